Context: an optimization exercise on an open-source flow, tuned for small area and a short achievable clock period. The choices shown serve that exercise and are no tape-out recipe.
Where RTL was checked, it was by simulation tests only, not by an equivalence proof against the original.
The runs stand in the order in which they began. Some may have run side by side, so a run need not build on the results above it, and the first need not be the original design.
The series may have gaps, and a smaller design here may also do less where the tests do not look.
The RTL of run 1 was laid out without a check of its function.
Power figures rest on the tool's default switching activity, not on a simulated workload.

===== flow/config.mk =====
export PLATFORM = sky130hd
export DESIGN_NAME = main
export DESIGN_NICKNAME = main
export VERILOG_FILES = /design/flow/design.v
export SDC_FILE = /design/flow/constraint.sdc
export NUM_CORES = 4
export LEC_CHECK = 0
export CAP_MARGIN = 20
export CORE_MARGIN = 2
export CORE_UTILIZATION = 40
export PLACE_DENSITY = 0.6
export SLEW_MARGIN = 20

===== flow/constraint.sdc =====
create_clock -name core_clock -period 5.5 [get_ports {clk}]
set_input_delay 1.1000 -clock core_clock [delete_from_list [all_inputs] [get_ports {clk}]]
set_output_delay 1.1000 -clock core_clock [all_outputs]
set_load 0.01 [all_outputs]

===== flow/run.sh =====
#!/bin/bash
# synth_recipe.tcl (not shown) runs the flow's synth.tcl, then flattens the netlist and writes it again
# the make line also repeats each setting of config.mk as NAME=value (left out here)
make -C /OpenROAD-flow-scripts/flow DESIGN_CONFIG=/design/flow/config.mk WORK_HOME=/design/flow/orfs CLKGATE_MAP_FILE= SYNTH_SCRIPT=/design/flow/synth_recipe.tcl finish

===== flow/design.v =====
module PC(  
    output reg [31:0] PC_out,		 
    input [31:0] branch_add,		 
	 input PCSrc, jump, 
	 input [25:0] jump_add, 
    input clk,
    input rst
    );
	always @(posedge clk or posedge rst)
		begin
			if (rst)
				begin
					PC_out <= 0;
				end
			else
				begin
					if (PCSrc)
						begin
							PC_out <= branch_add;
						end
					else if (jump)
						begin
							PC_out <= {PC_out[31:28], jump_add, 2'b00};
						end
					else
						begin
							PC_out <= PC_out + 1;
						end
				end			
		end
endmodule
module Instr_mem(
    output reg [31:0] instr_out,
    input [31:0] imem_data,		 
    input clk,
    input rst
    );
	always @(*)
		begin
			if (rst)
				begin
					instr_out = 32'b0;
				end
			else
				begin
					instr_out = imem_data;
				end
		end
endmodule
module IF_ID_reg(
	output reg [31:0] instr_out_reg,
	output reg [31:0] PC_out_reg,
	input [31:0] PC_out,
	input [31:0] instr_out, 
	input clk, rst
    );
	always@(posedge clk or posedge rst)
		begin 
			if (rst)
				begin
					instr_out_reg <= 0;
					PC_out_reg <= 0;
				end
			else 
				begin
					instr_out_reg <= instr_out;
					PC_out_reg <= PC_out;
				end
		end
endmodule
module IF(
	 output [31:0] instr_out_reg,
	 output [31:0] PC_out_reg,
    input [31:0] branch_add,		 
	 input [25:0] jump_add, 
	 input PCSrc, Jump, 
	 output [31:0] imem_addr,		 
	 input [31:0] imem_data,		 
	 input clk,
    input rst
    );
	 wire [31:0] PC_out;		 
    wire [31:0] instr_out;
	 assign imem_addr = PC_out;
	 PC PC_IF (
    .PC_out(PC_out),		
    .branch_add(branch_add),		
	 .PCSrc(PCSrc),	
	 .jump(Jump),
	 .jump_add(jump_add),
    .clk(clk),
    .rst(rst)
    );
	 Instr_mem instr_IF (
    .instr_out(instr_out),
    .imem_data(imem_data),
    .clk(clk),
    .rst(rst)
    );
	 IF_ID_reg reg1 (
	 .instr_out_reg(instr_out_reg),
	 .PC_out_reg(PC_out_reg),
	 .PC_out(PC_out),
	 .instr_out(instr_out), 
	 .clk(clk),
	 .rst(rst)
    );
endmodule
module decoder(
	output reg [25:0] add_jType, 
	output reg [15:0] imm_val_iType,
	output reg [5:0] opcode_instr,	
	output reg [5:0] funct_instr,	
	output reg [4:0] rs_add,	
	output reg [4:0] rt_add,	
	output reg [4:0] rd_add,	
	output reg [4:0] shamt,
	input [31:0] instr_out_reg,	 
	input clk, rst
    );
	always @(*)
		begin
			if(rst)
				begin
					add_jType = 0;
					imm_val_iType <= 0;
					opcode_instr <= 0;
					funct_instr <= 0;
					rs_add <= 0;
					rt_add <= 0;
					rd_add <= 0;
					shamt <= 0;
				end
			else
				begin 
					add_jType = instr_out_reg[25:0];
					imm_val_iType <= instr_out_reg[15:0];
					opcode_instr <= instr_out_reg[31:26];
					funct_instr <= instr_out_reg[5:0];
					rs_add <= instr_out_reg[25:21];
					rt_add <= instr_out_reg[20:16];
					rd_add <= instr_out_reg[15:11];
					shamt <= instr_out_reg[10:6];
				end
		end
endmodule
module controlSignals(
	output reg RegDst,
	output reg ExtOp,
	output reg ALUsrc,
	output reg Branch,
	output reg Jump, 
	output reg MemWrite,
	output reg MemRead,
	output reg MemToReg,
	output reg RegWriteFromCS,
	output reg [1:0]ALUop,
	input[5:0] opcode_instr,
	input clk, rst
    );
	always @(*)
		begin
			if(rst)
				begin 
					ALUop <= 2'b00;
					RegDst <= 0;
					ExtOp <= 0;	
					ALUsrc <= 0;
					Branch <= 0;
					Jump <= 0;
					MemWrite <= 0;
					MemRead <= 0;
					MemToReg <= 0;
					RegWriteFromCS <= 0; 
				end
			else
				begin
					case(opcode_instr)
						6'b100011:		 
							begin
								ALUop <= 2'b00;
								RegDst <= 0;
								ExtOp <= 1;	
								ALUsrc <= 1;
								Branch <= 0;
								Jump <= 0;
								MemWrite <= 0;
								MemRead <= 1;
								MemToReg <= 1;
								RegWriteFromCS <= 1; 
							end
						6'b101011:		 
							begin
								ALUop <= 2'b00;
								RegDst <= 0;
								ExtOp <= 1;
								ALUsrc <= 1;
								Branch <= 0;
								Jump <= 0;
								MemWrite <= 1;
								MemRead <= 0;
								MemToReg <= 0;
								RegWriteFromCS <= 0; 
							end
						6'b000100:		 
							begin
								ALUop <= 2'b01;
								RegDst <= 0;
								ExtOp <= 1;
								ALUsrc <= 0;
								Branch <= 1;
								Jump <= 0;
								MemWrite <= 0;	
								MemRead <= 0;
								MemToReg <= 0;
								RegWriteFromCS <= 0;
							end
						6'b000000:		 
							begin
								ALUop <= 2'b10;
								RegDst <= 1;
								ExtOp <= 0;	
								ALUsrc <= 0;
								Branch <= 0;
								Jump <= 0;
								MemWrite <= 0;
								MemRead <= 0;
								MemToReg <= 1;
								RegWriteFromCS <= 1; 
							end
						6'b000010:
							begin
								ALUop = 2'b00;
								RegDst = 0;
								ExtOp = 0;	
								ALUsrc = 0;
								Branch = 0;
								Jump = 1;
								MemWrite = 0;
								MemRead = 0;
								MemToReg = 0;
								RegWriteFromCS = 0; 
							end
						default:
							begin
								ALUop <= 2'b01;
								RegDst <= 0;
								ExtOp <= 1;	
								ALUsrc <= 0;
								Branch <= 1;
								Jump <= 0;
								MemWrite <= 0;	
								MemRead <= 0;
								MemToReg <= 0;
								RegWriteFromCS <= 0;
							end
					endcase
				end
		end
endmodule
module regFile(
	output [31:0] Rs_Data, Rt_Data, 		 
	output reg [31:0] Rd_data,
	input regWriteFromWB, regDst, extOp, clk, rst,
	input [4:0] rs_add, rt_add,
	input [31:0] writeData,			 
	input [4:0] Destination			 
    );
	function [31:0] regInit;
		input [4:0] idx;
		begin
			case (idx)
				5'd16: regInit = 32'h00000011;
				5'd17: regInit = 32'h00000012;
				5'd18: regInit = 32'h00000013;
				5'd19: regInit = 32'h00000014;
				5'd20: regInit = 32'h00000015;
				5'd21: regInit = 32'h00000016;
				5'd22: regInit = 32'h00000017;
				5'd23: regInit = 32'h00000018;
				5'd24: regInit = 32'h00000019;
				5'd25: regInit = 32'h0000001A;
				5'd26: regInit = 32'h0000001B;
				5'd27: regInit = 32'h0000001C;
				5'd28: regInit = 32'h0000001D;
				5'd29: regInit = 32'h0000001E;
				5'd30: regInit = 32'h0000001F;
				5'd31: regInit = 32'h00000010;
				default: regInit = {27'b0, idx};
			endcase
		end
	endfunction
	wire [31:0] rf [0:31];
	genvar g;
	generate
		for (g = 0; g < 32; g = g + 1) begin : regs
			reg [31:0] q;
			always @(posedge clk or posedge rst)
			begin
				if (rst)
					q <= regInit(g);
				else if (regWriteFromWB && Destination == g)
					q <= writeData;
			end
			assign rf[g] = q;
		end
	endgenerate
	assign Rs_Data = rf[rs_add];
	assign Rt_Data = rf[rt_add];
	always @(posedge clk or posedge rst)
	begin
		if (rst)
			Rd_data <= 32'b0;
	end
endmodule
module ext_immediate(
	 output reg [31:0] ext_imm,
	 input [15:0] imm_val_iType,
	 input extOp,
	 input clk, rst
    );
	always @(*) 		
		begin
			if (rst)
				begin
					ext_imm <= 0;
				end
			else 
				begin 
					if (extOp) 
						begin		 
							ext_imm <= { {16{imm_val_iType[15]}}, imm_val_iType};
						end
					else 
						begin		 
							ext_imm <= {16'b0, imm_val_iType};
						end
				end
		end
endmodule
module ID_EXE_reg(
	output reg RegDst_reg,
	output reg ALUsrc_reg,
	output reg Branch_reg,
	output reg Jump_reg, 
	output reg MemWrite_reg,
	output reg MemRead_reg,
	output reg MemToReg_reg,
	output reg RegWriteFromCS_reg,
	output reg [1:0] ALUop_reg,	
	output reg [4:0] rt_add_reg,	
	output reg [4:0] rd_add_reg,
	output reg [31:0] Rs_Data_reg, Rt_Data_reg,
	output reg [31:0] ext_imm_reg,
	output reg [31:0] PC_out_reg_out, 
	output reg [25:0] add_jType_out, 
	input RegDst,
	input ALUsrc,
	input Branch,
	input Jump, 
	input MemWrite,
	input MemRead,
	input MemToReg,
	input RegWriteFromCS,
	input [1:0] ALUop,	
	input [4:0] rt_add,	
	input [4:0] rd_add,
	input [31:0] Rs_Data, Rt_Data,
	input [31:0] ext_imm,
	input [31:0] PC_out_reg_in, 
	input [25:0] add_jType_in, 
	input clk, rst
    );
	 always@(posedge clk or posedge rst)
		begin 
			if (rst)
				begin
					RegDst_reg <= 0; 
					ALUsrc_reg <= 0;
					Branch_reg <= 0;
					Jump_reg <= 0;
					MemWrite_reg <= 0;
					MemRead_reg <= 0;
					MemToReg_reg <= 0;
					RegWriteFromCS_reg <= 0;
					ALUop_reg <= 0;
					rt_add_reg <= 0;
					rd_add_reg <= 0;
					Rs_Data_reg <= 0;
					Rt_Data_reg <= 0;
					ext_imm_reg <= 0;
					PC_out_reg_out <= 0;	
					add_jType_out <= 0;
				end
			else 
				begin
					RegDst_reg <= RegDst; 
					ALUsrc_reg <= ALUsrc;
					Branch_reg <= Branch;
					Jump_reg <= Jump;
					MemWrite_reg <= MemWrite;
					MemRead_reg <= MemRead;
					MemToReg_reg <= MemToReg;
					RegWriteFromCS_reg <= RegWriteFromCS;
					ALUop_reg <= ALUop;
					rt_add_reg <= rt_add;
					rd_add_reg <= rd_add;
					Rs_Data_reg <= Rs_Data;
					Rt_Data_reg <= Rt_Data;
					ext_imm_reg <= ext_imm;
					PC_out_reg_out <= PC_out_reg_in;	
					add_jType_out <= add_jType_in;
				end
		end
endmodule
module ID(
    output [31:0] PC_out_reg_out,
    output [31:0] Rs_Data_reg,
    output [31:0] Rt_Data_reg,
    output [31:0] ext_imm_reg,
    output [4:0] rt_add_reg,
    output [4:0] rd_add_reg,			 
    output [1:0] ALUop_reg,
	 output [25:0] add_jType_out, 
	 output Jump_reg, 
    output RegDst_reg,
    output ALUsrc_reg,
    output Branch_reg,
    output MemWrite_reg,
    output MemRead_reg,
    output MemToReg_reg,
    output RegWriteFromCS_reg,
	 input regWriteFromWB, 				 
	 input [31:0] writeData,			 
	 input [4:0] Destination, 			 
    input [31:0] instr_out_reg,  
    input [31:0] PC_out_reg_in,  
    input clk, 
    input rst
    );
    wire [5:0] opcode_instr;
    wire [5:0] funct_instr;
    wire [4:0] rs_add;
    wire [4:0] rt_add;
    wire [4:0] rd_add;
    wire [4:0] shamt;
    wire [15:0] imm_val_iType;
    wire [31:0] Rs_Data;
    wire [31:0] Rt_Data;
    wire [31:0] Rd_Data;
    wire [31:0] ext_imm;
	 wire [25:0] add_jType;
    wire RegDst;
    wire ExtOp;
    wire ALUsrc;
    wire Branch;
    wire MemWrite;
    wire MemRead;
    wire MemToReg;
    wire RegWriteFromCS, jump;
    wire [1:0] ALUop;
    decoder decode (
        .add_jType(add_jType),
		  .imm_val_iType(imm_val_iType),
        .opcode_instr(opcode_instr),
        .funct_instr(funct_instr),
        .rs_add(rs_add),
        .rt_add(rt_add),
        .rd_add(rd_add),
        .shamt(shamt),
        .instr_out_reg(instr_out_reg),
        .clk(clk),
        .rst(rst)
    );
    controlSignals control (
        .RegDst(RegDst),
        .ExtOp(ExtOp),
        .ALUsrc(ALUsrc),
        .Branch(Branch),
		  .Jump(jump),
        .MemWrite(MemWrite),
        .MemRead(MemRead),
        .MemToReg(MemToReg),
        .RegWriteFromCS(RegWriteFromCS),
        .ALUop(ALUop),
        .opcode_instr(opcode_instr),
        .clk(clk),
        .rst(rst)
    );
    regFile registers (
        .Rs_Data(Rs_Data),
        .Rt_Data(Rt_Data),
        .Rd_data(Rd_data), 
        .regWriteFromWB(regWriteFromWB), 
        .regDst(RegDst),
        .extOp(ExtOp),
        .clk(clk),
        .rst(rst),
        .rs_add(rs_add),
		  .rt_add(rt_add), 
        .writeData(writeData), 
        .Destination(Destination)
    );
    ext_immediate extender (
        .ext_imm(ext_imm),
        .imm_val_iType(imm_val_iType),
		  .extOp(ExtOp),
        .clk(clk),
        .rst(rst)
    );
    ID_EXE_reg reg2 (
        .RegDst_reg(RegDst_reg),
        .ALUsrc_reg(ALUsrc_reg),
        .Branch_reg(Branch_reg),
		  .Jump_reg(Jump_reg),
        .MemWrite_reg(MemWrite_reg),
        .MemRead_reg(MemRead_reg),
        .MemToReg_reg(MemToReg_reg),
        .RegWriteFromCS_reg(RegWriteFromCS_reg),
        .ALUop_reg(ALUop_reg),
        .rt_add_reg(rt_add_reg),
        .rd_add_reg(rd_add_reg),
        .Rs_Data_reg(Rs_Data_reg),
        .Rt_Data_reg(Rt_Data_reg),
        .ext_imm_reg(ext_imm_reg),
        .PC_out_reg_out(PC_out_reg_out),
		  .add_jType_out(add_jType_out),
        .RegDst(RegDst),
        .ALUsrc(ALUsrc),
        .Branch(Branch),
		  .Jump(jump),
        .MemWrite(MemWrite),
        .MemRead(MemRead),
        .MemToReg(MemToReg),
        .RegWriteFromCS(RegWriteFromCS),
        .ALUop(ALUop),
        .rt_add(rt_add),
        .rd_add(rd_add),
        .Rs_Data(Rs_Data),
        .Rt_Data(Rt_Data),
        .ext_imm(ext_imm),
        .PC_out_reg_in(PC_out_reg_in),
		  .add_jType_in(add_jType),
        .clk(clk),
        .rst(rst)
    );
endmodule
module PC_branch(
	 output reg [31:0] branchAddOut,		 
    input [31:0] addFromPC,		 
    input [31:0] branch_add,		 
    input clk,
    input rst
    );
	reg [31:0]	temp_branch;
	always @(posedge clk or posedge rst)
		begin
			if (rst)
				begin
					branchAddOut <= 0;
					temp_branch <= 0;
				end
			else
				begin
					temp_branch <= branch_add << 2;
					branchAddOut <= temp_branch + addFromPC;
				end			
		end
endmodule
module ALUcontrol(
	output reg [3:0] ALUoperation,
	input [1:0] ALUop_controlSignals,
	input [5:0] funct,
	input clk, rst
    );
	always @(*)
		begin
			if (rst) 
				begin
					ALUoperation <= 0;
				end
			else 
				begin
					case (ALUop_controlSignals)
						2'b00:
							begin
								ALUoperation <= 4'b0010;
							end
						2'b01: ALUoperation <= 4'b0110;
						2'b10:
							begin
								case (funct)
									6'b100000: ALUoperation <= 4'b0010;
									6'b100010: ALUoperation <= 4'b0110;
									6'b100100: ALUoperation <= 4'b0000;
									6'b100101: ALUoperation <= 4'b0001;
									6'b101010: ALUoperation <= 4'b0111;
									default: ALUoperation <= 4'b0010;
								endcase
							end
						default: ALUoperation <= 4'b0010;
					endcase
				end
		end
endmodule
module ALU(
	output reg [31:0] ALUresult,
	output reg zero,
	input [31:0] Rs_Data, Rt_Data,
	input [31:0] ext_imm,
	input [3:0] ALUoperation, 
	input ALUsrc, clk, rst
    );
	always @(*)
		begin
			if (rst)
				begin
					ALUresult <= 0;
					zero <= 0;
				end
			else 
				begin 
					case (ALUoperation)
						4'b0010:
							begin 
								if (ALUsrc)
									begin
										ALUresult <= Rs_Data + ext_imm;
									end
								else
									begin
										ALUresult <= Rs_Data + Rt_Data;
									end
							end
						4'b0110:
							begin 
								if (ALUsrc)
									begin
										ALUresult <= Rs_Data - ext_imm;
									end
								else
									begin
										ALUresult <= Rs_Data - Rt_Data;
									end
							end
						4'b0000: ALUresult <= Rs_Data & Rt_Data;
						4'b0001: ALUresult <= Rs_Data | Rt_Data;
						4'b0111: ALUresult <= (Rs_Data < Rt_Data) ? 1 : 0;
						default: ALUresult <= 0;
					endcase
					if (ALUresult == 0)
						begin
							zero <= 1;
						end
					else
						begin
							zero <= 0;
						end
				end
		end
endmodule 
module EXE_MEM_reg(
	 output reg Branch_regOut,
    output reg MemWrite_regOut,
    output reg MemRead_regOut,
    output reg MemToReg_regOut,
    output reg RegWriteFromCS_regOut,
    output reg zeroOut,
    output reg [4:0] DestinationOut,
	 output reg [31:0] branchAddOut, ALUresultOut, Rt_Data_out,
	 input Branch_regIn,
    input MemWrite_regIn,
    input MemRead_regIn,
    input MemToReg_regIn,
    input RegWriteFromCS_regIn,
    input zeroIn,
    input [4:0] DestinationIn,
	 input [31:0] branchAddIn, ALUresultIn, Rt_Data_in,
	 input clk, rst
    );
	always@(posedge clk or posedge rst)
		begin 
			if (rst)
				begin
					 Branch_regOut <= 0;
					 MemWrite_regOut <= 0;
					 MemRead_regOut <= 0;
					 MemToReg_regOut <= 0;
					 RegWriteFromCS_regOut <= 0;
					 zeroOut <= 0;
					 DestinationOut <= 0;
					 branchAddOut <= 0;
					 ALUresultOut <= 0;
					 Rt_Data_out <= 0;		
				end
			else 
				begin
					 Branch_regOut <= Branch_regIn;
					 MemWrite_regOut <= MemWrite_regIn;
					 MemRead_regOut <= MemRead_regIn;
					 MemToReg_regOut <= MemToReg_regIn;
					 RegWriteFromCS_regOut <= RegWriteFromCS_regIn;
					 zeroOut <= zeroIn;
					 DestinationOut <= DestinationIn;
					 branchAddOut <= branchAddIn;
					 ALUresultOut <= ALUresultIn;
					 Rt_Data_out <= Rt_Data_in;	
				end
		end
endmodule
module EXE(
	 output Branch_regOut,
    output MemWrite_regOut,
    output MemRead_regOut,
    output MemToReg_regOut,
    output RegWriteFromCS_regOut,
    output zero,
    output [4:0] Destination,
	 output [31:0] branchAddOut, ALUresult, Rt_Data_out,
	 input [31:0] PC_out_reg_out,
    input [31:0] Rs_Data_reg,
    input [31:0] Rt_Data_reg,
    input [31:0] ext_imm_reg,
    input [4:0] rt_add_reg,
    input [4:0] rd_add_reg,			 
    input [1:0] ALUop_reg,
    input RegDst_reg,
    input ALUsrc_reg,
    input Branch_reg,
    input MemWrite_reg,
    input MemRead_reg,
    input MemToReg_reg,
    input RegWriteFromCS_reg, clk, rst
    );
	wire [3:0] ALUoperation;
	wire [31:0] branch_address;
	wire [31:0] ALUresult_temp;
	wire zeroIn;
	wire [4:0] DestinationIn;
	ALUcontrol alu_control (
		.ALUoperation(ALUoperation),
		.ALUop_controlSignals(ALUop_reg),
		.funct(ext_imm_reg[5:0]),
		.clk(clk),
		.rst(rst)
	);
	ALU alu (
		.ALUresult(ALUresult_temp),
		.zero(zeroIn),
		.Rs_Data(Rs_Data_reg),
		.Rt_Data(Rt_Data_reg),
		.ext_imm(ext_imm_reg),	
		.ALUoperation(ALUoperation),
		.ALUsrc(ALUsrc_reg),
		.clk(clk),
		.rst(rst)
	);
	PC_branch pc_branch (
		.branchAddOut(branch_address),
		.addFromPC(PC_out_reg_out),
		.branch_add(ext_imm_reg),
		.clk(clk),
		.rst(rst)
	);
	assign DestinationIn = (RegDst_reg) ? rd_add_reg : rt_add_reg;
	EXE_MEM_reg exe_mem_reg (
		.Branch_regOut(Branch_regOut),
		.MemWrite_regOut(MemWrite_regOut),
		.MemRead_regOut(MemRead_regOut),
		.MemToReg_regOut(MemToReg_regOut),
		.RegWriteFromCS_regOut(RegWriteFromCS_regOut),
		.zeroOut(zero),
		.DestinationOut(Destination),
		.branchAddOut(branchAddOut),
		.ALUresultOut(ALUresult),
		.Rt_Data_out(Rt_Data_out),
		.Branch_regIn(Branch_reg),
		.MemWrite_regIn(MemWrite_reg),
		.MemRead_regIn(MemRead_reg),
		.MemToReg_regIn(MemToReg_reg),
		.RegWriteFromCS_regIn(RegWriteFromCS_reg),
		.zeroIn(zeroIn),
		.DestinationIn(DestinationIn),
		.branchAddIn(branch_address),
		.ALUresultIn(ALUresult_temp),
		.Rt_Data_in(Rt_Data_reg),
		.clk(clk),
		.rst(rst)
	);
endmodule
module dataMemory(
	output reg [31:0] readData,							 
	input [31:0] ALUresult, writeData,		 
	input memWrite, memRead, clk, rst		 
    );
	function [31:0] memInit;
		input [4:0] idx;
		begin
			case (idx)
				5'd16: memInit = 32'h00000011;
				5'd17: memInit = 32'h00000012;
				5'd18: memInit = 32'h00000013;
				5'd19: memInit = 32'h00000014;
				5'd20: memInit = 32'h00000015;
				5'd21: memInit = 32'h00000001;
				5'd22: memInit = 32'h00000010;
				5'd23: memInit = 32'h00000018;
				5'd24: memInit = 32'h00000019;
				5'd25: memInit = 32'h0000001A;
				5'd26: memInit = 32'h0000001B;
				5'd27: memInit = 32'h0000001C;
				5'd28: memInit = 32'h0000001D;
				5'd29: memInit = 32'h0000001E;
				5'd30: memInit = 32'h0000001F;
				5'd31: memInit = 32'h00000010;
				default: memInit = {27'b0, idx};
			endcase
		end
	endfunction
	wire [31:0] dm [0:31];
	genvar g;
	generate
		for (g = 0; g < 32; g = g + 1) begin : words
			reg [31:0] q;
			always @(posedge clk or posedge rst)
			begin
				if (rst)
					q <= memInit(g);
				else if (memWrite && ALUresult[4:0] == g)
					q <= writeData;
			end
			assign dm[g] = q;
		end
	endgenerate
	always @(*)
		begin
			if (memRead)
				readData = dm[ALUresult[4:0]];
			else
				readData = 32'b0;
		end
endmodule
module MEM_WB_reg(
	 output reg [31:0] ALUresultOut, readDataOut,
	 output reg regWriteOut, MemToRegOut,
	 output reg [4:0] Destination_out,
	 input [31:0] ALUresultIn, readDataIn,
	 input regWriteIn, MemToRegIn,
	 input [4:0] Destination_in,
	 input clk, rst
    );
	 always @(posedge clk or posedge rst)
		begin
			if (rst)
				begin
					 ALUresultOut <= 0;
					 readDataOut <= 0;
					 regWriteOut <= 0;
					 MemToRegOut <= 0;
					 Destination_out <= 0;
				end
			else
				begin
					 ALUresultOut <= ALUresultIn;
					 readDataOut <= readDataIn;
					 regWriteOut <= regWriteIn;
					 MemToRegOut <= MemToRegIn;
					 Destination_out <= Destination_in;
				end
		end
endmodule
module MEM(
	 output [31:0] branch_out, ALUresultOut, readData,		 
	 output PCsrc, regWriteOut, MemToRegOut,
	 output [4:0] Destination_out,
	 input [31:0] branch_in, ALUresult, Rt_data,
	 input [4:0] Destination_in,
	 input memRead, memWrite, zero, branch, regWriteIn, MemToRegIn, clk, rst
    );
	 wire [31:0] readDataMemory;
    wire memWriteSignal, memReadSignal;
    dataMemory mem (
        .readData(readDataMemory),       
        .ALUresult(ALUresult),           
        .writeData(Rt_data),             
        .memWrite(memWrite),             
        .memRead(memRead),               
        .clk(clk), 
        .rst(rst)
    );
    assign PCsrc = branch && zero;
    assign branch_out = branch_in;
    MEM_WB_reg mem_wb (
        .ALUresultOut(ALUresultOut), 
        .readDataOut(readData), 
        .regWriteOut(regWriteOut), 
        .MemToRegOut(MemToRegOut), 
        .Destination_out(Destination_out),
        .ALUresultIn(ALUresult), 
        .readDataIn(readDataMemory), 
        .regWriteIn(regWriteIn), 
        .MemToRegIn(MemToRegIn), 
        .Destination_in(Destination_in), 
        .clk(clk), 
        .rst(rst)
    );
endmodule
module WB(
	 output reg [31:0] writeData,		 
	 output reg regWriteOut,
	 output reg [4:0] Destination_out,
	 input MemToReg, regWriteIn,	 
	 input [31:0] memData, 	 
	 input [31:0] ALUreseult,	 
	 input [4:0] Destination_in,	 
	 input clk, rst
    );
	 always@ (posedge clk or posedge rst)
		begin
			if (rst)
				begin
					writeData <= 0;
					regWriteOut <= 0;
					Destination_out <= 0;
				end
			else
				begin
					if(MemToReg)
						begin
							writeData <= ALUreseult;		 
						end
					else
						begin
							writeData <= memData;
						end
					regWriteOut <= regWriteIn;
					Destination_out <= Destination_in;
				end
		end
endmodule
module main(
	 output [31:0] instr_out_reg_IF,
    output [31:0] PC_out_reg_IF,
    output [31:0] PC_out_reg_ID,
    output [31:0] Rs_Data_reg_ID,
    output [31:0] Rt_Data_reg_ID,
    output [31:0] ext_imm_reg_ID,
    output [4:0] rt_add_reg_ID,
    output [4:0] rd_add_reg_ID,
    output [1:0] ALUop_reg_ID,
    output RegDst_reg_ID,
    output ALUsrc_reg_ID,
    output Branch_reg_ID,
    output MemWrite_reg_ID,
    output MemRead_reg_ID,
    output MemToReg_reg_ID,
    output RegWriteFromCS_reg_ID,
	 output [25:0] add_jType_ID, 
	 output Jump_reg_ID, 
    output Branch_reg_EXE,
    output MemWrite_reg_EXE,
    output MemRead_reg_EXE,
    output MemToReg_reg_EXE,
    output RegWriteFromCS_reg_EXE,
    output zero_EXE,
    output [4:0] Destination_EXE,
    output [31:0] branchAddOut_EXE,
    output [31:0] ALUresult_EXE,
    output [31:0] Rt_Data_out_EXE,
    output [31:0] branch_out_MEM,
    output [31:0] ALUresultOut_MEM,
    output [31:0] readData_MEM,
    output PCsrc_MEM,
    output regWriteOut_MEM,
    output MemToRegOut_MEM,
    output [4:0] Destination_out_MEM,
    output [31:0] writeData_WB,
    output regWriteOut_WB,
    output [4:0] Destination_out_WB,
    output [31:0] imem_addr,
    input [31:0] imem_data,
    input clk,
    input rst
);
    IF if_module (
        .instr_out_reg(instr_out_reg_IF),
        .PC_out_reg(PC_out_reg_IF),
        .branch_add(branch_out_MEM),
		  .jump_add(add_jType_ID),
        .PCSrc(PCsrc_MEM),
		  .Jump(Jump_reg_ID),
        .imem_addr(imem_addr),
        .imem_data(imem_data),
        .clk(clk),
        .rst(rst) 
    );
    ID id_module (
        .PC_out_reg_out(PC_out_reg_ID),
        .Rs_Data_reg(Rs_Data_reg_ID),
        .Rt_Data_reg(Rt_Data_reg_ID),
        .ext_imm_reg(ext_imm_reg_ID),
        .rt_add_reg(rt_add_reg_ID),
        .rd_add_reg(rd_add_reg_ID),
        .ALUop_reg(ALUop_reg_ID),
		  .add_jType_out(add_jType_ID),
		  .Jump_reg(Jump_reg_ID),
        .RegDst_reg(RegDst_reg_ID),
        .ALUsrc_reg(ALUsrc_reg_ID),
        .Branch_reg(Branch_reg_ID),
        .MemWrite_reg(MemWrite_reg_ID),
        .MemRead_reg(MemRead_reg_ID),
        .MemToReg_reg(MemToReg_reg_ID),
        .RegWriteFromCS_reg(RegWriteFromCS_reg_ID),
        .regWriteFromWB(regWriteOut_WB),
        .writeData(writeData_WB),
        .Destination(Destination_out_WB),
        .instr_out_reg(instr_out_reg_IF),
        .PC_out_reg_in(PC_out_reg_IF),
        .clk(clk),
        .rst(rst)
    );
    EXE exe_module (
        .Branch_regOut(Branch_reg_EXE),
        .MemWrite_regOut(MemWrite_reg_EXE),
        .MemRead_regOut(MemRead_reg_EXE),
        .MemToReg_regOut(MemToReg_reg_EXE),
        .RegWriteFromCS_regOut(RegWriteFromCS_reg_EXE),
        .zero(zero_EXE),
        .Destination(Destination_EXE),
        .branchAddOut(branchAddOut_EXE),
        .ALUresult(ALUresult_EXE),
        .Rt_Data_out(Rt_Data_out_EXE),
        .PC_out_reg_out(PC_out_reg_ID),
        .Rs_Data_reg(Rs_Data_reg_ID),
        .Rt_Data_reg(Rt_Data_reg_ID),
        .ext_imm_reg(ext_imm_reg_ID),
        .rt_add_reg(rt_add_reg_ID),
        .rd_add_reg(rd_add_reg_ID),
        .ALUop_reg(ALUop_reg_ID),
        .RegDst_reg(RegDst_reg_ID),
        .ALUsrc_reg(ALUsrc_reg_ID),
        .Branch_reg(Branch_reg_ID),
        .MemWrite_reg(MemWrite_reg_ID),
        .MemRead_reg(MemRead_reg_ID),
        .MemToReg_reg(MemToReg_reg_ID),
        .RegWriteFromCS_reg(RegWriteFromCS_reg_ID),
        .clk(clk),
        .rst(rst)
    );
    MEM mem_module (
        .branch_out(branch_out_MEM),
        .ALUresultOut(ALUresultOut_MEM),
        .readData(readData_MEM),
        .PCsrc(PCsrc_MEM),
        .regWriteOut(regWriteOut_MEM),
        .MemToRegOut(MemToRegOut_MEM),
        .Destination_out(Destination_out_MEM),
        .branch_in(branchAddOut_EXE),
        .ALUresult(ALUresult_EXE),
        .Rt_data(Rt_Data_out_EXE),
        .Destination_in(Destination_EXE),
        .memRead(MemRead_reg_EXE),
        .memWrite(MemWrite_reg_EXE),
        .zero(zero_EXE),
        .branch(Branch_reg_EXE),
        .regWriteIn(RegWriteFromCS_reg_EXE),
        .MemToRegIn(MemToReg_reg_EXE),
        .clk(clk),
        .rst(rst)
    );
    WB wb_module (
        .writeData(writeData_WB),
        .regWriteOut(regWriteOut_WB),
        .Destination_out(Destination_out_WB),
        .MemToReg(MemToRegOut_MEM),
        .regWriteIn(RegWriteFromCS_reg_EXE),
        .memData(readData_MEM),
        .ALUreseult(ALUresultOut_MEM),
        .Destination_in(Destination_EXE),
        .clk(clk),
        .rst(rst)
    );
endmodule

==> impl.org, run 1 <==
** Worst setup path
- Ordered cell list for the critical path :: buf_12 > buf_4 > o21ai_0 > ha_1 > a21oi_1 > o21ai_0 > nor3_1 > a2bb2oi_1 > a21oi_1 > a211o_1 > o21ai_0 > xnor2_1 > a21oi_1 > o211ai_1 > buf_4 > nor4_2
- Worst setup path startpoint :: id_module.reg2.ALUsrc_reg
- Along the worst path, the maximum fanout reaches 42.
- Critical setup path kind :: register to register
- For this run, the slowest stage of the critical path takes roughly 0.57 ns.
- In this run the worst setup path terminates at exe_module.exe_mem_reg.zeroOut.
- CP Capture Type :: register
- Kind of start point of the critical path :: register
- Required time at the endpoint of the critical path :: around 6.3 ns
- For this design, the slowest cell found on the critical path is sky130_fd_sc_hd__a2bb2oi_1.
- End of the worst register-to-register path :: exe_module.exe_mem_reg.zeroOut
- For the worst flop-to-flop path, the logic depth is 16.
- Worst endpoint data arrival time :: between 5 and 6 ns
- The worst register-to-register path begins at id_module.reg2.ALUsrc_reg.
- Setup slack of the worst register-to-register path :: roughly 0.47 ns

** Power
- Maximum ir drop on the vdd rail :: 0.000257 V
- Total power per unit cell area :: approximately 310 nW/um^2
- Summed over all cells, the static leakage comes to between 60 and 70 nW.

** Yosys
- Prevailing post-synth register cell :: sky130_fd_sc_hd__dfrtp_1
- Synthesis produced a netlist with a net count of slightly below 10000.
- Simple-gate portion of the synthesized area :: 0.0598
- For this run, the number of Yosys warnings is 17.
- In this run the cell area of the synthesized design comes to ~120000 um^2.
- Of all cell types, the one taking the most synthesized area is sky130_fd_sc_hd__dfrtp_1.
- After synthesis, the cell types taking the most area are sky130_fd_sc_hd__dfrtp_1 (51%), sky130_fd_sc_hd__mux2_2 (20%), sky130_fd_sc_hd__a22oi_1 (6.0%).
- Of the total synthesized cell area, the portion taken by XOR and XNOR cells is 0.00722.
- The cell count after synthesis came out at roughly 9500.
- Flip-flop and latch count after synthesis :: between 2000 and 3000
- The share of synthesized area in the top cell type comes to 0.506.
- The compound-gate portion of the synthesized area was 0.136.
- Of the post-synthesis cell area, the part taken by muxes is 0.201.
- Counting instances in the post-synthesis netlist gives the leading cell types as sky130_fd_sc_hd__dfrtp_1 (2378), sky130_fd_sc_hd__mux2_2 (2086), sky130_fd_sc_hd__a22oi_1 (945).
- Most used standard cell by instance count after synthesis :: sky130_fd_sc_hd__dfrtp_1
- Main combinational cell family by area after synthesis :: multiplexers
- Post-synthesis average cell area :: between 10 and 15 um^2
- Yosys mapped the design onto roughly 90 distinct sky130hd cell types.
- Arithmetic-cell share of the synthesized area counting full adders, half adders and majority gates :: 0.0210
- For this run, the register share of the synthesized area comes to 0.541.
- Async set-or-reset flop fraction in the synthesized netlist :: 1.00
- Count of flip-flops with a built-in enable after synthesis :: 0

** Cells and area
- Area growth from synthesis to layout :: 18.9%
- In the final design database the tool counted ~10000 nets.
- Share of post-route cells with drive strength above 1 :: 0.335
- Final design area excluding fillers :: ~140000 um^2
- Regs by FF count :: id_module.registers.regs.q: 1024 flops, mem_module.mem.words.q: 1024 flops
- Layout Cells excl Fill :: around 14000
- Once layout is complete, the utilization of the core stands at 0.477.

** Placed design
- During placement, the flow inserted port buffers numbering about 550.
- Detailed placement ended at an HPWL of 365000 um.
- Placed cells :: approximately 14000
- Summing all placed instances gives a cell area of roughly 130000 um^2.
- The congestion estimate from routability-driven global placement came to between 1 and 1.5.

** Clock tree
- CTS HTree Levels :: 5
- Number of setup buffers added after CTS :: 0
- At the later pin of the worst-skew pair, clock insertion delay measures between 0.9 and 1 ns.
- CTS placed an instance of sky130_fd_sc_hd__clkbuf_16 at the clock tree root.
- Hold bufs inserted after CTS :: 0
- # clock sinks :: about 2500
- The number of gates resized after CTS was 0.
- TritonCTS built the clock tree.
- Clock transition at path regs :: 0.06 ns
- Buffers inserted during clock tree synthesis total around 290.
- Counting along the longest clock path gives a buffer depth of 4.

** Timing
- Final Hold Violating Endpoints :: 0
- Worst hold slack across all endpoints :: about 0.34 ns
- Subtracting the final worst setup slack from the clock period gives a little over 5 ns.
- Final setup fails :: 0
- Setup repair after global routing left no endpoint under its margin.
- Highest clock rate :: just under 0.2 GHz
- Total negative setup slack :: 0 ns
- Measured slew at the worst slew-check pin :: about 1.3 ns
- Final worst path period share :: 0.915
- Headroom to the max-slew limit came out at 0.157.
- Final setup skew :: between 0.03 and 0.04 ns
- Max-slew violations :: 0

** Detailed routing
- The first detailed-routing pass took 13 iterations.
- After the first detailed-routing iteration, the DRC count stood at approximately 13000.
- Via count of the routed design :: roughly 94000
- After detailed routing, the number of remaining DRC violations is 0.
- Wire length per cell after detailed routing :: 40.0 um
- In this run the remaining antenna-violating nets after routing total 0.
- For this block, the routed nets add up to 563000 um of wire.
- Dividing the detail-routed via count by the number of cells gives around 6.7.

** Min path
- Hold crit path type :: register to register

** Global routing
- For this run, the total global-route usage over all layers was measured as 0.368.
- Entering global routing, the biggest net connects 190 pins.
- The initial antenna violation count is 33.
- The via count of the first global-routing pass came to between 90000 and 100k.
- The first global-routing pass estimated ~770000 um of wire.
- Overflow left after global routing :: 0

** Die
- From left edge to right edge, the die measures about 550 um.
- Floorplan die height :: around 550 um
- The die covers between 200000 and 300000 um^2.
- Num ports :: about 550
- Starting utilization of the core area :: 0.401
- Area of the core :: ~300000 um^2
- Placement row count :: ~200

** Status
- The flow ran to the end and the layout has no timing, DRC or antenna violations.

** Job
- Max cap viols :: 0
placed cells by master, fill, tap and decap left out, types with 30 or more instances in the layout:
master,n
sky130_fd_sc_hd__xor2_1,40
sky130_fd_sc_hd__xnor2_1,57
sky130_fd_sc_hd__nand3_1,159
sky130_fd_sc_hd__dfstp_2,155
sky130_fd_sc_hd__a21oi_1,262
sky130_fd_sc_hd__mux2_2,2086
sky130_fd_sc_hd__buf_12,55
sky130_fd_sc_hd__clkbuf_8,63
sky130_fd_sc_hd__a22o_1,204
sky130_fd_sc_hd__clkbuf_1,54
sky130_fd_sc_hd__a211oi_1,30
sky130_fd_sc_hd__clkdlybuf4s50_1,551
sky130_fd_sc_hd__inv_1,131
sky130_fd_sc_hd__nand2b_1,32
sky130_fd_sc_hd__buf_4,395
sky130_fd_sc_hd__nor2b_1,75
sky130_fd_sc_hd__a222oi_1,52
sky130_fd_sc_hd__nand4_1,229
sky130_fd_sc_hd__nor2_1,161
sky130_fd_sc_hd__or3_1,45
sky130_fd_sc_hd__a22oi_1,940
sky130_fd_sc_hd__o21ai_0,180
sky130_fd_sc_hd__nor3_1,71
sky130_fd_sc_hd__clkbuf_16,289
sky130_fd_sc_hd__a21o_1,43
sky130_fd_sc_hd__nor2_4,89
sky130_fd_sc_hd__nand2_2,43
sky130_fd_sc_hd__clkinv_2,47
sky130_fd_sc_hd__a221oi_1,202
sky130_fd_sc_hd__nor4_1,40
sky130_fd_sc_hd__ha_1,191
sky130_fd_sc_hd__o2111ai_1,32
sky130_fd_sc_hd__dfrtp_1,2364
sky130_fd_sc_hd__nand2_1,291
critical path: cells and delay by family (launching register included):
family | cells | cell delay, ns
xor+xnor | 1 | 0.14
flops | 1 | 0.56
simple gates | 2 | 0.39
buf+inv | 3 | 0.78
compound gates | 9 | 2.51
fa+ha+maj | 1 | 0.46
kinds of logic after synthesis:
kind of cell,after synthesis
buffers and inverters,988
AOI/OAI and AO/OA,2164
xor gates and xnor gates,97
adders and majority gates,195
muxes,2104
DFF,2533
and+or+nand+nor,1389
worst min path at each step:
| stage | startpoint | endpoint | slack, ns | depth (start not counted) |
|---|---|---|---|---|
| after global routing | exe_module.pc_branch.branchAddOut[7] | exe_module.exe_mem_reg.branchAddOut[7] | 0.35 | 0 |
| after global placement | exe_module.pc_branch.branchAddOut[27] | exe_module.exe_mem_reg.branchAddOut[27] | 0.33 | 0 |
| after detailed placement | exe_module.pc_branch.branchAddOut[3] | exe_module.exe_mem_reg.branchAddOut[3] | 0.33 | 0 |
| after CTS | exe_module.pc_branch.branchAddOut[10] | exe_module.exe_mem_reg.branchAddOut[10] | 0.34 | 0 |
| final | exe_module.pc_branch.branchAddOut[7] | exe_module.exe_mem_reg.branchAddOut[7] | 0.34 | 0 |
| after floorplan | exe_module.pc_branch.branchAddOut[0] | exe_module.exe_mem_reg.branchAddOut[0] | 0.33 | 0 |
final cells by class:
type / instances / area [um^2]
fillers: 26096 / 153000
clock inverters: 111 / 1510
multi-input cells: 5949 / 51200
diodes: 19 / 47.5
clock buffers: 406 / 8300
inverters: 136 / 539
flip-flops and latches: 2533 / 63600
well taps: 3919 / 4900
repair buffers: 1008 / 9760
routing by layer:
metal	GRT usage	share of wire	up-vias
met3	0.107	0.11	2309
met4	0.247	0.082	10
met5	0.000962	0.00018	-
met1	0.451	0.37	48832
met2	0.564	0.44	6498
li1	-	-	36573
report_power, final:
part	total, W	internal (W)	switching [W]
combinational	0.00376	0.00157	0.00219
sequential	0.0200	0.0192	0.000774
clock	0.0201	0.0117	0.00841
metrics by stage:
stage	power, W	setup WS, ns
6_report	0.0439	0.467
5_1_grt	0.0450	0.265
4_1_cts	0.0440	0.541
3_5_place_dp	0.0240	0.373
3_3_place_gp	0.0240	0.241
2_1_floorplan	0.0217	-3.00
==> inputs of run 2 (changes only) <==
==> flow/design.v (replaced) <==
module kogge_stone_carry32(
    output [31:0] c,         
    output        cout,
    input  [31:0] p,
    input  [31:0] g
);
    wire [32*6-1:0] G, P;
    assign G[31:0] = g;
    assign P[31:0] = p;
    genvar l, i;
    generate
        for (l = 0; l < 5; l = l + 1) begin : lvl
            for (i = 0; i < 32; i = i + 1) begin : bit_
                if (i >= (1 << l)) begin : comb
                    assign G[32*(l+1) + i] = G[32*l + i] | (P[32*l + i] & G[32*l + i - (1 << l)]);
                    assign P[32*(l+1) + i] = P[32*l + i] & P[32*l + i - (1 << l)];
                end else begin : pass
                    assign G[32*(l+1) + i] = G[32*l + i];
                    assign P[32*(l+1) + i] = P[32*l + i];
                end
            end
        end
    endgenerate
    assign c    = {G[32*5 +: 31], 1'b0};
    assign cout = G[32*5 + 31];
endmodule
module main(
    output [31:0] instr_out_reg_IF,
    output [31:0] PC_out_reg_IF,
    output [31:0] PC_out_reg_ID,
    output [31:0] Rs_Data_reg_ID,
    output [31:0] Rt_Data_reg_ID,
    output [31:0] ext_imm_reg_ID,
    output [4:0] rt_add_reg_ID,
    output [4:0] rd_add_reg_ID,
    output [1:0] ALUop_reg_ID,
    output RegDst_reg_ID,
    output ALUsrc_reg_ID,
    output Branch_reg_ID,
    output MemWrite_reg_ID,
    output MemRead_reg_ID,
    output MemToReg_reg_ID,
    output RegWriteFromCS_reg_ID,
    output [25:0] add_jType_ID,
    output Jump_reg_ID,
    output Branch_reg_EXE,
    output MemWrite_reg_EXE,
    output MemRead_reg_EXE,
    output MemToReg_reg_EXE,
    output RegWriteFromCS_reg_EXE,
    output zero_EXE,
    output [4:0] Destination_EXE,
    output [31:0] branchAddOut_EXE,
    output [31:0] ALUresult_EXE,
    output [31:0] Rt_Data_out_EXE,
    output [31:0] branch_out_MEM,
    output [31:0] ALUresultOut_MEM,
    output [31:0] readData_MEM,
    output PCsrc_MEM,
    output regWriteOut_MEM,
    output MemToRegOut_MEM,
    output [4:0] Destination_out_MEM,
    output [31:0] writeData_WB,
    output regWriteOut_WB,
    output [4:0] Destination_out_WB,
    output [31:0] imem_addr,
    input [31:0] imem_data,
    input clk,
    input rst
);
    function [31:0] regInit;
        input [4:0] idx;
        begin
            case (idx)
                5'd16: regInit = 32'h00000011;
                5'd17: regInit = 32'h00000012;
                5'd18: regInit = 32'h00000013;
                5'd19: regInit = 32'h00000014;
                5'd20: regInit = 32'h00000015;
                5'd21: regInit = 32'h00000016;
                5'd22: regInit = 32'h00000017;
                5'd23: regInit = 32'h00000018;
                5'd24: regInit = 32'h00000019;
                5'd25: regInit = 32'h0000001A;
                5'd26: regInit = 32'h0000001B;
                5'd27: regInit = 32'h0000001C;
                5'd28: regInit = 32'h0000001D;
                5'd29: regInit = 32'h0000001E;
                5'd30: regInit = 32'h0000001F;
                5'd31: regInit = 32'h00000010;
                default: regInit = {27'b0, idx};
            endcase
        end
    endfunction
    function [31:0] memInit;
        input [4:0] idx;
        begin
            case (idx)
                5'd16: memInit = 32'h00000011;
                5'd17: memInit = 32'h00000012;
                5'd18: memInit = 32'h00000013;
                5'd19: memInit = 32'h00000014;
                5'd20: memInit = 32'h00000015;
                5'd21: memInit = 32'h00000001;
                5'd22: memInit = 32'h00000010;
                5'd23: memInit = 32'h00000018;
                5'd24: memInit = 32'h00000019;
                5'd25: memInit = 32'h0000001A;
                5'd26: memInit = 32'h0000001B;
                5'd27: memInit = 32'h0000001C;
                5'd28: memInit = 32'h0000001D;
                5'd29: memInit = 32'h0000001E;
                5'd30: memInit = 32'h0000001F;
                5'd31: memInit = 32'h00000010;
                default: memInit = {27'b0, idx};
            endcase
        end
    endfunction
    reg  [31:0] rf_valid, dm_valid;
    wire [31:0] rf_q [0:31];
    wire [31:0] dm_q [0:31];
    wire [31:0] rf_we, dm_we;
    reg  [31:0] wdata_WB;          
    reg         regwrite_MEM;      
    reg  [4:0]  dest_MEM;          
    reg  [31:0] alu_EXE, rt_EXE;
    reg         memwrite_EXE;
    reg  [31:0] rf_wdata, dm_wdata;
    genvar w;
    generate
        for (w = 0; w < 32; w = w + 1) begin : rf
            reg [31:0] q;
            assign rf_we[w] = regwrite_MEM & (dest_MEM == w);
            always @(posedge clk)
                if (rf_we[w])
                    q <= rf_wdata;
            assign rf_q[w] = q;
        end
        for (w = 0; w < 32; w = w + 1) begin : dm
            reg [31:0] q;
            assign dm_we[w] = memwrite_EXE & (alu_EXE[4:0] == w);
            always @(posedge clk)
                if (dm_we[w])
                    q <= dm_wdata;
            assign dm_q[w] = q;
        end
    endgenerate
    wire [31:0] rf_valid_nx = rf_valid | rf_we;
    wire [31:0] dm_valid_nx = dm_valid | dm_we;
    always @(posedge clk or posedge rst) begin
        if (rst) begin
            rf_valid <= 32'b0;
            dm_valid <= 32'b0;
        end else begin
            rf_valid <= rf_valid_nx;
            dm_valid <= dm_valid_nx;
        end
    end
    reg [31:0] pc;
    reg [31:0] instr_IF, pc_IF;
    reg [31:0] rs_hit, rt_hit;
    reg        pcsrc_r;            
    reg        jump_ID;
    reg [9:0]  jt_hi_ID;
    reg [15:0] imm_ID;
    wire [4:0] rs_nx = imem_data[25:21];
    wire [4:0] rt_nx = imem_data[20:16];
    wire rs_wr = regwrite_MEM & (rs_nx == dest_MEM);
    wire rt_wr = regwrite_MEM & (rt_nx == dest_MEM);
    assign imem_addr = pc;
    assign instr_out_reg_IF = instr_IF;
    assign PC_out_reg_IF = pc_IF;
    integer k_if, k_ex;    
    always @(posedge clk or posedge rst) begin
        if (rst) begin
            pc <= 32'b0;
            instr_IF <= 32'b0;
            pc_IF <= 32'b0;
            rs_hit <= 32'b0;
            rt_hit <= 32'b0;
        end else begin
            if (pcsrc_r)
                pc <= branchAddOut_EXE;
            else if (jump_ID)
                pc <= {pc[31:28], jt_hi_ID, imm_ID, 2'b00};
            else
                pc <= pc + 32'd1;
            instr_IF <= imem_data;
            pc_IF <= pc;
            for (k_if = 0; k_if < 32; k_if = k_if + 1) begin
                rs_hit[k_if] <= (rs_nx == k_if) & (rf_valid[k_if] | rs_wr);
                rt_hit[k_if] <= (rt_nx == k_if) & (rf_valid[k_if] | rt_wr);
            end
        end
    end
    wire [5:0] opcode = instr_IF[31:26];
    wire [5:0] funct  = instr_IF[5:0];
    wire is_lw = (opcode == 6'b100011);
    wire is_sw = (opcode == 6'b101011);
    wire is_r  = (opcode == 6'b000000);
    wire is_j  = (opcode == 6'b000010);
    wire is_br = ~(is_lw | is_sw | is_r | is_j);    
    wire ext_op = ~(is_r | is_j);
    wire f_sub = (funct == 6'b100010);
    wire f_and = (funct == 6'b100100);
    wire f_or  = (funct == 6'b100101);
    wire f_slt = (funct == 6'b101010);
    wire op_and = is_r & f_and;
    wire op_or  = is_r & f_or;
    wire op_slt = is_r & f_slt;
    wire op_sub = is_br | (is_r & f_sub);
    wire op_add = ~(op_and | op_or | op_slt | op_sub);
    wire [31:0] rs_init = regInit(instr_IF[25:21]);
    wire [31:0] rt_init = regInit(instr_IF[20:16]);
    wire [32*33-1:0] rs_or, rt_or;
    assign rs_or[31:0] = (|rs_hit) ? 32'b0 : rs_init;
    assign rt_or[31:0] = (|rt_hit) ? 32'b0 : rt_init;
    generate
        for (w = 0; w < 32; w = w + 1) begin : rd
            assign rs_or[32*(w+1) +: 32] = rs_or[32*w +: 32] | ({32{rs_hit[w]}} & rf_q[w]);
            assign rt_or[32*(w+1) +: 32] = rt_or[32*w +: 32] | ({32{rt_hit[w]}} & rf_q[w]);
        end
    endgenerate
    wire [31:0] rs_val = rs_or[32*32 +: 32];
    wire [31:0] rt_val = rt_or[32*32 +: 32];
    wire op_inv = op_sub | op_slt;
    wire [31:0] a_val = rs_val ^ {32{op_inv}};
    wire [31:0] b_val = (is_lw | is_sw) ? {{16{ext_op & instr_IF[15]}}, instr_IF[15:0]} : rt_val;
    reg [31:0] pc_ID, rs_ID, rt_ID;
    reg [31:0] p_ID, g_ID;
    reg        imm_hi_ID;
    reg [4:0]  rt_add_ID;
    reg        regdst_ID, alusrc_ID, branch_ID, memwrite_ID, memread_ID, memtoreg_ID;
    reg        add_ID, sub_ID, and_ID, or_ID, slt_ID;    
    always @(posedge clk or posedge rst) begin
        if (rst) begin
            pc_ID <= 32'b0;
            rs_ID <= 32'b0;
            rt_ID <= 32'b0;
            p_ID <= 32'b0;
            g_ID <= 32'b0;
            imm_ID <= 16'b0;
            imm_hi_ID <= 1'b0;
            rt_add_ID <= 5'b0;
            jt_hi_ID <= 10'b0;
            regdst_ID <= 1'b0;
            alusrc_ID <= 1'b0;
            branch_ID <= 1'b0;
            jump_ID <= 1'b0;
            memwrite_ID <= 1'b0;
            memread_ID <= 1'b0;
            memtoreg_ID <= 1'b0;
            add_ID <= 1'b1;
            sub_ID <= 1'b0;
            and_ID <= 1'b0;
            or_ID <= 1'b0;
            slt_ID <= 1'b0;
        end else begin
            pc_ID <= pc_IF;
            rs_ID <= rs_val;
            rt_ID <= rt_val;
            p_ID <= a_val ^ b_val;
            g_ID <= a_val & b_val;
            imm_ID <= instr_IF[15:0];
            imm_hi_ID <= ext_op & instr_IF[15];
            rt_add_ID <= instr_IF[20:16];
            jt_hi_ID <= instr_IF[25:16];
            regdst_ID <= is_r;
            alusrc_ID <= is_lw | is_sw;
            branch_ID <= is_br;
            jump_ID <= is_j;
            memwrite_ID <= is_sw;
            memread_ID <= is_lw;
            memtoreg_ID <= is_lw | is_r;
            add_ID <= op_add;
            sub_ID <= op_sub;
            and_ID <= op_and;
            or_ID <= op_or;
            slt_ID <= op_slt;
        end
    end
    wire [31:0] imm_ext_ID = {{16{imm_hi_ID}}, imm_ID};
    assign PC_out_reg_ID = pc_ID;
    assign Rs_Data_reg_ID = rs_ID;
    assign Rt_Data_reg_ID = rt_ID;
    assign ext_imm_reg_ID = imm_ext_ID;
    assign rt_add_reg_ID = rt_add_ID;
    assign rd_add_reg_ID = imm_ID[15:11];
    assign ALUop_reg_ID = {regdst_ID, branch_ID};
    assign RegDst_reg_ID = regdst_ID;
    assign ALUsrc_reg_ID = alusrc_ID;
    assign Branch_reg_ID = branch_ID;
    assign MemWrite_reg_ID = memwrite_ID;
    assign MemRead_reg_ID = memread_ID;
    assign MemToReg_reg_ID = memtoreg_ID;
    assign RegWriteFromCS_reg_ID = memtoreg_ID;
    assign add_jType_ID = {jt_hi_ID, imm_ID};
    assign Jump_reg_ID = jump_ID;
    wire [31:0] p = p_ID;
    wire [31:0] g = g_ID;
    wire [31:0] c;           
    wire        cout;
    kogge_stone_carry32 carries (.c(c), .cout(cout), .p(p), .g(g));
    wire [31:0] sum = p ^ c;
    wire inv = sub_ID | slt_ID;
    wire [31:0] zk = {inv | g[30:0] | p[30:0], inv};
    wire z_arith = &(p ~^ zk);
    wire z_and = ~|g;
    wire z_or  = ~|(g | p);
    wire [31:0] alu_res = ({32{add_ID}} & sum)
                        | ({32{sub_ID}} & ~sum)
                        | ({32{and_ID}} & g)
                        | ({32{or_ID}} & (g | p))
                        | {31'b0, slt_ID & cout};
    wire alu_zero = ((add_ID | sub_ID) & z_arith) | (and_ID & z_and) | (or_ID & z_or) | (slt_ID & ~cout);
    reg [31:0] br_off;       
    reg [31:0] br_addr;      
    wire [31:0] br_p = br_off ^ pc_ID;
    wire [31:0] br_c;
    wire        br_cout;
    kogge_stone_carry32 br_carries (.c(br_c), .cout(br_cout), .p(br_p), .g(br_off & pc_ID));
    reg branch_EXE, memread_EXE, memtoreg_EXE, zero_r;
    reg [4:0] dest_EXE;
    reg [31:0] brout_EXE;
    reg [31:0] dm_hit;
    wire [4:0] da_nx = sum[4:0];
    wire da_wr = memwrite_EXE & (da_nx == alu_EXE[4:0]);    
    always @(posedge clk or posedge rst) begin
        if (rst) begin
            br_off <= 32'b0;
            br_addr <= 32'b0;
            branch_EXE <= 1'b0;
            memwrite_EXE <= 1'b0;
            memread_EXE <= 1'b0;
            memtoreg_EXE <= 1'b0;
            zero_r <= 1'b0;
            pcsrc_r <= 1'b0;
            dest_EXE <= 5'b0;
            brout_EXE <= 32'b0;
            alu_EXE <= 32'b0;
            rt_EXE <= 32'b0;
            dm_hit <= 32'b0;
        end else begin
            br_off <= {imm_ext_ID[29:0], 2'b00};
            br_addr <= br_p ^ br_c;
            branch_EXE <= branch_ID;
            memwrite_EXE <= memwrite_ID;
            memread_EXE <= memread_ID;
            memtoreg_EXE <= memtoreg_ID;
            zero_r <= alu_zero;
            pcsrc_r <= branch_ID & alu_zero;
            dest_EXE <= regdst_ID ? imm_ID[15:11] : rt_add_ID;
            brout_EXE <= br_addr;
            alu_EXE <= alu_res;
            rt_EXE <= rt_ID;
            for (k_ex = 0; k_ex < 32; k_ex = k_ex + 1)
                dm_hit[k_ex] <= memread_ID & (da_nx == k_ex) & (dm_valid[k_ex] | da_wr);
        end
    end
    always @(posedge clk)
        dm_wdata <= rt_ID;
    assign Branch_reg_EXE = branch_EXE;
    assign MemWrite_reg_EXE = memwrite_EXE;
    assign MemRead_reg_EXE = memread_EXE;
    assign MemToReg_reg_EXE = memtoreg_EXE;
    assign RegWriteFromCS_reg_EXE = memtoreg_EXE;
    assign zero_EXE = zero_r;
    assign Destination_EXE = dest_EXE;
    assign branchAddOut_EXE = brout_EXE;
    assign ALUresult_EXE = alu_EXE;
    assign Rt_Data_out_EXE = rt_EXE;
    wire [31:0] dm_init = memInit(alu_EXE[4:0]);
    wire [32*33-1:0] dm_or;
    assign dm_or[31:0] = (memread_EXE & ~|dm_hit) ? dm_init : 32'b0;
    generate
        for (w = 0; w < 32; w = w + 1) begin : mrd
            assign dm_or[32*(w+1) +: 32] = dm_or[32*w +: 32] | ({32{dm_hit[w]}} & dm_q[w]);
        end
    endgenerate
    wire [31:0] dm_val = dm_or[32*32 +: 32];
    reg [31:0] alu_MEM, rdata_MEM;
    reg memtoreg_MEM;
    always @(posedge clk or posedge rst) begin
        if (rst) begin
            alu_MEM <= 32'b0;
            rdata_MEM <= 32'b0;
            regwrite_MEM <= 1'b0;
            memtoreg_MEM <= 1'b0;
            dest_MEM <= 5'b0;
        end else begin
            alu_MEM <= alu_EXE;
            rdata_MEM <= dm_val;
            regwrite_MEM <= memtoreg_EXE;
            memtoreg_MEM <= memtoreg_EXE;
            dest_MEM <= dest_EXE;
        end
    end
    assign PCsrc_MEM = pcsrc_r;
    assign branch_out_MEM = brout_EXE;
    assign ALUresultOut_MEM = alu_MEM;
    assign readData_MEM = rdata_MEM;
    assign regWriteOut_MEM = regwrite_MEM;
    assign MemToRegOut_MEM = memtoreg_MEM;
    assign Destination_out_MEM = dest_MEM;
    always @(posedge clk or posedge rst) begin
        if (rst)
            wdata_WB <= 32'b0;
        else
            wdata_WB <= memtoreg_MEM ? alu_MEM : 32'b0;
    end
    always @(posedge clk)
        rf_wdata <= memtoreg_MEM ? alu_MEM : 32'b0;
    assign writeData_WB = wdata_WB;
    assign regWriteOut_WB = regwrite_MEM;
    assign Destination_out_WB = dest_MEM;
endmodule
==> flow/flow/run.sh (new file) <==
#!/bin/bash
# Standard ORFS layout (standard.sh) with two changes:
#  * the port buffers that buffer_ports inserts are sky130_fd_sc_hd__buf_2
#    instead of the cell it picks by default (a clkdlybuf4s50_1 delay cell);
#    every port still gets its buffer.
#  * clock tree synthesis clusters up to 20 sinks (80 um across) per leaf buffer and inserts
#    no dummy loads.
# The make output goes to orfs_make.log; each ORFS step keeps its own log
# under orfs/logs.
set -euo pipefail
export BUFFER_PORTS_ARGS="-buffer_cell sky130_fd_sc_hd__buf_2"
export CTS_ARGS="-sink_clustering_enable -repair_clock_nets -sink_clustering_size 20 -sink_clustering_max_diameter 80 -dont_use_dummy_load"
bash standard.sh "$@" > orfs_make.log 2>&1
==> flow/standard.sh (new file) <==
#!/bin/bash
# synth_recipe.tcl (not shown) runs the flow's synth.tcl, then flattens the netlist and writes it again
# the make line also repeats each setting of config.mk as NAME=value (left out here)
make -C /OpenROAD-flow-scripts/flow DESIGN_CONFIG=/design/flow/config.mk WORK_HOME=/design/flow/orfs CLKGATE_MAP_FILE= SYNTH_SCRIPT=/design/flow/synth_recipe.tcl "${@:-finish}"
--- a/flow/config.mk
+++ b/flow/config.mk
@@ -5,8 +5,10 @@
 export SDC_FILE = /design/flow/constraint.sdc
 export NUM_CORES = 4
 export LEC_CHECK = 0
+export ABC_CLOCK_PERIOD_IN_PS = 2000
 export CAP_MARGIN = 20
 export CORE_MARGIN = 2
-export CORE_UTILIZATION = 40
-export PLACE_DENSITY = 0.6
+export CORE_UTILIZATION = 50
+export PLACE_DENSITY = 0.65
+export SETUP_SLACK_MARGIN = 2.7
 export SLEW_MARGIN = 20
removed: flow/run.sh
==> run 2 against run 1 <==
- critical path depth fell by 10
- synthesized cell count decreased by 28%
- still clean on timing, DRC and antenna
- power decreased by 8.1%
- synthesized area shrank 8.9%
- worst hold slack got worse by 0.0054 ns
- clock-buffer cell count shrank 242
- clock power down about 40%
- combinational power decreased by 2%
==> impl.org, run 2 <==
** Clock tree
- Hold bufs inserted after CTS :: 0 (unchanged)
- The clock transition at the registers of the reported paths came to 0.09 ns (+0.03 ns).
- # clock sinks :: 2825 (+12%)
- The number of buffers on the longest clock path came to 3 (-1).
- TritonCTS built the clock tree.
- Clock root buffer :: sky130_fd_sc_hd__clkbuf_16
- Worst-skew pair later-pin latency :: 0.89 ns (-0.06 ns)
- Total CTS buffers :: 164 (-43%)
- CTS HTree Levels :: 4 (-1)

** Timing
- The max-slew violation total from the final report came to 0 (unchanged).
- The final critical path time including I/O delays and setup is 2.90 ns (-2.13 ns).
- The maximum operating frequency was 0.345 GHz (+73%).
- The worst clock skew came to 0.0897 ns (+0.0514 ns).
- Final worst path period share :: 0.528 (-0.387)
- The pin slew with the least headroom to its limit is 1.20 ns (-0.0665 ns).
- The relative slew slack was 0.202 (+0.0452).
- The hold violation total from the final report is 0 (unchanged).
- Setup repair after global routing could not meet its margin everywhere.
- The total negative slack for setup checks came to 0 ns (unchanged).
- Final setup fails :: 0 (unchanged)

** Yosys
- Compound-Gate Fraction of Synth Area :: 0.142 (+0.00589)
- Post-synthesis average cell area :: 15.7 um^2 (+26%)
- Async set-or-reset flop fraction in the synthesized netlist :: 0.252 (-0.748)
- Arithmetic-cell share of the synthesized area counting full adders, half adders and majority gates :: 0.00755 (-0.0135)
- Main combinational cell family by area after synthesis :: compound AO/OA/AOI/OAI gates
- The number of synthesized flops with an enable pin was 2048 (+2048).
- Simple-gate portion of the synthesized area :: 0.0611 (+0.00128)
- Post-synth design cell area :: 107000 um^2 (-8.9%)
- The post-synthesis mux area share was 0.00370 (-0.198).
- The net count after synthesis came to 6922 (-29%).
- Cell types with the largest area share after synthesis :: sky130_fd_sc_hd__edfxtp_1 (57%), sky130_fd_sc_hd__dfrtp_1 (17%), sky130_fd_sc_hd__a22oi_1 (8.2%)
- The most common cell in the synthesized netlist is sky130_fd_sc_hd__edfxtp_1.
- Flip-flop and latch count after synthesis :: 2825 (+12%)
- The commonest cells after synthesis are sky130_fd_sc_hd__edfxtp_1 (2048), sky130_fd_sc_hd__a22oi_1 (1169), sky130_fd_sc_hd__dfrtp_1 (712).
- Prevailing post-synth register cell :: sky130_fd_sc_hd__edfxtp_1
- The sequential-to-total area share from yosys stat was 0.753 (+0.212).
- Parity-gate share of the synthesized area counting xor and xnor cells :: 0.00965 (+0.00243)
- Yosys Warn Count :: 1 (-16)
- Gate count of the mapped netlist :: 6824 (-28%)
- Share of the synthesized area in the top cell type :: 0.574 (+0.0683)
- The distinct cell type count of the synthesized netlist came to 85 (-3.4%).
- Largest area contributor in the synthesized netlist :: sky130_fd_sc_hd__edfxtp_1

** Detailed routing
- Number of remaining DRC errors :: 0 (unchanged)
- The violation count after the first detailed-routing iteration is 15740 (+22%).
- The number of vias per cell came to 7.49 (+12%).
- Total Wirelength :: 465000 um (-17%)
- Wire length per cell after detailed routing :: 45.1 um (+13%)
- The number of detailed-routing iterations run before antenna repair was 13 (unchanged).
- Via count of the routed design :: 77303 (-18%)
- Number of routed nets with antenna violations :: 0 (unchanged)

** Placed design
- Placed cells :: 9875 (-27%)
- The quantity of I/O buffers inserted on ports was 552 (unchanged).
- The routability congestion estimate came to 0.992 (-1.5%).
- The placed wire-length estimate after detailed placement came to 267000 um (-27%).

** Cells and area
- The proportion of layout cells with a drive suffix above 1 came to 0.222 (-0.113).
- The count of placed standard cells in the final layout, fillers left out was 10319 (-27%).
- The final-layout fill cell count was 16426 (-37%).
- The library cells used most frequently in the layout, excluding fill and tap cells, are sky130_fd_sc_hd__edfxtp_1 (2048), sky130_fd_sc_hd__a22oi_1 (1168), sky130_fd_sc_hd__buf_2 (551).
- Total number of nets in the final design :: 7551 (-26%)
- Area growth from synthesis to layout :: 13.3%
- The storage element area was 81000 um^2 (+27%).
- Area of the multi-input gates :: 25400 um^2 (-50%)
- The largest registers in the layout are dm.q: 1024 flops, rf.q: 1024 flops.
- Leaving out fill and tap cells, the most frequent cell in the layout is sky130_fd_sc_hd__edfxtp_1.

** Die
- Area of the core :: 213000 um^2 (-28%)
- The total die area is 218000 um^2 (-27%).
- The number of rows created at floorplan came to 169 (-15%).
- The boundary pin count came to 553 (unchanged).
- The height of the chip came to 467 um (-15%).
- Starting utilization of the core area :: 0.504 (+0.103)
- The overall die width came to 467 um (-15%).

** Worst setup path
- The setup path with the least slack is of type register to register.
- Critical-path maximum fanout :: 17 (-60%)
- The data arrival at the endpoint of the critical path was 3.58 ns (-2.28 ns).
- Tracing the worst setup path back leads to its startpoint at dm_hit[31].
- The worst-case register-to-register setup slack came to 2.60 ns (+2.13 ns).
- Required time at the endpoint of the critical path :: 6.18 ns (-0.15 ns)
- Crit path capture :: rdata_MEM[4]
- Kind of start point of the critical path :: register
- FF-to-FF path depth :: 6 (-10)
- The worst setup path is captured at a register.
- In this run the critical register-to-register path is captured at rdata_MEM[4].
- R2R Path Start :: dm_hit[31]

** Global routing
- The total congestion overflow came to 0 (unchanged).
- The pin count of the biggest net entering global routing was 115 (-39%).
- The global-route total usage across every layer is 0.419 (+0.0503).
- First-pass GRT wire length :: 621000 um (-20%)
- The via count of the first global-routing pass came to 72487 (-23%).
- The initial antenna violation count came to 43 (+30%).

** Status
- Outcome :: complete, no violations

** Min path
- Worst Hold Depth :: 0 (unchanged)
- Hold crit path type :: register to register

** Power
- The power density relative to cell area was 332 nW/um^2 (+5.9%).
- The peak supply drop came to 0.000376 V (+46%).
- Static Leak :: 45.7 nW (-29%)

** Job
- The max-capacitance violation count came to 0 (unchanged).
## run 2: area by class of cell
class,count,area share
antenna,47,0.000969
clock buffer,164,0.0338
inverter,35,0.00114
multi-input combinational,3427,0.209
sequential,2825,0.667
tap,2821,0.0291
timing repair buffer,999,0.0585
timing repair inverter,1,0.0000412
## run 2: worst min-delay path by stage
stage,startpoint,endpoint
2_1_floorplan,br_addr[0],brout_EXE[0]
6_report,br_addr[27],brout_EXE[27]
4_1_cts,imem_data[4],instr_IF[4]
3_5_place_dp,br_addr[9],brout_EXE[9]
5_1_grt,imem_data[28],instr_IF[28]
3_3_place_gp,br_addr[3],brout_EXE[3]
## run 2: critical path, stage by stage (launching register included)
cell and delay, ns:
sky130_fd_sc_hd__dfrtp_2 0.64, sky130_fd_sc_hd__buf_4 0.35, sky130_fd_sc_hd__nor4_1 0.46, sky130_fd_sc_hd__nand4_1 0.14
sky130_fd_sc_hd__nor4_1 0.29, sky130_fd_sc_hd__nand4_1 0.32, sky130_fd_sc_hd__o21ai_0 0.52
## run 2: through the flow
step	setup slack [ns]	power (W)	cell area (um^2)	utilization	hold slack [ns]
2_1_floorplan	-5.36	0.0265	107000	-	0.331
3_3_place_gp	1.79	0.0283	113000	0.534	0.331
3_5_place_dp	2.00	0.0283	113000	0.534	0.336
4_1_cts	2.54	0.0401	120000	0.564	0.311
5_1_grt	2.53	0.0413	121000	0.571	0.328
6_report	2.60	0.0403	121000	0.571	0.337
## run 2: per-layer routing
| metal | routed length [um] | GRT usage | up-vias |
|---|---|---|---|
| met1 | 157000 | 0.526 | 38788 |
| met2 | 204000 | 0.624 | 7741 |
| met3 | 65000 | 0.138 | 2212 |
| met4 | 39300 | 0.270 | 20 |
| met5 | 358 | 0.00615 | - |
| li1 | - | - | 28542 |
## run 2: kinds of logic after synthesis
family / Yosys count
compound gates: 1980
flops: 2825
simple gates: 1225
mux: 38
fa+ha+maj: 64
xor+xnor: 118
buf+inv: 574
## run 2: report_power, final
part / internal (W) / switching, W
combinational: 0.00143 / 0.00225
sequential: 0.0235 / 0.00119
clock: 0.00529 / 0.00668
## run 2: what timing repair did
item / in CTS / in global routing
pin swaps: 67 / 48
setup buffers: 136 / 90
gates resized for setup: 244 / 129
endpoints found under the setup margin: 1860 / 254
cloned: 6 / 1
==> inputs of run 3 (changes only) <==
--- a/flow/design.v
+++ b/flow/design.v
@@ -119,7 +119,7 @@
     reg  [31:0] rf_valid, dm_valid;
     wire [31:0] rf_q [0:31];
     wire [31:0] dm_q [0:31];
-    wire [31:0] rf_we, dm_we;
+    reg  [31:0] rf_we, dm_we;
     reg  [31:0] wdata_WB;          
     reg         regwrite_MEM;      
     reg  [4:0]  dest_MEM;          
@@ -130,7 +130,6 @@
     generate
         for (w = 0; w < 32; w = w + 1) begin : rf
             reg [31:0] q;
-            assign rf_we[w] = regwrite_MEM & (dest_MEM == w);
             always @(posedge clk)
                 if (rf_we[w])
                     q <= rf_wdata;
@@ -138,7 +137,6 @@
         end
         for (w = 0; w < 32; w = w + 1) begin : dm
             reg [31:0] q;
-            assign dm_we[w] = memwrite_EXE & (alu_EXE[4:0] == w);
             always @(posedge clk)
                 if (dm_we[w])
                     q <= dm_wdata;
@@ -170,7 +168,7 @@
     assign imem_addr = pc;
     assign instr_out_reg_IF = instr_IF;
     assign PC_out_reg_IF = pc_IF;
-    integer k_if, k_ex;    
+    integer k_if, k_ex, k_mem;    
     always @(posedge clk or posedge rst) begin
         if (rst) begin
             pc <= 32'b0;
@@ -340,6 +338,7 @@
             alu_EXE <= 32'b0;
             rt_EXE <= 32'b0;
             dm_hit <= 32'b0;
+            dm_we <= 32'b0;
         end else begin
             br_off <= {imm_ext_ID[29:0], 2'b00};
             br_addr <= br_p ^ br_c;
@@ -353,8 +352,10 @@
             brout_EXE <= br_addr;
             alu_EXE <= alu_res;
             rt_EXE <= rt_ID;
-            for (k_ex = 0; k_ex < 32; k_ex = k_ex + 1)
+            for (k_ex = 0; k_ex < 32; k_ex = k_ex + 1) begin
                 dm_hit[k_ex] <= memread_ID & (da_nx == k_ex) & (dm_valid[k_ex] | da_wr);
+                dm_we[k_ex] <= memwrite_ID & (da_nx == k_ex);
+            end
         end
     end
     always @(posedge clk)
@@ -387,12 +388,15 @@
             regwrite_MEM <= 1'b0;
             memtoreg_MEM <= 1'b0;
             dest_MEM <= 5'b0;
+            rf_we <= 32'b0;
         end else begin
             alu_MEM <= alu_EXE;
             rdata_MEM <= dm_val;
             regwrite_MEM <= memtoreg_EXE;
             memtoreg_MEM <= memtoreg_EXE;
             dest_MEM <= dest_EXE;
+            for (k_mem = 0; k_mem < 32; k_mem = k_mem + 1)
+                rf_we[k_mem] <= memtoreg_EXE & (dest_EXE == k_mem);
         end
     end
     assign PCsrc_MEM = pcsrc_r;
==> flow/flow/run.sh (replaced) <==
#!/bin/bash
# Standard ORFS layout (standard.sh) with two changes:
#  * the port buffers that buffer_ports inserts are sky130_fd_sc_hd__buf_2
#    instead of the cell it picks by default (a clkdlybuf4s50_1 delay cell);
#    every port still gets its buffer.
#  * clock tree synthesis clusters up to 25 sinks (100 um across) per leaf buffer and inserts
#    no dummy loads.
# The make output goes to orfs_make.log; each ORFS step keeps its own log
# under orfs/logs.
set -euo pipefail
export BUFFER_PORTS_ARGS="-buffer_cell sky130_fd_sc_hd__buf_2"
export CTS_ARGS="-sink_clustering_enable -repair_clock_nets -sink_clustering_size 25 -sink_clustering_max_diameter 100 -dont_use_dummy_load"
bash standard.sh "$@" > orfs_make.log 2>&1
==> run 3 against run 2 <==
- final area shrank 1.7%
- sequential power is essentially flat
- worst setup slack gained 0.025 ns
- critical endpoint is now p_ID[12]
- flip-flop and latch count grew 64
==> impl.org, run 3 <==
** Status
- Outcome :: complete, no violations

** Detailed routing
- The number of vias per cell was 7.44 (-0.69%).
- The total DRC errors in the routed layout is 0 (unchanged).
- Number of routed nets with antenna violations :: 0 (unchanged)
- Wire length per cell after detailed routing :: 43.7 um (-3.0%)
- The sum of routed wire length over all layers came to 445000 um (-4.3%).
- The number of detailed-routing iterations run before antenna repair was 13 (unchanged).
- Via count of the routed design :: 75713 (-2.1%)
- Iter 0 DRT Violations :: 14987 (-4.8%)

** Timing
- The pin slew with the least headroom to its limit came to 1.20 ns (+0.0000813 ns).
- The maximum operating frequency came to 0.348 GHz (+0.88%).
- Final setup skew :: 0.0810 ns (-0.00879 ns)
- The max-slew violation total from the final report is 0 (unchanged).
- The portion of the clock cycle consumed by the worst path in the final layout came to 0.523 (-0.00463).
- The relative slew slack is 0.203 (+0.00104).
- Final setup fails :: 0 (unchanged)
- The worst hold slack across all endpoints came to 0.355 ns (+0.0177 ns).
- Time the final worst path needs with I/O delays and setup :: 2.88 ns (-0.0255 ns)
- Unrepaired setup endpoints after global routing :: true
- Worst-case setup margin in the final layout :: 2.62 ns (+0.0255 ns)
- Final Hold Violating Endpoints :: 0 (unchanged)

** Yosys
- Prevailing post-synth register cell :: sky130_fd_sc_hd__edfxtp_1
- Post-synthesis average cell area :: 15.7 um^2 (+0.16%)
- Simple-gate portion of the synthesized area :: 0.0636 (+0.00250)
- Async set-or-reset flop fraction in the synthesized netlist :: 0.269 (+0.0166)
- Cell types with the largest area share after synthesis :: sky130_fd_sc_hd__edfxtp_1 (57%), sky130_fd_sc_hd__dfrtp_1 (18%), sky130_fd_sc_hd__a22oi_1 (8.1%)
- The compound-gate portion of the synthesized area came to 0.134 (-0.00785).
- Commonest cells in the netlist :: sky130_fd_sc_hd__edfxtp_1 (2048), sky130_fd_sc_hd__a22oi_1 (1168), sky130_fd_sc_hd__dfrtp_1 (776)
- The post-synthesis adder-cell area fraction is 0.00744 (-0.000107).
- Count of cell types in the netlist :: 84 (-1.2%)
- Post-synth design cell area :: 109000 um^2 (+1.4%)
- The XOR/XNOR share of the synthesized area came to 0.0103 (+0.000669).
- The synthesized design spends more area on one cell type than any other, namely sky130_fd_sc_hd__edfxtp_1.
- Sequential element share of the synthesized area :: 0.757 (+0.00407)
- Synth Net Count :: 7009 (+1.3%)
- The post-synthesis mux area share is 0.00502 (+0.00132).
- Main combinational cell family by area after synthesis :: compound AO/OA/AOI/OAI gates
- Most used standard cell by instance count after synthesis :: sky130_fd_sc_hd__edfxtp_1
- Gate count of the mapped netlist :: 6911 (+1.3%)
- Count of flip-flops with a built-in enable after synthesis :: 2048 (unchanged)
- Share of the synthesized area in the top cell type :: 0.566 (-0.00814)
- The synthesis warning total is 1 (unchanged).
- The register bit total from synthesis was 2889 (+2.3%).

** Power
- The cell-internal power was 0.0296 W (-1.9%).
- The combinational share of power came to 0.083 (-0.008).
- Clk pwr share :: 0.283 (-0.014)
- The post-layout total power was 0.0392 W (-2.8%).
- Total power per unit cell area :: 329 nW/um^2 (-1.0%)
- Switching part of the total power :: 0.244 (-0.00651)
- The peak supply drop came to 0.000316 V (-16%).
- The register share of total power is 0.634 (+0.022).
- Sw power :: 0.00959 W (-5.3%)
- The leakage dissipation came to 43.7 nW (-4.3%).

** Die
- Floorplan die height :: 470 um (+0.71%)
- The effective utilization at floorplan was 0.502 (-0.00223).
- Die area :: 221000 um^2 (+1.4%)
- Area of the core :: 217000 um^2 (+1.9%)
- Placement row count :: 171 (+1.2%)
- Horizontal die dimension :: 470 um (+0.71%)
- Num ports :: 553 (unchanged)

** Worst setup path
- STA classifies the critical path startpoint as a register.
- Critical setup path kind :: register to register
- CP Capture Type :: register
- Critical-path maximum fanout :: 33 (+16)
- The data arrival at the endpoint of the critical path is 3.61 ns (+0.03 ns).
- The critical path data required time was 6.23 ns (+0.05 ns).

** Global routing
- The via count of the first global-routing pass is 71390 (-1.5%).
- Total Routing Usage GR :: 0.391 (-0.0275)
- Antenna violations before repair :: 45 (+4.7%)
- Largest net degree at the start of global routing :: 125 (+8.7%)
- The total congestion overflow was 0 (unchanged).
- The wire length of the first global-routing pass was 594000 um (-4.2%).

** Min path
- The tightest min-delay check is of the register to register type.

** Clock tree
- CTS tree :: yes
- Clock root buffer :: sky130_fd_sc_hd__clkbuf_16
- Worst-skew pair later-pin latency :: 0.86 ns (-0.03 ns)
- Clock transition at path regs :: 0.10 ns (about the same)
- CTS HTree Levels :: 4 (unchanged)
- The clock sink total came to 2889 (+2.3%).
- The hold buffer count at cts is 0 (unchanged).
- Clock buffer depth :: 3 (unchanged)
- The CTS buffer count was 138 (-16%).

** Cells and area
- Final design area excluding fillers :: 119000 um^2 (-1.7%)
- The library cell used most frequently in the layout, excluding fill and tap cells, is sky130_fd_sc_hd__edfxtp_1.
- Regs by FF count :: dm.q: 1024 flops, rf.q: 1024 flops
- Total number of nets in the final design :: 7400 (-2.0%)
- Most frequent cells in the layout :: sky130_fd_sc_hd__edfxtp_1 (2048), sky130_fd_sc_hd__a22oi_1 (1168), sky130_fd_sc_hd__buf_2 (552)
- The proportion of layout cells with a drive suffix above 1 was 0.188 (-0.0340).
- From synthesis to final layout, the design area changed by 9.74%.

** Placed design
- Post-Place Setup Slack :: 2.17 ns (+0.173 ns)
- The placed wire-length estimate after detailed placement came to 239000 um (-10%).
- The placement-stage cell area came to 114000 um^2 (+0.65%).
- The quantity of I/O buffers inserted on ports is 552 (unchanged).
- The routability congestion estimate came to 0.958 (-3.5%).

** Job
- The max-capacitance violation count is 0 (unchanged).
[run 3: changes by cell type after synthesis, sizes merged, moves of 9 or more]
cell / change
mux2: +12
nor3: +39
nor2: +39
o211a: -36
o21ai: -17
clkbuf: -9
dfrtp: +64
xor2: +14
[run 3: power by group through the flow]
stage                     combinational, W  clock (W)  sequential [W]
after floorplan                    0.00165          0          0.0250
after global placement             0.00300          0          0.0253
after detailed placement           0.00302          0          0.0253
after CTS                          0.00310     0.0111          0.0248
after global routing               0.00347     0.0118          0.0249
final                              0.00325     0.0111          0.0249
[run 3: path summary, 6_finish.rpt]
check,end,cells past startpoint,slack (ns),startpoint
min in group asynchronous,instr_IF[26],2,0.41,rst
hold / removal,brout_EXE[20],0,0.35,br_addr[20]
setup reg to reg,p_ID[12],7,2.62,rs_hit[20]
hold reg to reg,brout_EXE[20],0,0.35,br_addr[20]
setup / recovery,p_ID[12],7,2.62,rs_hit[20]
max in group asynchronous,rt_ID[8],3,3.68,rst
[run 3: logic make-up (layout without fill, tap and decap cells)]
| kind of cell | after synthesis | in the layout |
|---|---|---|
| fa+ha+maj | 64 | 64 |
| flops | 2889 | 2889 |
| other cells | 0 | 23 |
| mux | 51 | 51 |
| buf+inv | 565 | 954 |
| xor+xnor | 128 | 128 |
| compound gates | 1909 | 1909 |
| simple gates | 1305 | 1305 |
[run 3: area by class of cell]
| class | instances | area (um^2) |
|---|---|---|
| clock buffers | 138 | 3450 |
| diodes | 23 | 57.6 |
| flip-flops and latches | 2889 | 82600 |
| multi-input cells | 3457 | 24500 |
| fillers | 17076 | 97300 |
| inverters | 29 | 113 |
| repair buffers | 787 | 4940 |
| well taps | 2854 | 3570 |
[run 3: through the flow]
stage	setup TNS (ns)	std cells	utilization
2_1_floorplan	-4859.59	6911	-
3_3_place_gp	0	9947	0.527
3_5_place_dp	0	9947	0.527
4_1_cts	0	10120	0.547
5_1_grt	0	10160	0.550
6_report	0	10177	0.551
[run 3: worst max-delay path: stages, from the launching register on]
cell,delay [ns]
sky130_fd_sc_hd__dfrtp_2,0.41
sky130_fd_sc_hd__buf_4,0.40
sky130_fd_sc_hd__a22o_1,0.32
sky130_fd_sc_hd__a221oi_1,0.25
sky130_fd_sc_hd__nand3_1,0.11
sky130_fd_sc_hd__or4_1,0.71
sky130_fd_sc_hd__xnor2_1,0.26
sky130_fd_sc_hd__ha_1,0.26
[run 3: timing repair]
action	CTS	global route
pin swaps	8	11
gates resized for setup	165	91
endpoints found under the setup margin	202	86
cloned	0	1
hold endpoints to repair	0	0
setup buffers	35	32
[run 3: routing by layer]
layer,global-route usage,vias to the layer above,share of wire
met3,0.131,2047,0.15
met1,0.489,38063,0.33
met5,0,-,0.00049
li1,-,28222,-
met4,0.235,36,0.077
met2,0.593,7345,0.44
==> inputs of run 4 (changes only) <==
--- a/flow/design.v
+++ b/flow/design.v
@@ -119,27 +119,28 @@
     reg  [31:0] rf_valid, dm_valid;
     wire [31:0] rf_q [0:31];
     wire [31:0] dm_q [0:31];
-    reg  [31:0] rf_we, dm_we;
+    wire [31:0] rf_we, dm_we;
     reg  [31:0] wdata_WB;          
     reg         regwrite_MEM;      
     reg  [4:0]  dest_MEM;          
     reg  [31:0] alu_EXE, rt_EXE;
     reg         memwrite_EXE;
-    reg  [31:0] rf_wdata, dm_wdata;
     genvar w;
     generate
         for (w = 0; w < 32; w = w + 1) begin : rf
             reg [31:0] q;
+            assign rf_we[w] = regwrite_MEM & (dest_MEM == w);
             always @(posedge clk)
                 if (rf_we[w])
-                    q <= rf_wdata;
+                    q <= wdata_WB;
             assign rf_q[w] = q;
         end
         for (w = 0; w < 32; w = w + 1) begin : dm
             reg [31:0] q;
+            assign dm_we[w] = memwrite_EXE & (alu_EXE[4:0] == w);
             always @(posedge clk)
                 if (dm_we[w])
-                    q <= dm_wdata;
+                    q <= rt_EXE;
             assign dm_q[w] = q;
         end
     endgenerate
@@ -168,7 +169,7 @@
     assign imem_addr = pc;
     assign instr_out_reg_IF = instr_IF;
     assign PC_out_reg_IF = pc_IF;
-    integer k_if, k_ex, k_mem;    
+    integer k_if, k_ex;    
     always @(posedge clk or posedge rst) begin
         if (rst) begin
             pc <= 32'b0;
@@ -338,7 +339,6 @@
             alu_EXE <= 32'b0;
             rt_EXE <= 32'b0;
             dm_hit <= 32'b0;
-            dm_we <= 32'b0;
         end else begin
             br_off <= {imm_ext_ID[29:0], 2'b00};
             br_addr <= br_p ^ br_c;
@@ -352,14 +352,10 @@
             brout_EXE <= br_addr;
             alu_EXE <= alu_res;
             rt_EXE <= rt_ID;
-            for (k_ex = 0; k_ex < 32; k_ex = k_ex + 1) begin
+            for (k_ex = 0; k_ex < 32; k_ex = k_ex + 1)
                 dm_hit[k_ex] <= memread_ID & (da_nx == k_ex) & (dm_valid[k_ex] | da_wr);
-                dm_we[k_ex] <= memwrite_ID & (da_nx == k_ex);
-            end
         end
     end
-    always @(posedge clk)
-        dm_wdata <= rt_ID;
     assign Branch_reg_EXE = branch_EXE;
     assign MemWrite_reg_EXE = memwrite_EXE;
     assign MemRead_reg_EXE = memread_EXE;
@@ -388,15 +384,12 @@
             regwrite_MEM <= 1'b0;
             memtoreg_MEM <= 1'b0;
             dest_MEM <= 5'b0;
-            rf_we <= 32'b0;
         end else begin
             alu_MEM <= alu_EXE;
             rdata_MEM <= dm_val;
             regwrite_MEM <= memtoreg_EXE;
             memtoreg_MEM <= memtoreg_EXE;
             dest_MEM <= dest_EXE;
-            for (k_mem = 0; k_mem < 32; k_mem = k_mem + 1)
-                rf_we[k_mem] <= memtoreg_EXE & (dest_EXE == k_mem);
         end
     end
     assign PCsrc_MEM = pcsrc_r;
@@ -412,8 +405,6 @@
         else
             wdata_WB <= memtoreg_MEM ? alu_MEM : 32'b0;
     end
-    always @(posedge clk)
-        rf_wdata <= memtoreg_MEM ? alu_MEM : 32'b0;
     assign writeData_WB = wdata_WB;
     assign regWriteOut_WB = regwrite_MEM;
     assign Destination_out_WB = dest_MEM;
==> run 4 against run 3 <==
- still clean on timing, DRC and antenna
- non-clock buffer count rose by 234
- sequential share of layout area fell by 2.6 points
- sequential power fell by 3%
- worst setup slack got worse by 0.080 ns
- utilization rose by 1.8 points
- critical path depth fell by 6
- global-route usage rose by 1.5 points
- final cell count rose by 0.42%
- register-to-register slack got worse by 0.02 ns
- routed wire length rose by 1.5%
- flip-flop and latch count fell by 128
- largest cell class unchanged
==> impl.org, run 4 <==
** Timing
- Setup repair after global routing could not meet its margin everywhere.
- The portion of the clock cycle consumed by the worst path in the final layout was 0.538 (+0.0146).
- The final critical path time including I/O delays and setup is 2.96 ns (+0.0801 ns).
- Worst hold slack across all endpoints :: 0.353 ns (-0.00153 ns)
- The relative slew slack is 0.212 (+0.00884).
- Max-slew violations :: 0 (unchanged)
- Final setup skew :: 0.0887 ns (+0.00773 ns)
- The pin slew with the least headroom to its limit came to 1.18 ns (-0.0133 ns).
- The maximum operating frequency is 0.338 GHz (-2.7%).
- The count of endpoints failing setup in the final report is 0 (unchanged).
- The hold violation total from the final report was 0 (unchanged).

** Detailed routing
- Drt first pass iters :: 16 (+3)
- Number of routed nets with antenna violations :: 0 (unchanged)
- The number of vias per cell was 7.55 (+1.4%).
- Iter 0 DRT Violations :: 15482 (+3.3%)
- The count of vias placed by the detailed router is 77130 (+1.9%).
- The sum of routed wire length over all layers was 452000 um (+1.5%).
- The average wire length per cell after detail routing is 44.2 um (+1.1%).
- Number of remaining DRC errors :: 0 (unchanged)

** Yosys
- The number of synthesized flops with an enable pin came to 2048 (unchanged).
- The share of the synthesized area in the top cell type came to 0.581 (+0.0154).
- Async set-or-reset flop fraction in the synthesized netlist :: 0.258 (-0.0107)
- By instance count, the leading cell after synthesis is sky130_fd_sc_hd__edfxtp_1.
- The mean post-synth cell area came to 15.6 um^2 (-0.48%).
- Largest area contributor in the synthesized netlist :: sky130_fd_sc_hd__edfxtp_1
- The sequential-to-total area share from yosys stat was 0.750 (-0.00672).
- Synth Net Count :: 6859 (-2.1%)
- Post-synth design cell area :: 106000 um^2 (-2.6%)
- The synthesis warning total came to 1 (unchanged).
- Prevailing post-synth register cell :: sky130_fd_sc_hd__edfxtp_1
- The synthesized instance count came to 6761 (-2.2%).
- Cell types with the largest area share after synthesis :: sky130_fd_sc_hd__edfxtp_1 (58%), sky130_fd_sc_hd__dfrtp_1 (17%), sky130_fd_sc_hd__a22oi_1 (8.3%)
- Ranked by instance count, the synthesized netlist is headed by sky130_fd_sc_hd__edfxtp_1 (2048), sky130_fd_sc_hd__a22oi_1 (1171), sky130_fd_sc_hd__dfrtp_1 (712).
- Count of cell types in the netlist :: 90 (+7.1%)
- Flip-flop and latch count after synthesis :: 2761 (-4.4%)

** Cells and area
- The proportion of layout cells with a drive suffix above 1 is 0.219 (+0.0317).
- The library cells used most frequently in the layout, excluding fill and tap cells, are sky130_fd_sc_hd__edfxtp_1 (2048), sky130_fd_sc_hd__a22oi_1 (1171), sky130_fd_sc_hd__buf_2 (545).
- The total number of nets in the final design was 7472 (+0.97%).
- Leaving out fill and tap cells, the most frequent cell in the layout is sky130_fd_sc_hd__edfxtp_1.
- The count of placed standard cells in the final layout, fillers left out came to 10220 (+0.42%).
- Relative to the synthesized area, the layout overhead comes to 12.9%.
- Regs by FF count :: dm.q: 1024 flops, rf.q: 1024 flops

** Global routing
- Overflow left after global routing :: 0 (unchanged)
- Number of global-route vias before repair :: 72047 (+0.92%)
- First-pass GRT wire length :: 601000 um (+1.0%)
- The initial antenna violation count is 31 (-31%).
- The pin count of the biggest net entering global routing came to 155 (+24%).
- The global-route total usage across every layer came to 0.406 (+0.0151).

** Worst setup path
- The critical path data required time came to 4.40 ns (-1.83 ns).
- The peak fanout along the critical path came to 33 (unchanged).
- The critical path in this run is classified as register to output pin.
- Worst endpoint data arrival time :: 1.86 ns (-1.75 ns)
- In this run the critical register-to-register path is launched from pc_ID[2].
- The total buffers and inverters traversed by the critical path was 1 (unchanged).
- CP Capture Type :: output pin
- Maximum single-stage delay on the critical path :: 0.71 ns (about the same)
- Cell family with the largest share of critical-path delay :: flip-flops
- The endpoint identified for the worst register-to-register timing path is br_addr[26].
- The worst-case register-to-register setup slack was 2.60 ns (-0.02 ns).
- The worst setup path is launched from a register.
- Ordered cell list for the critical path :: buf_2
- Slowest stage cell, crit path :: sky130_fd_sc_hd__dfrtp_4
- The worst-case reg-to-reg path depth came to 15 (+8).

** Min path
- The worst hold path begins at imem_data[30].
- The path with the worst hold slack has its endpoint at instr_IF[30].
- The number of cells on the worst hold path is 1 (+1).
- Hold crit path type :: input port to register

** Clock tree
- Worst-skew pair later-pin latency :: 0.85 ns (about the same)
- Clock transition at path regs :: 0.11 ns (about the same)
- The CTS buffer count came to 131 (-5.1%).
- CTS HTree Levels :: 4 (unchanged)
- CTS tree :: yes
- Clock buffer depth :: 3 (unchanged)
- The clock sink total was 2761 (-4.4%).
- The cell sitting at the root of the clock tree is a sky130_fd_sc_hd__clkbuf_16.

** Power
- Total power per unit cell area :: 325 nW/um^2 (-1.2%)
- The peak supply drop was 0.000372 V (+18%).
- Total Power Consumption :: 0.0388 W (-1.0%)
- The leakage dissipation is 44.2 nW (+1.1%).

** Placed design
- The number of placed cells counting well taps came to 9817 (-1.3%).
- The quantity of I/O buffers inserted on ports came to 552 (unchanged).
- The placed wire-length estimate after detailed placement came to 248000 um (+3.4%).
- The routability congestion estimate was 0.959 (+0.20%).

** Die
- The overall die width was 464 um (-1.3%).
- Die area :: 215000 um^2 (-2.6%)
- The number of rows created at floorplan is 168 (-1.8%).
- Starting utilization of the core area :: 0.504 (+0.00194)
- Num ports :: 553 (unchanged)
- Floorplan die height :: 464 um (-1.3%)
- The core box area was 210000 um^2 (-3.0%).

** Status
- Outcome :: complete, no violations

** Job
- Max cap viols :: 0 (unchanged)
## run 4: cell count changes after synthesis, sizes merged, moves of 13 or more
cell   delta
mux2     -20
o211a    +39
nor3     -35
dfrtp    -64
mux2i    -13
nor2     -41
dfxtp    -64
## run 4: per-stage QoR
stage	util	worst slack (ns)	setup TNS, ns	cell area [um^2]
global route	0.568	2.46	0	119000
CTS	0.562	2.39	0	118000
global placement	0.534	2.11	0	112000
finish	0.569	2.54	0	119000
detailed placement	0.534	2.05	0	112000
floorplan	-	-5.36	-3821.05	106000
## run 4: final cells by class
class	instances	area, um^2
Antenna cell	43	108
Clock buffer	131	3280
Fill cell	16235	90600
Sequential cell	2761	79700
Multi-Input combinational cell	3431	25200
Tap cell	2805	3510
Inverter	28	114
Timing Repair Buffer	1021	7510
## run 4: kinds of logic (layout without fill, tap and decap cells)
| logic type | count (synthesis) | in the layout | synth area share |
|---|---|---|---|
| fa+ha+maj | 64 | 64 | 0.00764 |
| simple gates | 1225 | 1226 | 0.0619 |
| flops | 2761 | 2761 | 0.750 |
| other cells | 0 | 43 | 0 |
| buf+inv | 570 | 1180 | 0.0236 |
| mux | 18 | 18 | 0.00176 |
| xor+xnor | 123 | 123 | 0.0102 |
| compound gates | 2000 | 2000 | 0.145 |
## run 4: worst max path at each step
stage                 startpoint                 end  depth (start not counted)
finish                 rt_EXE[1]  Rt_Data_out_EXE[1]                          1
global route            pc_ID[2]         br_addr[22]                         14
global placement      alu_EXE[0]        dm[13].q[13]                          3
floorplan                    rst          alu_EXE[0]                          1
detailed placement  instr_IF[28]            p_ID[28]                          9
CTS                    rt_EXE[1]  Rt_Data_out_EXE[1]                          1
## run 4: per-layer routing
metal / global-route usage / share of wire / routed length, um / vias to the layer above
met3: 0.159 / 0.16 / 71400 / 2340
met1: 0.505 / 0.33 / 148000 / 38378
met4: 0.248 / 0.087 / 39200 / 29
li1: - / - / - / 28321
met5: 0.000891 / 0.0011 / 490 / -
met2: 0.600 / 0.43 / 193000 / 8062
## run 4: what timing repair did
| action | 4_1_cts | 5_1_grt |
|---|---|---|
| cloned | 1 | 4 |
| gates resized for setup | 301 | 170 |
| hold buffers | 0 | 0 |
| setup endpoints to repair | 1561 | 298 |
| buffers inserted | 150 | 74 |
| pin swaps | 56 | 43 |
## run 4: report_power, final
part	internal (W)	switching [W]	total [W]
registers	0.0231	0.00109	0.0242
clock network	0.00428	0.00634	0.0106
logic	0.00155	0.00247	0.00401
total	0.0289	0.00989	0.0388
==> inputs of run 5 (changes only) <==
--- a/flow/config.mk
+++ b/flow/config.mk
@@ -8,7 +8,7 @@
 export ABC_CLOCK_PERIOD_IN_PS = 2000
 export CAP_MARGIN = 20
 export CORE_MARGIN = 2
-export CORE_UTILIZATION = 50
-export PLACE_DENSITY = 0.65
+export CORE_UTILIZATION = 55
+export PLACE_DENSITY = 0.7
 export SETUP_SLACK_MARGIN = 2.7
 export SLEW_MARGIN = 20
==> run 5 against run 4 <==
- still clean
- via count grew 0.78%
- final cell count is 3.1% lower
- largest cell class unchanged
- routed wire length is 2.6% lower
==> impl.org, run 5 <==
** Timing
- Worst-case setup margin in the final layout :: 2.54 ns (+0.00118 ns)
- The count of endpoints failing setup in the final report came to 0 (unchanged).
- The total negative slack for setup checks is 0 ns (unchanged).
- Measured slew at the worst slew-check pin :: 1.28 ns (+0.103 ns)
- Final worst path period share :: 0.537 (about the same)
- The maximum operating frequency was 0.338 GHz (about the same).
- Unrepaired setup endpoints after global routing :: true
- The max-slew violation total from the final report was 0 (unchanged).
- Time the final worst path needs with I/O delays and setup :: 2.96 ns (-0.00118 ns)
- Max-Slew Margin vs Limit :: 0.142 (-0.0693)
- Final Hold Violating Endpoints :: 0 (unchanged)
- Final setup skew :: 0.0936 ns (+0.00495 ns)

** Worst setup path
- Required time at the endpoint of the critical path :: 6.19 ns (+1.79 ns)
- By startpoint and endpoint, the worst setup path is classified as register to register.
- Maximum single-stage delay on the critical path :: 0.67 ns (-0.04 ns)
- Among all stages on the critical path, the largest delay is contributed by sky130_fd_sc_hd__nor4_2.
- Critical-path maximum fanout :: 26 (-21%)
- STA classifies the critical path endpoint as a register.
- Worst endpoint data arrival time :: 3.65 ns (+1.79 ns)
- Kind of start point of the critical path :: register
- Ordered cell list for the critical path :: buf_6 > a22oi_1 > nand4_1 > nor4_2 > o21ai_4 > xnor2_1 > ha_1

** Cells and area
- The proportion of layout cells with a drive suffix above 1 is 0.218 (-0.00163).
- The area growth from synthesis to layout is 12.4%.
- Leaving out fill and tap cells, the most frequent cell in the layout is sky130_fd_sc_hd__edfxtp_1.
- Regs by FF count :: dm.q: 1024 flops, rf.q: 1024 flops
- Most frequent cells in the layout :: sky130_fd_sc_hd__edfxtp_1 (2048), sky130_fd_sc_hd__a22oi_1 (1171), sky130_fd_sc_hd__buf_2 (548)
- Total number of nets in the final design :: 7472 (unchanged)

** Detailed routing
- Number of routed nets with antenna violations :: 0 (unchanged)
- Via count of the routed design :: 77730 (+0.78%)
- Ratio of routed vias to standard cells :: 7.85 (+4.0%)
- Total Wirelength :: 440000 um (-2.6%)
- The violation count after the first detailed-routing iteration came to 16870 (+9.0%).
- The total DRC errors in the routed layout was 0 (unchanged).
- The average wire length per cell after detail routing was 44.4 um (+0.49%).
- Drt first pass iters :: 15 (-1)

** Die
- Starting utilization of the core area :: 0.555 (+0.0513)
- Die area :: 196000 um^2 (-9.0%)
- The overall die width came to 443 um (-4.6%).
- The number of rows created at floorplan was 160 (-4.8%).
- The height of the chip was 443 um (-4.6%).
- The core box area is 191000 um^2 (-9.2%).
- The boundary pin count came to 553 (unchanged).

** Clock tree
- The clock transition at the registers of the reported paths came to 0.10 ns (about the same).
- The clock sink total is 2761 (unchanged).
- Total CTS buffers :: 130 (-0.76%)
- TritonCTS built the clock tree.
- The clock latency on the worst-skew pair is 0.86 ns (about the same).
- Clock root buffer :: sky130_fd_sc_hd__clkbuf_16
- Clock buffer depth :: 3 (unchanged)
- CTS HTree Levels :: 4 (unchanged)

** Yosys
- Sequential element share of the synthesized area :: 0.750 (unchanged)
- Sorting the synthesized cells by area gives the leading types as sky130_fd_sc_hd__edfxtp_1 (58%), sky130_fd_sc_hd__dfrtp_1 (17%), sky130_fd_sc_hd__a22oi_1 (8.3%).
- In the synthesized netlist the dominant register cell turns out to be sky130_fd_sc_hd__edfxtp_1.
- Counting instances in the post-synthesis netlist gives the leading cell types as sky130_fd_sc_hd__edfxtp_1 (2048), sky130_fd_sc_hd__a22oi_1 (1171), sky130_fd_sc_hd__dfrtp_1 (712).
- The distinct cell type count of the synthesized netlist came to 90 (unchanged).
- Async set-or-reset flop fraction in the synthesized netlist :: 0.258 (unchanged)
- Count of flip-flops with a built-in enable after synthesis :: 2048 (unchanged)
- The synthesized instance count was 6761 (unchanged).
- The net count after synthesis is 6859 (unchanged).
- The synthesis warning total is 1 (unchanged).
- The share of the synthesized area in the top cell type was 0.581 (unchanged).
- In the post-synthesis netlist, the cell with the most instances is sky130_fd_sc_hd__edfxtp_1.
- Post-synthesis average cell area :: 15.6 um^2 (unchanged)
- The combined area of all synthesized cells was 106000 um^2 (unchanged).
- Summed over all instances, the cell type with the most area after synthesis is sky130_fd_sc_hd__edfxtp_1.
- The register bit total from synthesis is 2761 (unchanged).

** Job
- Max cap viols :: 0 (unchanged)

** Power
- Static Leak :: 44.2 nW (about the same)
- The switching part of the total power is 0.254 (-0.000605).
- Sw power :: 0.00984 W (-0.57%)
- The cell-internal power came to 0.0289 W (-0.25%).
- The peak supply drop was 0.000357 V (-4.1%).
- The register share of total power came to 0.625 (+0.002).
- The part of the power in the clock network is 0.273 (about the same).
- The combinational share of power came to 0.102 (about the same).
- The power density relative to cell area came to 326 nW/um^2 (+0.14%).

** Placed design
- Post-Place Setup Slack :: 2.07 ns (+0.0266 ns)
- Buffers on Ports :: 552 (unchanged)
- Final HPWL DP :: 243000 um (-1.8%)
- Placer's final routability congestion estimate :: 1.00 (+4.4%)

** Min path
- The min-delay analysis places its worst path in the category register to register.

** Global routing
- First-pass GRT wire length :: 586000 um (-2.4%)
- Total Routing Usage GR :: 0.434 (+0.0280)
- The total congestion overflow is 0 (unchanged).
- Largest net degree at the start of global routing :: 144 (-7.1%)
- The via count of the first global-routing pass came to 72299 (+0.35%).
- Antenna violations before repair :: 28 (-9.7%)

** Status
- The run finished with no timing, DRC or antenna violations.
[run 5: path summary, 6_finish.rpt]
check / start / end / slack, ns / cells after the start
max in group asynchronous: rst / wdata_WB[16] / 3.51 / 4
min reg2reg: br_addr[30] / brout_EXE[30] / 0.35 / 0
max reg2reg: rs_hit[2] / p_ID[3] / 2.54 / 7
max: rs_hit[2] / p_ID[3] / 2.54 / 7
min in group asynchronous: rst / pc[25] / 0.44 / 2
min: br_addr[30] / brout_EXE[30] / 0.35 / 0
[run 5: cells by family (layout without fill, tap and decap cells)]
kind of cell    Yosys count  after routing  share of synthesized area
compound gates         2000           2000                      0.145
xor+xnor                123            123                     0.0102
fa+ha+maj                64             64                    0.00764
buf+inv                 570           1180                     0.0236
flops                  2761           2761                      0.750
mux                      18             18                    0.00176
other cells               0             22                          0
simple gates           1225           1226                     0.0619
[run 5: repair_timing]
item / in CTS / in global routing
cloned: 2 / 7
endpoints found under the setup margin: 1024 / 298
hold buffers: 0 / 0
pin swaps: 57 / 52
setup buffers: 116 / 106
resized for setup: 302 / 153
[run 5: final cells by class]
cell class | instances | area (um^2)
multi-input combinational | 3431 | 25100
clock buffer | 130 | 3250
fill | 13801 | 71700
sequential | 2761 | 79700
inverter | 28 | 109
antenna | 22 | 55.1
tap | 2511 | 3140
timing repair buffer | 1022 | 7420
[run 5: through the flow]
stage                     cells  utilization  hold slack, ns  total power (W)  instance area [um^2]
after CTS                  9769        0.615           0.340           0.0383                117000
after global routing       9887        0.623           0.349           0.0396                119000
final                      9905        0.624           0.355           0.0387                119000
after global placement     9520        0.587           0.331           0.0280                112000
after detailed placement   9521        0.587           0.335           0.0280                112000
after floorplan            6761            -           0.331           0.0262                106000
[run 5: power by group through the flow]
stage                     Combinational [W]  Sequential (W)  Clock [W]
after global placement              0.00333          0.0246          0
after floorplan                     0.00183          0.0243          0
after detailed placement            0.00338          0.0246          0
final                               0.00395          0.0242     0.0105
after global routing                0.00416          0.0242     0.0112
after CTS                           0.00367          0.0241     0.0105
[run 5: worst max-delay path, delay by kind of cell (launching register included)]
kind	cells	cell delay, ns
buf+inv	1	0.35
flops	1	0.57
simple gates	2	0.87
xor+xnor	1	0.18
fa+ha+maj	1	0.32
compound gates	2	0.50
[run 5: per-layer routing]
layer | track usage | up-vias | part of all wire
li1 | - | 28290 | -
met1 | 0.526 | 38057 | 0.31
met2 | 0.635 | 8614 | 0.42
met3 | 0.179 | 2743 | 0.17
met4 | 0.298 | 26 | 0.096
met5 | 0.00513 | - | 0.00089

==> port drivers added, routing unchanged <==
In the flow no input, the clock included, has a driving cell. The finished layouts below were timed again as built, in two steps. Step 1: set_driving_cell puts a clkbuf_16 on clk and a buf_2 on each other input, an assumption about the parent block. Step 2 moves the port delays by t, midway between the first and last clock arrival at a register: inputs arrive t later, outputs are due t later. That takes back most of the time a late clock gives input paths. Slacks: ideal ports / drivers / drivers and shift; pairs: ideal ports / drivers.
| run | t (ns) | setup slack, ns | hold slack, ns | worst setup path after step 2 | pins driven straight from the clock port |
|---|---|---|---|---|---|
| run 1 | 1.010 | 0.467 / 0.467 / 0.232 | 0.342 / 0.324 / 0.342 | input to register | 1 |
| run 2 | 0.934 | 2.597 / 2.597 / 1.987 | 0.337 / 0.285 / 0.337 | input to register | 1 |
| run 3 | 0.914 | 2.623 / 2.623 / 2.479 | 0.355 / 0.296 / 0.355 | input to register | 1 |
| run 4 | 0.896 | 2.543 / 2.452 / 2.591 | 0.353 / 0.302 / 0.354 | input to register | 1 |
| run 5 | 0.910 | 2.544 / 2.544 / 2.211 | 0.355 / 0.300 / 0.355 | input to register | 1 |
After both steps setup and hold are still met in every run listed. The setup slack of run 2, which loses most, moves by 0.000 ns with the drivers and by -0.610 ns with both steps.
